This is an optimization exercise on Yosys and OpenROAD, whose aim is a short achievable clock period and few clock cycles, not a production implementation. Where RTL was checked, it was by simulation tests only, not by an equivalence proof against the original. Runs are listed by start time; runs that overlapped did not see each other's results, and the first one shown may already differ from the original design. Some runs may be left out. An edit can pass the tests and still lose a function that they never use. No functional check of the RTL was part of runs 2 and 3. Power is estimated from default activity; no workload was simulated.

[design.v]
`default_nettype none
module processor( input         clk, reset,
                  output [31:0] PC,
                  input  [31:0] instruction,
                  output        WE,
                  output [31:0] address_to_mem,
                  output [31:0] data_to_mem,
                  input  [31:0] data_from_mem
                );
    wire BranchBeq;
    wire BranchBlt;
    wire BranchJal;
    wire RegWrite;
    wire BranchJalr;
    wire MemToReg;
    wire MemWrite;
    wire [3:0] ALUControl;
    wire ALUSrc;
    wire [2:0] immControl;
    wire luiSignal;
    wire auipcSignal;
    control_unit control_unit_inst (   .instruction ( instruction ), 
                                       .BranchBeq ( BranchBeq ), 
                                       .BranchBlt ( BranchBlt ), 
                                       .BranchJal ( BranchJal ), 
                                       .RegWrite ( RegWrite ), 
                                       .BranchJalr ( BranchJalr ), 
                                       .MemToReg ( MemToReg ), 
                                       .MemWrite ( MemWrite ), 
                                       .ALUControl ( ALUControl ), 
                                       .ALUSrc ( ALUSrc ), 
                                       .immControl ( immControl ),
                                       .luiSignal ( luiSignal ), 
                                       .auipcSignal ( auipcSignal )
                        ); 
    data_path  data_path_inst   (      .clk ( clk ), 
                                       .reset ( reset ), 
                                       .instruction ( instruction ), 
                                       .data_from_mem ( data_from_mem ), 
                                       .PC ( PC ), 
                                       .address_to_mem ( address_to_mem ),
                                       .data_to_mem ( data_to_mem ),
                                       .BranchBeq ( BranchBeq ), 
                                       .BranchBlt ( BranchBlt ), 
                                       .BranchJal ( BranchJal ), 
                                       .RegWrite ( RegWrite ), 
                                       .BranchJalr ( BranchJalr ), 
                                       .MemToReg ( MemToReg ), 
                                       .MemWrite ( MemWrite ), 
                                       .ALUControl ( ALUControl ), 
                                       .ALUSrc ( ALUSrc ), 
                                       .immControl ( immControl ),
                                       .luiSignal ( luiSignal ), 
                                       .auipcSignal ( auipcSignal )
                                ); 
    assign WE = MemWrite;
endmodule
module control_unit (   input   [31:0]   instruction, 
                        output           BranchBeq, 
                        output           BranchBlt, 
                        output           BranchJal, 
                        output           RegWrite, 
                        output           BranchJalr, 
                        output           MemToReg, 
                        output           MemWrite, 
                        output   [3:0]   ALUControl, 
                        output           ALUSrc, 
                        output   [2:0]   immControl,
                        output           luiSignal, 
                        output           auipcSignal
                    ); 
    reg [6:0] opcode;
    reg [2:0] funct3;
    reg [6:0] funct7;
    reg BranchBeq_res ;
    reg BranchBlt_res ;
    reg BranchJal_res ;
    reg RegWrite_res ;
    reg BranchJalr_res ;
    reg MemToReg_res ;
    reg MemWrite_res ;
    reg [3:0] ALUControl_res ;
    reg ALUSrc_res ;
    reg [2:0] immControl_res;
    reg luiSignal_res ;
    reg auipcSignal_res;
    always @(*) begin
        opcode = instruction[6:0];
        funct3 = instruction[14:12];
        funct7 = instruction[31:25];
        BranchBeq_res = 0;
        BranchBlt_res = 0;
        BranchJal_res = 0;
        RegWrite_res = 0;
        BranchJalr_res = 0;
        MemToReg_res = 0;
        MemWrite_res = 0;
        ALUControl_res = 0;
        ALUSrc_res = 0;
        immControl_res= 0;
        luiSignal_res = 0;
        auipcSignal_res= 0;
        case ( opcode )
            7'b0110011: begin
                RegWrite_res = 1;
                case (funct3)
                    3'b000: begin
                        case (funct7)
                            7'b0000000: begin
                                ALUControl_res = 0;
                            end
                            7'b0100000: begin
                                ALUControl_res = 1;
                            end
                        endcase
                    end
                    3'b111: begin
                        ALUControl_res = 2;
                    end
                    3'b010: begin
                        ALUControl_res = 3;
                    end
                    3'b100: begin
                        ALUControl_res = 4;
                    end
                    3'b110: begin
                        ALUControl_res = 5;
                    end
                    3'b001: begin
                        ALUControl_res = 6;
                    end
                    3'b101: begin
                        case ( funct7 ) 
                            7'b0000000: begin
                                ALUControl_res = 7;
                            end
                            7'b0100000: begin
                                ALUControl_res = 8;
                            end
                        endcase
                    end
                endcase
            end
            7'b0010011: begin
                immControl_res = 0;
                ALUSrc_res = 1;
                ALUControl_res = 0;  
                RegWrite_res = 1;
            end
            7'b1100011: begin
                immControl_res = 2;
                ALUSrc_res = 0;  
                case ( funct3 ) 
                    3'b000: begin
                        BranchBeq_res = 1;
                        ALUControl_res = 1;  
                    end
                    3'b100: begin
                        BranchBlt_res = 1;
                        ALUControl_res = 3;  
                    end
                endcase
            end
            7'b0000011: begin
                immControl_res = 0;
                ALUSrc_res = 1;
                MemToReg_res = 1;
                RegWrite_res = 1;
            end
            7'b0100011: begin
                immControl_res = 1;
                ALUSrc_res = 1;
                ALUControl_res = 0;   
                MemWrite_res = 1;
            end
            7'b0110111: begin
                immControl_res = 3;
                RegWrite_res = 1;
                luiSignal_res = 1;
            end
            7'b1101111: begin
                immControl_res = 4;
                RegWrite_res = 1;
                BranchJal_res = 1;
            end
            7'b1100111: begin
                immControl_res = 0;
                ALUSrc_res = 1;
                ALUControl_res = 0;  
                RegWrite_res = 1;
                BranchJalr_res = 1;
            end
            7'b0010111: begin
                immControl_res = 3;
                RegWrite_res = 1;
                auipcSignal_res = 1;
            end
        endcase
    end
    assign BranchBeq = BranchBeq_res ;
    assign BranchBlt = BranchBlt_res ;
    assign BranchJal = BranchJal_res ;
    assign RegWrite = RegWrite_res ;
    assign BranchJalr = BranchJalr_res ;
    assign MemToReg = MemToReg_res ;
    assign MemWrite = MemWrite_res ;
    assign ALUControl = ALUControl_res ;
    assign ALUSrc = ALUSrc_res ;
    assign immControl= immControl_res;
    assign luiSignal = luiSignal_res ;
    assign auipcSignal= auipcSignal_res;
endmodule
module data_path    (   input           clk, reset, 
                        input  [31:0]   instruction, 
                        input  [31:0]   data_from_mem, 
                        output [31:0]   PC, 
                        output [31:0]   address_to_mem,
                        output [31:0]   data_to_mem,
                        input           BranchBeq, 
                        input           BranchBlt, 
                        input           BranchJal, 
                        input           RegWrite, 
                        input           BranchJalr, 
                        input           MemToReg, 
                        input           MemWrite, 
                        input   [3:0]   ALUControl, 
                        input           ALUSrc, 
                        input   [2:0]   immControl,
                        input           luiSignal, 
                        input           auipcSignal 
                    ); 
    wire [31:0] data_to_reg,
                rs1, 
                rs2;
    gpr_set gpr_set_inst    (   .clk ( clk ), 
                                .we3 ( RegWrite ), 
                                .a1 ( instruction[19:15] ),
                                .a2 ( instruction[24:20] ),
                                .a3 ( instruction[11:7]  ),
                                .wd3 ( data_to_reg ), 
                                .rd1 ( rs1 ), 
                                .rd2 ( rs2 ) 
                            );
    wire [31:0] ImmOp;
    imm_decode imm_decode_inst  (   .imm_ctrl ( immControl ),    
                                    .inst ( instruction ),   
                                    .imm_out ( ImmOp ) 
                                );
    wire [31:0] SrcA, SrcB;
    assign SrcA = rs1;
    assign SrcB = ALUSrc ? ImmOp : rs2  ;
    wire [31:0] ALUOut;
    wire zeroFlag, lessThanFlag;
    alu alu_inst    (   .alu_ctrl ( ALUControl ),
                        .src_a ( SrcA ), 
                        .src_b ( SrcB ), 
                        .alu_out ( ALUOut ), 
                        .zero ( zeroFlag ), 
                        .lessThan ( lessThanFlag )
                    );
    wire [31:0] ImmPcSum;
    assign ImmPcSum = $signed(ImmOp) + PC;       
    wire [31:0] BranchTarget;
    assign BranchTarget = BranchJalr ? ALUOut : ImmPcSum ;
    wire BranchJalx;
    assign BranchJalx = BranchJal | BranchJalr  ;
    wire [31:0] PCPlus4;
    assign PCPlus4 = PC + 4;
    wire [31:0] ALUOut_PCPlus4_res;
    assign ALUOut_PCPlus4_res = BranchJalx ? PCPlus4 : ALUOut;
    wire [31:0] res;
    assign res = MemToReg ? data_from_mem : ALUOut_PCPlus4_res  ;
    reg [31:0] data_to_reg_res;
    always @ ( * ) begin
        data_to_reg_res = luiSignal ? ImmOp : auipcSignal ? ImmPcSum : res ;
    end
    assign data_to_reg = data_to_reg_res;
    wire BranchBeq_res = BranchBeq & zeroFlag ;
    wire BranchBlt_res = BranchBlt & lessThanFlag ;
    wire BranchOutcome;
    assign BranchOutcome = BranchJalx | BranchBeq_res | BranchBlt_res ;
    wire [31:0] PCn;
    assign PCn = BranchOutcome ? BranchTarget : PCPlus4 ;
    register register_inst  (   .data_in ( PCn ), 
                                .clk ( clk ),
                                .reset ( reset ),
                                .data_out ( PC ) 
                            );
    assign address_to_mem = ALUOut;     
    assign data_to_mem = rs2;
endmodule
module gpr_set (    input clk, we3, 
                    input [4:0] a1, a2, a3, 
                    input [31:0] wd3, 
                    output [31:0] rd1, rd2 
                );
    reg [31:0] registers [31:0];
    always @(posedge clk) begin
        registers[0] = 0;
        if ( we3 ) begin
            registers[a3] = wd3;
        end
        registers[0] = 0;
    end
    assign rd1 = registers[a1];
    assign rd2 = registers[a2];
endmodule
module imm_decode   (   input [2:0] imm_ctrl,    
                        input [31:0] inst,   
                        output [31:0] imm_out 
                    );
    reg [31:0] res;
    reg zero;
    always @(*) begin
        res = 0;
        zero = 0;
        case ( imm_ctrl ) 
            0: begin
                res = {{21{inst[31]}}, inst[30:20] };
            end
            1: begin
                res = {{21{inst[31]}}, inst[30:25], inst[11:8], inst[7] };
            end 
            2: begin
                res = {{20{inst[31]}}, inst[7], inst[30:25], inst[11:8], zero };
            end
            3: begin
                res = {inst[31], inst[30:20], inst[19:12], {12{zero}} };
            end
            4: begin
                res = {{12{inst[31]}}, inst[19:12], inst[20], inst[30:21], zero };
            end
            default: begin
                res = 0;
            end
        endcase
    end
    assign imm_out = res;
endmodule
module alu  (   input [3:0] alu_ctrl,
                input [31:0] src_a, src_b, 
                output [31:0] alu_out, 
                output zero, 
                output lessThan
            );
    reg [31:0] res;
    reg zero_res;
    reg lessThan_res;
    wire div_zero = src_b == 32'h00000000;
    wire div_ovf  = src_a == 32'h80000000 && src_b == 32'hffffffff;
    wire [31:0] divisor = ( div_zero | div_ovf ) ? 32'h00000001 : src_b;
    wire signed [31:0] quot = $signed(src_a) / $signed(divisor);
    wire signed [31:0] remd = $signed(src_a) % $signed(divisor);
    always @(*) begin
        zero_res = 0;
        lessThan_res = 0;
        case ( alu_ctrl ) 
            0:  begin
                res = $signed(src_a) + $signed(src_b);
            end
            1: begin
                res = $signed(src_a) - $signed(src_b);
            end
            2: begin
                res = src_a & src_b;
            end
            3: begin
                res = ($signed(src_a)) < ($signed(src_b)) ? 1 : 0;
                lessThan_res = res;
            end
            4: begin
                res = div_zero ? 32'hffffffff : quot;
            end
            5: begin
                res = div_zero ? src_a : remd;
            end
            6: begin
                res = src_a << src_b;
            end
            7: begin
                res = $unsigned(src_a) >> src_b;
            end
            8: begin
                res = $signed(src_a) >>> src_b;  
            end             
            default:  begin
                res = 0;
            end
        endcase
        zero_res = res == 0 ? 1 : 0;
    end
    assign alu_out = res;
    assign zero = zero_res;
    assign lessThan = lessThan_res;
endmodule
module register (   input [31:0] data_in, 
                    input clk,
                    input reset,
                    output [31:0] data_out 
                );
    reg [31:0] rgst;
    assign data_out = rgst;
    always @(posedge clk, posedge reset ) begin
        if ( reset ) begin
            rgst = 0;
        end
        else begin
            rgst = data_in;
        end
    end
endmodule
`default_nettype wire
[run.sh]
#!/bin/bash
# synth_recipe.tcl (not shown) runs the flow's synth.tcl, then flattens the netlist and writes it again
# the make line also repeats each setting of config.mk as NAME=value (left out here)
make -C /OpenROAD-flow-scripts/flow DESIGN_CONFIG=/design/flow/config.mk WORK_HOME=/design/flow/orfs CLKGATE_MAP_FILE= SYNTH_SCRIPT=/design/flow/synth_recipe.tcl finish
[config.mk]
export PLATFORM = sky130hd
export DESIGN_NAME = processor
export DESIGN_NICKNAME = processor
export VERILOG_FILES = /design/flow/design.v
export SDC_FILE = /design/flow/constraint.sdc
export NUM_CORES = 4
export LEC_CHECK = 0
export CAP_MARGIN = 20
export CORE_MARGIN = 2
export CORE_UTILIZATION = 40
export SLEW_MARGIN = 20
[constraint.sdc]
create_clock -name core_clock -period 150.0 [get_ports {clk}]
set_input_delay 30.0000 -clock core_clock [delete_from_list [all_inputs] [get_ports {clk}]]
set_output_delay 30.0000 -clock core_clock [all_outputs]
set_load 0.01 [all_outputs]
==> impl_metrics.env, run 1 <==
export IMPL_status="no timing/DRC/antenna violations"
export IMPL_grt_pass1_vias=95164
export IMPL_grt_pass1_wl_mm=702
export IMPL_fin_crit_sh_pct=97.3
export IMPL_cp_slowest_stage_delay_ns=0.54
export IMPL_syn_area_um2=95600
export IMPL_crit_type="input port to primary output"
export IMPL_syn_avg_cell_area_um2=9.43
export IMPL_cts_tree="built"
export IMPL_routedWlPerCell_um=33.4
export IMPL_postCtsHoldBufs=0
export IMPL_yosysWarningCount=6
export IMPL_critPathArrivalTime_ns=115.89
export IMPL_gp_routability_congestion=1.03
export IMPL_period_minus_slack_ns=145.89
export IMPL_start_util_pct=40.2
export IMPL_ctsHtreeMaxLevel=3
export IMPL_nets=12646
export IMPL_async_flop_share_pct=3.03
export IMPL_synth_largest_area_cell="edfxtp_1"
export IMPL_fin_skew_ns=0.0562
export IMPL_ys_flop_type="edfxtp_1"
export IMPL_clock_sinks=1056
export IMPL_cp_start_kind="input port"
export IMPL_multi_input_area_um2=63400
export IMPL_fp_coreArea_um2=238000
export IMPL_tns_ns=0
export IMPL_seq_area_frac_synth_pct=32.7
export IMPL_worst_hold_path_type="flop to flop"
export IMPL_synth_compound_area_share_pct=20.9
export IMPL_setup_ws_ns=4.11
export IMPL_cap_violations=0
export IMPL_routed_wirelength_mm=509
export IMPL_die_area_um2=243000
export IMPL_startpoint="instruction[15]"
export IMPL_worst_setup_path_end_kind="primary output"
export IMPL_port_buffers=162
export IMPL_reg2reg_depth=451
export IMPL_layoutNonFillerInstCount=15206
export IMPL_via_per_inst=6.40
export IMPL_drc_errors=0
export IMPL_cpMaxStageDelayCell="clkdlybuf4s50_1"
export IMPL_synth_xor_area_share_pct=4.98
export IMPL_slew_violations=0
export IMPL_cts_root_buf="clkbuf_16"
export IMPL_worst_slew_pin_slew_ns=1.21
export IMPL_ff_latch_area_um2=31200
export IMPL_yosys_area_share_simple_pct=15.3
export IMPL_netlist_instances=10139
export IMPL_num_io_pins=163
export IMPL_rrSetupSlack_ns=61.09
export IMPL_pre_cts_slack_ns=-3.24
export IMPL_pwr_density_cell_nw_per_um2=25.4
export IMPL_clkTransAtPathRegs_ns=0.06
export IMPL_crit_fanout=21
export IMPL_slew_headroom_pct=18.8
export IMPL_vdd_ir_drop_max_uv=38.5
export IMPL_cellLeakagePower_nw=49.7
export IMPL_yosysMostFrequentCell="edfxtp_1"
export IMPL_whs_ns=0.639
export IMPL_max_freq_ghz=0.00685
export IMPL_p_total_mw=3.09
export IMPL_cp_common_cell="buf_4"
export IMPL_placedCellCount=14875
export IMPL_antenna_found_initial=15
export IMPL_synthTopCellsByCount="edfxtp_1 (992), nor2_1 (928), nand2_1 (890)"
export IMPL_track_usage_pct=39.9
export IMPL_detail_route_antenna_nets=0
export IMPL_crit_path_end="address_to_mem[26]"
export IMPL_synth_edf_count=992
export IMPL_synth_cell_type_count=149
export IMPL_route_vias_total=97381
export IMPL_dp_hpwl_mm=379
export IMPL_yosys_area_share_adder_pct=8.32
export IMPL_die_h_um=493
export IMPL_drive_gt1_share_pct=26.5
export IMPL_r2r_end="data_path_inst.register_inst.rgst[1]$_DFFE_PP0P_"
export IMPL_synthTopCellsByArea="edfxtp_1 (31%), ha_1 (8.2%), mux2i_1 (7.8%), mux4_2 (5.1%), a21oi_1 (4.0%)"
export IMPL_rr_startpoint="data_path_inst.gpr_set_inst.registers[24][17]$_DFFE_PP_"
export IMPL_synth_mux_area_share_pct=13.8
export IMPL_ys_ff_latch=1056
export IMPL_numCtsBuffers=98
export IMPL_detail_route_iter0_violations=11140
export IMPL_clk_latency_ns=0.74
export IMPL_synth_top_area_share_pct=31.2
export IMPL_synth_top_family_by_area="compound AO/OA/AOI/OAI gates"
export IMPL_required_ns=120.00
export IMPL_die_x_um=493
export IMPL_overflow=0
export IMPL_rows=179
export IMPL_num_fill_cells=22065
export IMPL_final_hold_viol_count=0
export IMPL_grt_setup_unrepaired="true"
export IMPL_post_route_util_pct=51.1
export IMPL_setup_viol=0
export IMPL_grt_max_degree=67
export IMPL_syn_to_final_growth_pct=27.0
export IMPL_cts_buffer_depth=3
export IMPL_place_area_um2=114000
export IMPL_firstDrtPassIters=6
export IMPL_final_area_um2=121000
[registers in the layout, summed over array words and instances (netlist names)]
register                               count
data_path_inst.gpr_set_inst.registers   1024
data_path_inst.register_inst.rgst         32
[what timing repair did]
item | in CTS | in global routing
gates resized for setup | 74 | 436
setup buffers | 16 | 100
pin swaps | 8 | 115
hold endpoints to repair | 0 | 0
cloned | 3 | 21
setup endpoints to repair | 32 | 32
[final cells by class]
cell class / instances / share of cell area, %
flip-flops and latches: 1056 / 25.7
clock buffers: 129 / 2.23
diodes: 9 / 0.0186
multi-input cells: 8289 / 52.3
well taps: 3167 / 3.26
repair buffers: 2214 / 15.1
clock inverters: 54 / 0.529
inverters: 288 / 0.896
[how the worst min path moves through the flow]
stage / from / end / slack (ns) / depth (start not counted)
5_1_grt: data_path_inst.register_inst.rgst[0]$_DFFE_PP0P_ / data_path_inst.register_inst.rgst[0]$_DFFE_PP0P_ / 0.65 / 1
3_5_place_dp: data_path_inst.register_inst.rgst[0]$_DFFE_PP0P_ / data_path_inst.register_inst.rgst[0]$_DFFE_PP0P_ / 0.62 / 1
3_3_place_gp: data_path_inst.register_inst.rgst[0]$_DFFE_PP0P_ / data_path_inst.register_inst.rgst[0]$_DFFE_PP0P_ / 0.62 / 1
6_report: data_path_inst.register_inst.rgst[0]$_DFFE_PP0P_ / data_path_inst.register_inst.rgst[0]$_DFFE_PP0P_ / 0.64 / 1
2_1_floorplan: data_path_inst.register_inst.rgst[0]$_DFFE_PP0P_ / data_path_inst.register_inst.rgst[0]$_DFFE_PP0P_ / 0.57 / 1
4_1_cts: data_path_inst.register_inst.rgst[0]$_DFFE_PP0P_ / data_path_inst.register_inst.rgst[0]$_DFFE_PP0P_ / 0.63 / 1
[cells by family after synthesis]
group | count (synthesis)
AND/OR/NAND/NOR | 3064
other | 1
AO/OA/AOI/OAI | 2977
multiplexers | 1037
buffers and inverters | 828
flip-flops | 1056
XOR/XNOR | 543
adder cells (fa/ha/maj) | 633
[critical path, delay by kind of cell]
| family | cells | cell delay, ns |
|---|---|---|
| AOI/OAI and AO/OA | 232 | 43.62 |
| and+or+nand+nor | 123 | 21.36 |
| adders and majority gates | 32 | 8.99 |
| muxes | 6 | 1.78 |
| buffers and inverters | 58 | 9.78 |
[layout by cell type (no fill, tap or decap), types with 39 or more instances in the layout]
cell type and n:
a211oi_1 89, a21o_1 197, a21oi_1 701, a21oi_2 67, a22oi_1 339, a31oi_1 128
and2_1 66, and3_1 64, buf_4 1947, clkbuf_16 117, clkdlybuf4s50_1 144, edfxtp_1 992
ha_1 626, inv_1 270, mux2_2 65, mux2i_1 742, mux4_2 215, nand2_1 880
nand2b_1 68, nand3_1 221, nand4_1 69, nor2_1 871, nor2_4 39, nor2b_1 91
nor3_1 241, o211ai_1 85, o21a_1 140, o21ai_0 437, o21ai_1 63, o21bai_1 57
o31ai_1 52, or2_2 64, or3_1 73, xnor2_1 343, xor2_1 174
[report_power, final]
part | internal, mW | switching, mW | leakage, nW | total [mW]
clock | 0.146 | 0.117 | 1.64 | 0.262
sequential | 0.372 | 0.00972 | 9.54 | 0.381
combinational | 1.05 | 1.39 | 38.5 | 2.44
[routing by layer]
| layer | global-route usage (%) | routed length (um) | vias to the layer above |
|---|---|---|---|
| li1 | - | - | 42364 |
| met1 | 47.6 | 188000 | 48191 |
| met2 | 67.3 | 240000 | 5286 |
| met3 | 5.71 | 39700 | 1532 |
| met4 | 25.4 | 40800 | 8 |
| met5 | 0 | 58 | - |
Testbench counts, summed over its fixed seeds: cycles 30,283.
==> run 2: changes to the inputs <==
==> design.v (replaced) <==
`default_nettype none
module processor( input         clk, reset,
                  output [31:0] PC,
                  input  [31:0] instruction,
                  output        WE,
                  output [31:0] address_to_mem,
                  output [31:0] data_to_mem,
                  input  [31:0] data_from_mem
                );
    localparam K_ADD = 4'd0, K_SUB = 4'd1, K_AND = 4'd2, K_SLT = 4'd3,
               K_SLL = 4'd4, K_SRL = 4'd5, K_SRA = 4'd6, K_DIV = 4'd7,
               K_PASS = 4'd8, K_MEM = 4'd9, K_JALR = 4'd10;
    reg  [31:0] pc_q;
    reg         mc_q;           
    reg         s2_v;           
    reg         s2_wen;         
    reg  [3:0]  s2_k;
    reg  [4:0]  s2_rd;
    reg  [31:0] s2_a, s2_b;
    reg  [31:0] sd_q;           
    reg         we_q;
    reg         d_rem, d_first;
    reg  [31:0] d_r, d_q;
    reg  [1:0]  d_idx;          
    reg  [31:0] rf [1:31];
    assign PC = pc_q;
    assign WE = we_q;
    assign data_to_mem = sd_q;
    wire [31:0] pc4 = pc_q + 32'd4;
    wire [31:0] sum  = s2_a + s2_b;
    wire [31:0] diff = s2_a - s2_b;
    wire        slt  = $signed(s2_a) < $signed(s2_b);
    wire        big  = |s2_b[31:5];
    wire [31:0] shl  = big ? 32'd0 : (s2_a << s2_b[4:0]);
    wire [31:0] shr  = big ? 32'd0 : (s2_a >> s2_b[4:0]);
    wire signed [31:0] s2_as = s2_a;
    wire [31:0] sra0 = s2_as >>> s2_b[4:0];
    wire [31:0] sra  = big ? {32{s2_a[31]}} : sra0;
    assign address_to_mem = sum;
    wire [31:0] mag_a = s2_a[31] ? -s2_a : s2_a;
    wire [31:0] mag_b = s2_b[31] ? -s2_b : s2_b;
    wire [33:0] mag_b3 = {2'b00, mag_b} + {1'b0, mag_b, 1'b0};
    function [35:0] r16;        
        input [31:0] r;
        input [3:0]  nib;
        input [31:0] b;
        input [33:0] b3;
        reg   [36:0] rn, y;
        reg   [36:0] m0, m1;
        reg   [15:0] ge;
        reg   [31:0] ro;
        reg   [3:0]  q;
        integer k;
        begin
            rn = ~{1'b0, r, nib};               
            ge = 16'd1;
            ro = {r[27:0], nib};
            q  = 4'd0;
            for (k = 1; k < 16; k = k + 1) begin
                case (k[3:2])
                    2'd0: m0 = 37'd0;
                    2'd1: m0 = {3'd0, b, 2'd0};
                    2'd2: m0 = {2'd0, b, 3'd0};
                    default: m0 = {1'b0, b3, 2'd0};
                endcase
                case (k[1:0])
                    2'd0: m1 = 37'd0;
                    2'd1: m1 = {5'd0, b};
                    2'd2: m1 = {4'd0, b, 1'b0};
                    default: m1 = {3'd0, b3};
                endcase
                y = rn + m0 + m1;               
                ge[k] = y[36];                  
            end
            for (k = 1; k < 16; k = k + 1) begin
                case (k[3:2])
                    2'd0: m0 = 37'd0;
                    2'd1: m0 = {3'd0, b, 2'd0};
                    2'd2: m0 = {2'd0, b, 3'd0};
                    default: m0 = {1'b0, b3, 2'd0};
                endcase
                case (k[1:0])
                    2'd0: m1 = 37'd0;
                    2'd1: m1 = {5'd0, b};
                    2'd2: m1 = {4'd0, b, 1'b0};
                    default: m1 = {3'd0, b3};
                endcase
                y = rn + m0 + m1;
                if (ge[k] && (k == 15 || !ge[(k + 1) % 16])) begin
                    ro = ~y[31:0];
                    q  = k;
                end
            end
            r16 = {q, ro};
        end
    endfunction
    wire        t1 = (mag_a >> 8)  < mag_b;
    wire        t2 = (mag_a >> 16) < mag_b;
    wire        t3 = (mag_a >> 24) < mag_b;
    reg  [31:0] f_r;
    reg  [7:0]  f_byte;
    reg  [1:0]  f_idx;          
    always @(*) begin
        if (t1)      begin f_r = {8'd0, mag_a[31:8]};  f_byte = mag_a[7:0];   f_idx = 2'd0; end
        else if (t2) begin f_r = {16'd0, mag_a[31:16]}; f_byte = mag_a[15:8];  f_idx = 2'd1; end
        else if (t3) begin f_r = {24'd0, mag_a[31:24]}; f_byte = mag_a[23:16]; f_idx = 2'd2; end
        else         begin f_r = 32'd0;                 f_byte = mag_a[31:24]; f_idx = 2'd3; end
    end
    wire [31:0] b_r    = d_first ? f_r : d_r;
    wire [7:0]  b_byte = d_first ? f_byte : mag_a[{d_idx, 3'd0} +: 8];
    wire [31:0] b_q    = d_first ? 32'd0 : d_q;
    wire [35:0] dg1 = r16(b_r, b_byte[7:4], mag_b, mag_b3);
    wire [35:0] dg2 = r16(dg1[31:0], b_byte[3:0], mag_b, mag_b3);
    wire [31:0] o_r = dg2[31:0];
    wire [31:0] o_q = {b_q[23:0], dg1[35:32], dg2[35:32]};
    wire [1:0]  c_idx  = d_first ? f_idx : d_idx;
    wire        d_bz   = s2_b == 32'd0;
    wire        d_done = d_bz | (c_idx == 2'd0);
    wire        d_sa   = s2_a[31];
    wire        d_sq   = s2_a[31] ^ s2_b[31];
    wire [31:0] d_x    = d_bz ? (d_rem ? s2_a : 32'hffffffff) : (d_rem ? o_r : o_q);
    wire        d_neg  = !d_bz & (d_rem ? d_sa : d_sq);
    wire [31:0] d_res  = (d_x ^ {32{d_neg}}) + {31'd0, d_neg};
    reg [31:0] s2_res;
    always @(*) begin
        case (s2_k)
            K_ADD:   s2_res = sum;
            K_SUB:   s2_res = diff;
            K_AND:   s2_res = s2_a & s2_b;
            K_SLT:   s2_res = {31'd0, slt};
            K_SLL:   s2_res = shl;
            K_SRL:   s2_res = shr;
            K_SRA:   s2_res = sra;
            K_DIV:   s2_res = d_res;
            K_JALR:  s2_res = pc4;
            default: s2_res = s2_a;
        endcase
    end
    wire s2_isdiv = s2_v && s2_k == K_DIV;
    wire stall    = s2_isdiv && !d_done;
    wire s2_write = s2_v && s2_wen && !stall;
    always @(posedge clk)
        if (s2_write) rf[s2_rd] <= s2_res;
    always @(posedge clk or posedge reset) begin
        if (reset) d_first <= 1'b0;
        else       d_first <= !stall;     
    end
    always @(posedge clk) begin
        if (stall) begin
            d_r   <= o_r;
            d_q   <= o_q;
            d_idx <= c_idx - 2'd1;
        end
    end
    wire [6:0] op  = instruction[6:0];
    wire [2:0] f3  = instruction[14:12];
    wire [6:0] f7  = instruction[31:25];
    wire [4:0] rd  = instruction[11:7];
    wire [4:0] ra1 = instruction[19:15];
    wire [4:0] ra2 = instruction[24:20];
    wire is_r    = op == 7'b0110011;
    wire is_addi = op == 7'b0010011;
    wire is_br   = op == 7'b1100011;
    wire is_lw   = op == 7'b0000011;
    wire is_sw   = op == 7'b0100011;
    wire is_lui  = op == 7'b0110111;
    wire is_jal  = op == 7'b1101111;
    wire is_jalr = op == 7'b1100111;
    wire is_aui  = op == 7'b0010111;
    wire [31:0] imm_i = {{20{instruction[31]}}, instruction[31:20]};
    wire [31:0] imm_s = {{20{instruction[31]}}, instruction[31:25], instruction[11:7]};
    wire [31:0] imm_b = {{20{instruction[31]}}, instruction[7], instruction[30:25], instruction[11:8], 1'b0};
    wire [31:0] imm_u = {instruction[31:12], 12'd0};
    wire [31:0] imm_j = {{12{instruction[31]}}, instruction[19:12], instruction[20], instruction[30:21], 1'b0};
    wire fw1 = s2_write && s2_rd == ra1;
    wire fw2 = s2_write && s2_rd == ra2;
    wire [31:0] rv1 = fw1 ? s2_res : (ra1 == 5'd0) ? 32'd0 : rf[ra1];
    wire [31:0] rv2 = fw2 ? s2_res : (ra2 == 5'd0) ? 32'd0 : rf[ra2];
    wire beq_t = rv1 == rv2;
    wire blt_t = $signed(rv1) < $signed(rv2);
    wire taken = (f3 == 3'b000) ? beq_t : (f3 == 3'b100) ? blt_t : 1'b0;
    wire [31:0] br_tgt  = pc_q + imm_b;
    wire [31:0] jal_tgt = pc_q + imm_j;
    wire two   = is_lw | is_sw | is_jalr;     
    wire first = two & !mc_q;                
    reg        n_v, n_wen;
    reg [3:0]  n_k;
    reg [31:0] n_a, n_b;
    wire       mdiv = f7 == 7'b0000001;
    always @(*) begin
        n_v = 1'b1; n_wen = rd != 5'd0; n_k = K_ADD; n_a = rv1; n_b = rv2;
        if (is_r) begin
            if (mdiv) begin
                n_k = K_DIV;
            end else case (f3)
                3'b000:  n_k = f7[5] ? K_SUB : K_ADD;
                3'b111:  n_k = K_AND;
                3'b010:  n_k = K_SLT;
                3'b001:  n_k = K_SLL;
                3'b101:  n_k = f7[5] ? K_SRA : K_SRL;
                default: n_k = K_ADD;
            endcase
        end else if (is_addi) begin
            n_b = imm_i;
        end else if (is_lui) begin
            n_k = K_PASS; n_a = imm_u;
        end else if (is_aui) begin
            n_a = pc_q; n_b = imm_u;
        end else if (is_jal) begin
            n_k = K_PASS; n_a = pc4;
        end else if (is_jalr) begin
            n_k = K_JALR; n_b = imm_i;
            if (mc_q) n_v = 1'b0;
        end else if (is_lw) begin
            n_k = K_MEM; n_b = imm_i; n_wen = 1'b0;
            if (mc_q) begin n_k = K_PASS; n_a = data_from_mem; n_wen = rd != 5'd0; end
        end else if (is_sw) begin
            n_k = K_MEM; n_b = imm_s; n_wen = 1'b0;
            if (mc_q) n_v = 1'b0;
        end else begin
            n_v = 1'b0;
        end
    end
    wire jalr2 = is_jalr & mc_q;
    reg [31:0] pc_n;
    always @(*) begin
        if (is_jal)               pc_n = jal_tgt;
        else if (is_br && taken)  pc_n = br_tgt;
        else if (jalr2)           pc_n = sum;
        else                      pc_n = pc4;
    end
    always @(posedge clk or posedge reset) begin
        if (reset) begin
            pc_q <= 32'd0;
            mc_q <= 1'b0;
            s2_v <= 1'b0;
            we_q <= 1'b0;
        end else if (!stall) begin
            if (!first) pc_q <= pc_n;
            mc_q <= first;
            s2_v <= n_v;
            we_q <= is_sw & !mc_q;
        end
    end
    always @(posedge clk) begin
        if (!stall) begin
            s2_wen <= n_wen;
            s2_k   <= n_k;
            s2_rd  <= rd;
            s2_a   <= n_a;
            s2_b   <= n_b;
            sd_q   <= rv2;
            d_rem  <= f3[1];
        end
    end
endmodule
`default_nettype wire
==> flow/run.sh (new file) <==
#!/bin/bash
# The standard ORFS layout (standard.sh), with repair_timing asked to
# keep a setup margin: the I/O delays are fixed at 30 ns, so at the 150 ns
# clock every path has a large positive slack and the resizer would otherwise
# leave the critical paths alone.
set -euo pipefail
bash standard.sh SETUP_SLACK_MARGIN=116 finish > standard_make.log 2>&1
==> standard.sh (new file) <==
#!/bin/bash
# synth_recipe.tcl (not shown) runs the flow's synth.tcl, then flattens the netlist and writes it again
# the make line also repeats each setting of config.mk as NAME=value (left out here)
make -C /OpenROAD-flow-scripts/flow DESIGN_CONFIG=/design/flow/config.mk WORK_HOME=/design/flow/orfs CLKGATE_MAP_FILE= SYNTH_SCRIPT=/design/flow/synth_recipe.tcl "${@:-finish}"
removed: run.sh
==> run 2 against run 1 <==
Compared with the run above: worst hold slack got worse by 0.016 ns; synthesized cell count rose by 40%; via count rose by 34%; worst setup slack improved by 110 ns; sequential share of layout area fell by 1.7 points; register-to-register slack improved by 56 ns; non-clock buffer count fell by 1344; area after synthesis rose by 37%; first-iteration DRC count rose by 64%; die area rose by 36%; flip-flop and latch count rose by 137.
==> impl_metrics.env, run 2 <==
export IMPL_status="no timing/DRC/antenna violations"
export IMPL_port_buffers=162
export IMPL_nets=15726
export IMPL_min_to="d_q[19]$_DFFE_PP_"
export IMPL_required_ns=120.00
export IMPL_ys_flop_type="edfxtp_1"
export IMPL_die_x_um=575
export IMPL_layout_common_cells="a21oi_1 (1302), edfxtp_1 (1157), nor2_1 (1142)"
export IMPL_num_fill_cells=31152
export IMPL_final_hold_viol_count=0
export IMPL_largest_reg_flops=992
export IMPL_antenna_found_initial=40
export IMPL_worst_slew_pin_slew_ns=1.31
export IMPL_netlist_instances=14219
export IMPL_rrSetupSlack_ns=116.90
export IMPL_fp_coreArea_um2=324000
export IMPL_route_vias_total=130069
export IMPL_cp_slowest_stage_delay_ns=0.45
export IMPL_cpMaxStageDelayCell="edfxtp_1"
export IMPL_clk_latency_ns=0.84
export IMPL_cts_buffer_depth=3
export IMPL_cp_start_kind="flop"
export IMPL_slew_headroom_pct=12.4
export IMPL_reg2reg_depth=116
export IMPL_yosysMostFrequentCell="a21oi_1"
export IMPL_worst_setup_path_end_kind="primary output"
export IMPL_top_layer="met5"
export IMPL_final_common_cell="a21oi_1"
export IMPL_gp_routability_congestion=1.05
export IMPL_clock_sinks=1193
export IMPL_period_minus_slack_ns=36.09
export IMPL_yosysWarningCount=1
export IMPL_grt_max_degree=113
export IMPL_multi_input_area_um2=92100
export IMPL_ys_ff_latch=1193
export IMPL_numCtsBuffers=119
export IMPL_dp_hpwl_mm=481
export IMPL_r2r_end="pc_q[15]$_DFFE_PP0P_"
export IMPL_firstDrtPassIters=8
export IMPL_hold_path_depth=1
export IMPL_rr_startpoint="s2_b[0]$_DFFE_PN_"
export IMPL_num_io_pins=163
export IMPL_synth_top_area_share_pct=26.6
export IMPL_setup_viol=0
export IMPL_die_h_um=575
export IMPL_drive_gt1_share_pct=14.0
export IMPL_grt_pass1_vias=120073
export IMPL_tns_ns=0
export IMPL_syn_area_um2=130000
export IMPL_ctsHtreeMaxLevel=3
export IMPL_ff_latch_area_um2=35600
export IMPL_overflow=0
export IMPL_crit_family="compound AO/OA/AOI/OAI gates"
export IMPL_via_per_inst=6.85
export IMPL_routed_wirelength_mm=670
export IMPL_drc_errors=0
export IMPL_crit_type="flop to primary output"
export IMPL_clkTransAtPathRegs_ns=0.07
export IMPL_cts_root_buf="clkbuf_16"
export IMPL_routedWlPerCell_um=35.3
export IMPL_grt_pass1_wl_mm=924
export IMPL_synth_edf_count=1157
export IMPL_syn_avg_cell_area_um2=9.18
export IMPL_synthTopCellsByArea="edfxtp_1 (27%), ha_1 (11%), mux4_2 (9.1%), a21oi_1 (5.3%), xnor2_1 (4.9%)"
export IMPL_synth_largest_area_cell="edfxtp_1"
export IMPL_max_freq_ghz=0.0277
export IMPL_min_from="d_q[11]$_DFFE_PP_"
export IMPL_wl_met2_mm=284
export IMPL_critPathArrivalTime_ns=6.09
export IMPL_grt_setup_unrepaired="true"
export IMPL_worst_hold_path_type="flop to flop"
export IMPL_track_usage_pct=39.0
export IMPL_fin_skew_ns=0.148
export IMPL_wl_met3_mm=76.9
export IMPL_synth_cell_type_count=143
export IMPL_drt_met1_wl_mm=245
export IMPL_detail_route_iter0_violations=18253
export IMPL_async_flop_share_pct=3.02
export IMPL_fin_crit_sh_pct=24.1
export IMPL_postCtsHoldBufs=0
export IMPL_cap_violations=0
export IMPL_seq_area_frac_synth_pct=27.3
export IMPL_cts_tree="built"
export IMPL_crit_buf_inv=2
export IMPL_rows=209
export IMPL_start_util_pct=40.2
export IMPL_die_area_um2=331000
export IMPL_syn_to_final_growth_pct=13.9
export IMPL_detail_route_antenna_nets=0
export IMPL_synthTopCellsByCount="a21oi_1 (1377), nor2_1 (1202), edfxtp_1 (1157)"
export IMPL_crit_fanout=5
export IMPL_slew_violations=0
[run 2: logic make-up (layout without fill, tap and decap cells)]
kind of cell	after synthesis	count (layout)	synth area share, %
compound gates	4909	4910	25.0
xor+xnor	1073	1073	7.21
fa+ha+maj	1169	1169	11.3
buf+inv	1261	1662	3.75
flops	1193	1193	27.3
mux	889	889	11.9
other cells	0	31	0
simple gates	3725	3727	13.6
[run 2: worst max path at each step]
stage | from | endpoint | slack, ns | cells past startpoint
2_1_floorplan | s2_b[1]$_DFFE_PN_ | address_to_mem[31] | 114.78 | 36
3_3_place_gp | instruction[15] | pc_q[21]$_DFFE_PP0P_ | 112.28 | 30
3_5_place_dp | instruction[15] | pc_q[15]$_DFFE_PP0P_ | 112.20 | 30
4_1_cts | s2_b[0]$_DFFE_PN_ | address_to_mem[31] | 113.84 | 34
5_1_grt | s2_b[0]$_DFFE_PN_ | address_to_mem[31] | 113.55 | 34
6_report | s2_b[2]$_DFFE_PN_ | address_to_mem[30] | 113.91 | 33
[run 2: area by class of cell]
type / instances / share of cell area [%]
antenna: 31 / 0.0522
clock buffer: 141 / 2.07
clock inverter: 85 / 0.691
inverter: 562 / 1.45
multi-input combinational: 11768 / 62.0
sequential: 1193 / 24.0
tap: 4325 / 3.64
timing repair buffer: 870 / 6.13
timing repair inverter: 4 / 0.0236
[run 2: through the flow]
stage          hold slack [ns]  instance area [um2]  utilization (%)  std cells  worst slack (ns)
3_5_place_dp             0.607               140000             43.1      18504            112.20
4_1_cts                  0.624               148000             45.5      18888            113.84
2_1_floorplan            0.517               132000                -      14219            114.78
3_3_place_gp             0.609               140000             43.0      18501            112.28
6_report                 0.624               149000             45.8      18979            113.91
5_1_grt                  0.646               149000             45.8      18951            113.55
[run 2: metal layers]
metal,up-vias,GRT usage [%]
met1,63046,48.3
met2,9085,58.4
li1,55600,-
met4,26,30.8
met3,2312,8.89
met5,-,0
[run 2: repair_timing]
item	in CTS	in global routing
resized for setup	359	97
pin swaps	78	67
hold endpoints to repair	0	0
endpoints found under the setup margin	74	54
cloned	56	4
setup buffers	102	52
Power of run 2 is left out: the tool's default activity adds up to more than one toggle a clock period on the data nets, which glitch-free logic cannot reach.
==> run 3: changes to the inputs <==
==> design.v (replaced) <==
`default_nettype none
module processor( input         clk, reset,
                  output [31:0] PC,
                  input  [31:0] instruction,
                  output        WE,
                  output [31:0] address_to_mem,
                  output [31:0] data_to_mem,
                  input  [31:0] data_from_mem
                );
    reg  [31:0] pc_q;
    reg         mc_q;           
    reg         s2_v;           
    reg         s2_wen;         
    reg  [3:0]  s2_k;
    reg  [4:0]  s2_rd;
    reg  [31:0] s2_a, s2_b;
    reg  [31:0] sd_q;           
    reg         we_q;
    reg         d_rem, d_first;
    reg  [31:0] d_r, d_q;
    reg  [1:0]  d_idx;          
    assign PC = pc_q;
    assign WE = we_q;
    assign data_to_mem = sd_q;
    wire [31:0] pc4 = pc_q + 32'd4;
    wire [31:0] sum;
    rv_add add_inst ( .a(s2_a), .b(s2_b), .y(sum) );
    assign address_to_mem = sum;
    wire [31:0] o_r, o_q, d_res;
    wire [1:0]  c_idx;
    wire        d_done;
    rv_div div_inst ( .a(s2_a), .b(s2_b), .rem(d_rem), .first(d_first),
                      .r_in(d_r), .q_in(d_q), .idx_in(d_idx),
                      .r_out(o_r), .q_out(o_q), .idx_out(c_idx),
                      .done(d_done), .res(d_res) );
    wire [31:0] s2_res;
    rv_alu alu_inst ( .k(s2_k), .a(s2_a), .b(s2_b), .pc4(pc4), .div_res(d_res),
                      .res(s2_res) );
    wire s2_isdiv = s2_v && s2_k == 4'd7;
    wire stall    = s2_isdiv && !d_done;
    wire s2_write = s2_v && s2_wen && !stall;
    wire [1023:0] rf_flat;
    assign rf_flat[31:0] = 32'd0;
    genvar gi;
    generate
        for (gi = 1; gi < 32; gi = gi + 1) begin : g_rf
            reg [31:0] r;
            always @(posedge clk)
                if (s2_write && s2_rd == gi) r <= s2_res;
            assign rf_flat[gi*32 +: 32] = r;
        end
    endgenerate
    always @(posedge clk or posedge reset) begin
        if (reset) d_first <= 1'b0;
        else       d_first <= !stall;     
    end
    always @(posedge clk) begin
        if (stall) begin
            d_r   <= o_r;
            d_q   <= o_q;
            d_idx <= c_idx - 2'd1;
        end
    end
    wire [31:0] pc_n, n_a, n_b, rv2;
    wire        first, n_v, n_wen, we_n;
    wire [3:0]  n_k;
    rv_stage1 st1_inst ( .instruction(instruction), .rf(rf_flat), .pc(pc_q), .pc4(pc4),
                         .mc(mc_q), .fw_en(s2_write), .fw_rd(s2_rd), .fw_val(s2_res),
                         .data_from_mem(data_from_mem), .jalr_tgt(sum),
                         .pc_n(pc_n), .first(first), .n_v(n_v), .n_wen(n_wen),
                         .n_k(n_k), .n_a(n_a), .n_b(n_b), .rv2(rv2), .we_n(we_n) );
    always @(posedge clk or posedge reset) begin
        if (reset) begin
            pc_q <= 32'd0;
            mc_q <= 1'b0;
            s2_v <= 1'b0;
            we_q <= 1'b0;
        end else if (!stall) begin
            if (!first) pc_q <= pc_n;
            mc_q <= first;
            s2_v <= n_v;
            we_q <= we_n;
        end
    end
    always @(posedge clk) begin
        if (!stall) begin
            s2_wen <= n_wen;
            s2_k   <= n_k;
            s2_rd  <= instruction[11:7];
            s2_a   <= n_a;
            s2_b   <= n_b;
            sd_q   <= rv2;
            d_rem  <= instruction[13];
        end
    end
endmodule
module rv_stage1 ( input  [31:0]   instruction,
                   input  [1023:0] rf,
                   input  [31:0]   pc, pc4,
                   input           mc,
                   input           fw_en,
                   input  [4:0]    fw_rd,
                   input  [31:0]   fw_val,
                   input  [31:0]   data_from_mem,
                   input  [31:0]   jalr_tgt,
                   output [31:0]   pc_n,
                   output          first,
                   output reg      n_v, n_wen,
                   output reg [3:0]  n_k,
                   output reg [31:0] n_a, n_b,
                   output [31:0]   rv2,
                   output          we_n );
    wire [6:0] op  = instruction[6:0];
    wire [2:0] f3  = instruction[14:12];
    wire [6:0] f7  = instruction[31:25];
    wire [4:0] rd  = instruction[11:7];
    wire [4:0] ra1 = instruction[19:15];
    wire [4:0] ra2 = instruction[24:20];
    wire is_r    = op == 7'b0110011;
    wire is_addi = op == 7'b0010011;
    wire is_br   = op == 7'b1100011;
    wire is_lw   = op == 7'b0000011;
    wire is_sw   = op == 7'b0100011;
    wire is_lui  = op == 7'b0110111;
    wire is_jal  = op == 7'b1101111;
    wire is_jalr = op == 7'b1100111;
    wire is_aui  = op == 7'b0010111;
    wire [31:0] imm_i = {{20{instruction[31]}}, instruction[31:20]};
    wire [31:0] imm_s = {{20{instruction[31]}}, instruction[31:25], instruction[11:7]};
    wire [31:0] imm_b = {{20{instruction[31]}}, instruction[7], instruction[30:25], instruction[11:8], 1'b0};
    wire [31:0] imm_u = {instruction[31:12], 12'd0};
    wire [31:0] imm_j = {{12{instruction[31]}}, instruction[19:12], instruction[20], instruction[30:21], 1'b0};
    wire fw1 = fw_en && fw_rd == ra1;
    wire fw2 = fw_en && fw_rd == ra2;
    wire [31:0] rv1 = fw1 ? fw_val : rf[ra1*32 +: 32];
    assign      rv2 = fw2 ? fw_val : rf[ra2*32 +: 32];
    wire beq_t = rv1 == rv2;
    wire blt_t = $signed(rv1) < $signed(rv2);
    wire taken = is_br && ((f3 == 3'b000) ? beq_t : (f3 == 3'b100) ? blt_t : 1'b0);
    wire [31:0] tgt = pc + (is_jal ? imm_j : imm_b);
    wire two = is_lw | is_sw | is_jalr;      
    assign first = two & !mc;                
    wire jalr2 = is_jalr & mc;
    wire [31:0] seq = jalr2 ? jalr_tgt : pc4;
    assign pc_n = (is_jal | taken) ? tgt : seq;
    assign we_n = is_sw & !mc;
    wire mdiv = f7 == 7'b0000001;
    always @(*) begin
        n_v = 1'b1; n_wen = rd != 5'd0; n_k = 4'd0; n_a = rv1; n_b = rv2;
        if (is_r) begin
            if (mdiv) n_k = 4'd7;
            else case (f3)
                3'b000:  n_k = f7[5] ? 4'd1 : 4'd0;
                3'b111:  n_k = 4'd2;
                3'b010:  n_k = 4'd3;
                3'b001:  n_k = 4'd4;
                3'b101:  n_k = f7[5] ? 4'd6 : 4'd5;
                default: n_k = 4'd0;
            endcase
        end else if (is_addi) begin
            n_b = imm_i;
        end else if (is_lui) begin
            n_k = 4'd8; n_a = imm_u;
        end else if (is_aui) begin
            n_a = pc; n_b = imm_u;
        end else if (is_jal) begin
            n_k = 4'd8; n_a = pc4;
        end else if (is_jalr) begin
            n_k = 4'd10; n_b = imm_i;
            if (mc) n_v = 1'b0;
        end else if (is_lw) begin
            n_k = 4'd9; n_b = imm_i; n_wen = 1'b0;
            if (mc) begin n_k = 4'd8; n_a = data_from_mem; n_wen = rd != 5'd0; end
        end else if (is_sw) begin
            n_k = 4'd9; n_b = imm_s; n_wen = 1'b0;
            if (mc) n_v = 1'b0;
        end else begin
            n_v = 1'b0;
        end
    end
endmodule
module rv_add ( input [31:0] a, b, output [31:0] y );
    assign y = a + b;
endmodule
module rv_alu ( input [3:0] k, input [31:0] a, b, pc4, div_res, output reg [31:0] res );
    wire [31:0] sum  = a + b;
    wire [31:0] diff = a - b;
    wire        slt  = $signed(a) < $signed(b);
    wire        big  = |b[31:5];
    wire signed [31:0] as = a;
    wire [31:0] shl  = big ? 32'd0 : (a << b[4:0]);
    wire [31:0] shr  = big ? 32'd0 : (a >> b[4:0]);
    wire [31:0] sra0 = as >>> b[4:0];
    wire [31:0] sra  = big ? {32{a[31]}} : sra0;
    always @(*) begin
        case (k)
            4'd0:  res = sum;
            4'd1:  res = diff;
            4'd2:  res = a & b;
            4'd3:  res = {31'd0, slt};
            4'd4:  res = shl;
            4'd5:  res = shr;
            4'd6:  res = sra;
            4'd7:  res = div_res;
            4'd10: res = pc4;
            default: res = a;
        endcase
    end
endmodule
module rv_div ( input  [31:0] a, b,
                input         rem, first,
                input  [31:0] r_in, q_in,
                input  [1:0]  idx_in,
                output [31:0] r_out, q_out,
                output [1:0]  idx_out,
                output        done,
                output [31:0] res );
    wire [31:0] mag_a = a[31] ? -a : a;
    wire [31:0] mag_b = b[31] ? -b : b;
    wire [33:0] mag_b3 = {2'b00, mag_b} + {1'b0, mag_b, 1'b0};
    function [35:0] r16;        
        input [31:0] r;
        input [3:0]  nib;
        input [31:0] bb;
        input [33:0] b3;
        reg   [36:0] rn, y;
        reg   [36:0] m0, m1;
        reg   [15:0] ge;
        reg   [31:0] ro;
        reg   [3:0]  q;
        integer k;
        begin
            rn = ~{1'b0, r, nib};               
            ge = 16'd1;
            ro = {r[27:0], nib};
            q  = 4'd0;
            for (k = 1; k < 16; k = k + 1) begin
                case (k[3:2])
                    2'd0: m0 = 37'd0;
                    2'd1: m0 = {3'd0, bb, 2'd0};
                    2'd2: m0 = {2'd0, bb, 3'd0};
                    default: m0 = {1'b0, b3, 2'd0};
                endcase
                case (k[1:0])
                    2'd0: m1 = 37'd0;
                    2'd1: m1 = {5'd0, bb};
                    2'd2: m1 = {4'd0, bb, 1'b0};
                    default: m1 = {3'd0, b3};
                endcase
                y = rn + m0 + m1;               
                ge[k] = y[36];                  
            end
            for (k = 1; k < 16; k = k + 1) begin
                case (k[3:2])
                    2'd0: m0 = 37'd0;
                    2'd1: m0 = {3'd0, bb, 2'd0};
                    2'd2: m0 = {2'd0, bb, 3'd0};
                    default: m0 = {1'b0, b3, 2'd0};
                endcase
                case (k[1:0])
                    2'd0: m1 = 37'd0;
                    2'd1: m1 = {5'd0, bb};
                    2'd2: m1 = {4'd0, bb, 1'b0};
                    default: m1 = {3'd0, b3};
                endcase
                y = rn + m0 + m1;
                if (ge[k] && (k == 15 || !ge[(k + 1) % 16])) begin
                    ro = ~y[31:0];
                    q  = k;
                end
            end
            r16 = {q, ro};
        end
    endfunction
    wire        t1 = (mag_a >> 8)  < mag_b;
    wire        t2 = (mag_a >> 16) < mag_b;
    wire        t3 = (mag_a >> 24) < mag_b;
    reg  [31:0] f_r;
    reg  [7:0]  f_byte;
    reg  [1:0]  f_idx;          
    always @(*) begin
        if (t1)      begin f_r = {8'd0, mag_a[31:8]};  f_byte = mag_a[7:0];   f_idx = 2'd0; end
        else if (t2) begin f_r = {16'd0, mag_a[31:16]}; f_byte = mag_a[15:8];  f_idx = 2'd1; end
        else if (t3) begin f_r = {24'd0, mag_a[31:24]}; f_byte = mag_a[23:16]; f_idx = 2'd2; end
        else         begin f_r = 32'd0;                 f_byte = mag_a[31:24]; f_idx = 2'd3; end
    end
    wire [31:0] b_r    = first ? f_r : r_in;
    wire [7:0]  b_byte = first ? f_byte : mag_a[{idx_in, 3'd0} +: 8];
    wire [31:0] b_q    = first ? 32'd0 : q_in;
    wire [35:0] dg1 = r16(b_r, b_byte[7:4], mag_b, mag_b3);
    wire [35:0] dg2 = r16(dg1[31:0], b_byte[3:0], mag_b, mag_b3);
    assign r_out   = dg2[31:0];
    assign q_out   = {b_q[23:0], dg1[35:32], dg2[35:32]};
    assign idx_out = first ? f_idx : idx_in;
    wire   bz      = b == 32'd0;
    assign done    = bz | (idx_out == 2'd0);
    wire [31:0] x  = bz ? (rem ? a : 32'hffffffff) : (rem ? r_out : q_out);
    wire   neg     = !bz & (rem ? a[31] : a[31] ^ b[31]);
    assign res     = (x ^ {32{neg}}) + {31'd0, neg};
endmodule
`default_nettype wire
--- a/config.mk
+++ b/config.mk
@@ -11 +11,2 @@
 export SLEW_MARGIN = 20
+export SYNTH_HIERARCHICAL = 1
==> run 3 against run 2 <==
Compared with the run above: still clean; critical path depth fell by 12; worst hold slack improved by 0.0062 ns; die area increased by 1.5%; global-route usage decreased by 1.2 points; highest routed layer unchanged.
==> impl_metrics.env, run 3 <==
export IMPL_start_util_pct=40.1
export IMPL_nets=15526
export IMPL_firstDrtPassIters=11
export IMPL_track_usage_pct=37.8
export IMPL_antenna_found_initial=42
export IMPL_fin_crit_sh_pct=22.7
export IMPL_final_hold_viol_count=0
export IMPL_die_h_um=579
export IMPL_syn_area_um2=132000
export IMPL_gp_routability_congestion=1.05
export IMPL_status="no timing/DRC/antenna violations"
export IMPL_period_minus_slack_ns=34.05
export IMPL_numCtsBuffers=120
export IMPL_cts_buffer_depth=3
export IMPL_whs_ns=0.630
export IMPL_clkTransAtPathRegs_ns=0.06
export IMPL_die_area_um2=336000
export IMPL_layout_common_cells="a21oi_1 (1164), edfxtp_1 (1157), ha_1 (1123)"
export IMPL_crit_family="multiplexers"
export IMPL_postCtsHoldBufs=0
export IMPL_rows=211
export IMPL_syn_avg_cell_area_um2=9.49
export IMPL_final_common_cell="a21oi_1"
export IMPL_num_io_pins=163
export IMPL_cts_tree="built"
export IMPL_detail_route_antenna_nets=0
export IMPL_worst_slew_pin_slew_ns=1.33
export IMPL_largest_reg_flops=992
export IMPL_grt_pass1_wl_mm=907
export IMPL_crit_fanout=12
export IMPL_tns_ns=0
export IMPL_worstPathCellList="buf_16, buf_4, buf_12, buf_16, mux4_2, mux4_2, mux2i_4, a21oi_2, ha_1, nand4_4, or3_4, a2111oi_4, o41ai_4, buf_6, a211oi_4, buf_12, nor3_4, buf_12, a2111o_1, o221a_4, mux2_4"
export IMPL_dp_hpwl_mm=473
export IMPL_cpMaxStageDelayCell="mux4_2"
export IMPL_fp_coreArea_um2=330000
export IMPL_slew_headroom_pct=11.1
export IMPL_cp_slowest_stage_delay_ns=0.51
export IMPL_crit_type="input port to flop"
export IMPL_route_vias_total=129412
export IMPL_ctsHtreeMaxLevel=3
export IMPL_required_ns=150.67
export IMPL_clk_latency_ns=0.81
export IMPL_syn_to_final_growth_pct=13.3
export IMPL_critPathArrivalTime_ns=34.72
export IMPL_yosysWarningCount=10
export IMPL_overflow=0
export IMPL_clock_sinks=1193
export IMPL_fin_skew_ns=0.0914
export IMPL_netlist_instances=13955
export IMPL_cap_violations=0
export IMPL_detail_route_iter0_violations=18422
export IMPL_routed_wirelength_mm=657
export IMPL_drive_gt1_share_pct=14.9
export IMPL_cts_root_buf="clkbuf_16"
export IMPL_cp_common_cell="buf_12"
export IMPL_routedWlPerCell_um=34.9
export IMPL_worst_setup_path_end_kind="flop"
export IMPL_crit_buf_inv=7
export IMPL_rrSetupSlack_ns=117.55
export IMPL_via_per_inst=6.88
export IMPL_drc_errors=0
export IMPL_cp_start_kind="input port"
export IMPL_worst_hold_path_type="flop to flop"
export IMPL_setup_viol=0
export IMPL_grt_setup_unrepaired="true"
export IMPL_grt_pass1_vias=120046
export IMPL_port_buffers=162
export IMPL_grt_max_degree=73
export IMPL_max_freq_ghz=0.0294
export IMPL_slew_violations=0
export IMPL_die_x_um=579
==> run 3: cell types whose count changed in the layout (fill, tap and decap cells not counted), moves of 41 or more <==
cell,previous run,this run
a21oi_1,1302,1164
o21ai_0,818,767
mux2i_1,313,232
a21oi_2,75,34
nor3_1,314,273
a22oi_1,51,112
mux4_2,525,638
nor2_1,1142,939
o22ai_1,124,81
conb_1,0,64
==> run 3: worst reg2reg max path: cells and delay by family, from the launching register on <==
| kind | cells | cell delay (ns) |
|---|---|---|
| AO/OA/AOI/OAI | 54 | 14.61 |
| AND/OR/NAND/NOR | 34 | 8.51 |
| buffers and inverters | 15 | 3.66 |
| adder cells (fa/ha/maj) | 8 | 2.72 |
| XOR/XNOR | 4 | 1.50 |
| multiplexers | 3 | 0.94 |
| flip-flops | 1 | 0.46 |
==> run 3: path summary, 6_finish.rpt <==
| path | from | endpoint | cells past startpoint |
|---|---|---|---|
| max in group asynchronous | reset | d_first$_DFF_PP0_ | 3 |
| max reg2reg | s2_b[5]$_DFFE_PP_ | pc_q[29]$_DFFE_PP0P_ | 118 |
| min reg2reg | d_q[11]$_DFFE_PN_ | d_q[19]$_DFFE_PN_ | 1 |
| min in group asynchronous | reset | pc_q[30]$_DFFE_PP0P_ | 3 |
| min | d_q[11]$_DFFE_PN_ | d_q[19]$_DFFE_PN_ | 1 |
| max | instruction[15] | pc_q[29]$_DFFE_PP0P_ | 21 |
==> run 3: final cells by class <==
type / instances / area (um2)
Antenna cell: 40 / 100
Clock inverter: 96 / 1330
Inverter: 556 / 2090
Fill cell: 31387 / 180000
Sequential cell: 1193 / 35600
Multi-Input combinational cell: 11626 / 94100
Timing Repair Buffer: 805 / 8240
Tap cell: 4366 / 5460
Clock buffer: 131 / 3050
==> run 3: timing repair <==
item,in CTS,in global routing
pin swaps,20,31
endpoints found under the setup margin,58,46
setup buffers,38,55
hold endpoints to repair,0,0
gates cloned,49,10
gates resized for setup,202,100
==> run 3: per-layer routing <==
layer	part of all wire, %	up-vias	routed length [um]	track usage, %
met2	42	9452	275000	55.8
met3	13	2353	82600	9.95
met1	36	62422	234000	46.3
met4	9.9	20	65300	31.3
met5	0.025	-	162	0
li1	-	55165	-	-
==> run 3: through the flow <==
step / setup WS, ns / utilization, % / cells / cell area, um2
floorplan: 115.85 / - / 14018 / 133000
global placement: 113.30 / 42.9 / 18390 / 142000
detailed placement: 113.15 / 42.9 / 18391 / 142000
CTS: 115.86 / 45.0 / 18705 / 149000
global route: 115.87 / 45.4 / 18774 / 150000
finish: 115.95 / 45.5 / 18813 / 150000
Power of run 3 is left out for the same reason.
==> run 4: changes to the inputs <==
--- a/design.v
+++ b/design.v
@@ -9,3 +9,5 @@
                 );
-    reg  [31:0] pc_q;
+    reg  [31:0] pca_q, pcb_q;   
+    reg         pcsel_q;
+    reg  [31:0] ad_a, ad_b;     
     reg         mc_q;           
@@ -21,8 +23,9 @@
     reg  [1:0]  d_idx;          
-    assign PC = pc_q;
+    wire [31:0] pc_cur = pcsel_q ? pca_q : pcb_q;
+    assign PC = pc_cur;
     assign WE = we_q;
     assign data_to_mem = sd_q;
-    wire [31:0] pc4 = pc_q + 32'd4;
+    wire [31:0] pc4 = pc_cur + 32'd4;
     wire [31:0] sum;
-    rv_add add_inst ( .a(s2_a), .b(s2_b), .y(sum) );
+    rv_add add_inst ( .a(ad_a), .b(ad_b), .y(sum) );
     assign address_to_mem = sum;
@@ -63,13 +66,27 @@
     end
-    wire [31:0] pc_n, n_a, n_b, rv2;
-    wire        first, n_v, n_wen, we_n;
+    wire [31:0] tgt, seq, n_a, n_b, rv1, rv2, n_adb;
+    wire        first, n_v, n_wen, we_n, take;
     wire [3:0]  n_k;
-    rv_stage1 st1_inst ( .instruction(instruction), .rf(rf_flat), .pc(pc_q), .pc4(pc4),
+    rv_stage1 st1_inst ( .instruction(instruction), .rf(rf_flat), .pc(pc_cur), .pc4(pc4),
                          .mc(mc_q), .fw_en(s2_write), .fw_rd(s2_rd), .fw_val(s2_res),
                          .data_from_mem(data_from_mem), .jalr_tgt(sum),
-                         .pc_n(pc_n), .first(first), .n_v(n_v), .n_wen(n_wen),
-                         .n_k(n_k), .n_a(n_a), .n_b(n_b), .rv2(rv2), .we_n(we_n) );
+                         .tgt(tgt), .seq(seq), .first(first), .n_v(n_v), .n_wen(n_wen),
+                         .n_k(n_k), .n_a(n_a), .n_b(n_b), .rv1(rv1), .rv2(rv2),
+                         .n_adb(n_adb), .we_n(we_n) );
+    rv_take take_inst ( .instruction(instruction), .rf(rf_flat), .fw_en(s2_write),
+                        .fw_rd(s2_rd), .fw_val(s2_res), .take(take) );
+    wire hold = stall | first;
+    always @(posedge clk or posedge reset) begin
+        if (reset) begin
+            pca_q   <= 32'd0;
+            pcb_q   <= 32'd0;
+            pcsel_q <= 1'b0;
+        end else begin
+            pca_q   <= hold ? pc_cur : tgt;
+            pcb_q   <= hold ? pc_cur : seq;
+            pcsel_q <= take & !hold;
+        end
+    end
     always @(posedge clk or posedge reset) begin
         if (reset) begin
-            pc_q <= 32'd0;
             mc_q <= 1'b0;
@@ -78,3 +95,2 @@
         end else if (!stall) begin
-            if (!first) pc_q <= pc_n;
             mc_q <= first;
@@ -92,2 +108,4 @@
             sd_q   <= rv2;
+            ad_a   <= rv1;
+            ad_b   <= n_adb;
             d_rem  <= instruction[13];
@@ -105,3 +123,3 @@
                    input  [31:0]   jalr_tgt,
-                   output [31:0]   pc_n,
+                   output [31:0]   tgt, seq,
                    output          first,
@@ -110,3 +128,3 @@
                    output reg [31:0] n_a, n_b,
-                   output [31:0]   rv2,
+                   output [31:0]   rv1, rv2, n_adb,
                    output          we_n );
@@ -134,8 +152,6 @@
     wire fw2 = fw_en && fw_rd == ra2;
-    wire [31:0] rv1 = fw1 ? fw_val : rf[ra1*32 +: 32];
-    assign      rv2 = fw2 ? fw_val : rf[ra2*32 +: 32];
-    wire beq_t = rv1 == rv2;
-    wire blt_t = $signed(rv1) < $signed(rv2);
-    wire taken = is_br && ((f3 == 3'b000) ? beq_t : (f3 == 3'b100) ? blt_t : 1'b0);
-    wire [31:0] tgt = pc + (is_jal ? imm_j : imm_b);
+    assign rv1 = fw1 ? fw_val : rf[ra1*32 +: 32];
+    assign rv2 = fw2 ? fw_val : rf[ra2*32 +: 32];
+    assign tgt = pc + (is_jal ? imm_j : imm_b);
+    assign n_adb = is_sw ? imm_s : imm_i;
     wire two = is_lw | is_sw | is_jalr;      
@@ -143,4 +159,3 @@
     wire jalr2 = is_jalr & mc;
-    wire [31:0] seq = jalr2 ? jalr_tgt : pc4;
-    assign pc_n = (is_jal | taken) ? tgt : seq;
+    assign seq = jalr2 ? jalr_tgt : pc4;
     assign we_n = is_sw & !mc;
@@ -181,2 +196,29 @@
 endmodule
+module rv_take ( input  [31:0]   instruction,
+                 input  [1023:0] rf,
+                 input           fw_en,
+                 input  [4:0]    fw_rd,
+                 input  [31:0]   fw_val,
+                 output          take );
+    wire [6:0] op  = instruction[6:0];
+    wire [2:0] f3  = instruction[14:12];
+    wire [4:0] ra1 = instruction[19:15];
+    wire [4:0] ra2 = instruction[24:20];
+    wire fw1 = fw_en && fw_rd == ra1;
+    wire fw2 = fw_en && fw_rd == ra2;
+    reg  [31:0] v1, v2;
+    integer i;
+    always @(*) begin
+        v1 = fw1 ? fw_val : 32'd0;
+        v2 = fw2 ? fw_val : 32'd0;
+        for (i = 1; i < 32; i = i + 1) begin
+            if (!fw1 && ra1 == i) v1 = v1 | rf[i*32 +: 32];
+            if (!fw2 && ra2 == i) v2 = v2 | rf[i*32 +: 32];
+        end
+    end
+    wire beq_t = v1 == v2;
+    wire blt_t = $signed(v1) < $signed(v2);
+    assign take = (op == 7'b1101111) |
+                  ((op == 7'b1100011) && ((f3 == 3'b000) ? beq_t : (f3 == 3'b100) ? blt_t : 1'b0));
+endmodule
 module rv_add ( input [31:0] a, b, output [31:0] y );
--- a/flow/run.sh
+++ b/flow/run.sh
@@ -6,2 +6,2 @@
 set -euo pipefail
-bash standard.sh SETUP_SLACK_MARGIN=116 finish > standard_make.log 2>&1
+bash standard.sh SETUP_SLACK_MARGIN=118.5 finish > standard_make.log 2>&1
==> run 4 against run 3 <==
Compared with the run above: first-iteration DRC count increased by 61%; clock-buffer cell count increased by 43; worst setup slack got worse by 0.063 ns; design area increased by 24%; sequential share of layout area decreased by 3.2 points; critical path type unchanged; largest cell class unchanged.
==> impl_metrics.env, run 4 <==
export IMPL_nets=18804
export IMPL_crit_family="simple AND/OR/NAND/NOR gates"
export IMPL_overflow=0
export IMPL_worst_hold_path_type="flop to flop"
export IMPL_num_io_pins=163
export IMPL_worst_setup_path_end_kind="flop"
export IMPL_multi_input_area_um2=115000
export IMPL_via_per_inst=7.64
export IMPL_syn_to_final_growth_pct=21.7
export IMPL_cts_root_buf="clkbuf_16"
export IMPL_required_ns=150.87
export IMPL_firstDrtPassIters=14
export IMPL_post_route_util_pct=48.8
export IMPL_cp_common_cell="buf_4"
export IMPL_detail_route_antenna_nets=0
export IMPL_crit_type="input port to flop"
export IMPL_largest_reg_flops=992
export IMPL_routed_wirelength_mm=1030
export IMPL_routedWlPerCell_um=44.9
export IMPL_rrSetupSlack_ns=116.87
export IMPL_worstPathCellList="buf_4, xnor2_4, nand2_4, buf_16, o211ai_1, buf_4, o2111ai_1, or4_1, nor4_1, ha_4, nand4_1, nor3_4, o21a_1, o31ai_1, a211oi_4, inv_2, nor2_1"
export IMPL_cts_tree="built"
export IMPL_track_usage_pct=50.4
export IMPL_wl_met2_mm=410
export IMPL_port_buffers=162
export IMPL_num_fill_cells=35433
export IMPL_crit_path_end="pcsel_q$_DFF_PP0_"
export IMPL_cp_slowest_stage_delay_ns=0.55
export IMPL_fp_coreArea_um2=381000
export IMPL_startpoint="instruction[22]"
export IMPL_syn_area_um2=153000
export IMPL_yosysWarningCount=11
export IMPL_syn_avg_cell_area_um2=9.11
export IMPL_tns_ns=0
export IMPL_route_vias_total=174456
export IMPL_grt_pass1_vias=156848
export IMPL_grt_setup_unrepaired="true"
export IMPL_rows=227
export IMPL_final_common_cell="nand2_1"
export IMPL_dp_hpwl_mm=693
export IMPL_final_hold_viol_count=0
export IMPL_worst_slew_pin_slew_ns=1.38
export IMPL_fin_crit_sh_pct=22.7
export IMPL_max_freq_ghz=0.0293
export IMPL_drive_gt1_share_pct=21.2
export IMPL_die_h_um=623
export IMPL_ff_latch_area_um2=38400
export IMPL_rr_startpoint="s2_b[6]$_DFFE_PN_"
export IMPL_detail_route_iter0_violations=29686
export IMPL_clock_sinks=1290
export IMPL_die_area_um2=388000
export IMPL_layout_common_cells="nand2_1 (1233), edfxtp_1 (1221), a21oi_1 (1206)"
export IMPL_antenna_found_initial=100
export IMPL_period_minus_slack_ns=34.11
export IMPL_cts_buffer_depth=4
export IMPL_setup_viol=0
export IMPL_grt_max_degree=128
export IMPL_cap_violations=0
export IMPL_r2r_end="pcsel_q$_DFF_PP0_"
export IMPL_crit_fanout=81
export IMPL_slew_headroom_pct=7.10
export IMPL_gp_routability_congestion=1.07
export IMPL_reg2reg_depth=113
export IMPL_clkTransAtPathRegs_ns=0.07
export IMPL_slew_violations=0
export IMPL_critPathArrivalTime_ns=34.98
export IMPL_start_util_pct=40.1
export IMPL_status="no timing/DRC/antenna violations"
export IMPL_drt_met1_wl_mm=342
export IMPL_postCtsHoldBufs=0
export IMPL_ctsHtreeMaxLevel=4
export IMPL_wl_met3_mm=146
export IMPL_clk_latency_ns=0.97
export IMPL_cp_start_kind="input port"
export IMPL_crit_buf_inv=4
export IMPL_grt_pass1_wl_mm=1350
export IMPL_hold_path_depth=2
export IMPL_crit_cells=17
export IMPL_die_x_um=623
export IMPL_fin_skew_ns=0.127
export IMPL_top_layer="met5"
export IMPL_drc_errors=0
export IMPL_netlist_instances=16796
export IMPL_cpMaxStageDelayCell="o211ai_1"
export IMPL_numCtsBuffers=150
## run 4: through the flow
step           hold slack, ns  cell area (um2)  worst slack, ns  std cells
2_1_floorplan           0.507           155000           116.45      16859
3_3_place_gp            0.554           164000           112.23      21650
3_5_place_dp            0.559           164000           112.29      21652
4_1_cts                 0.572           182000           116.37      22481
5_1_grt                 0.609           186000           116.11      22749
6_report                0.564           186000           115.89      22827
## run 4: how the worst min path moves through the flow
stage | startpoint | endpoint | slack (ns)
floorplan | we_q$_DFFE_PP0N_ | we_q$_DFFE_PP0N_ | 0.51
global placement | d_q[9]$_DFFE_PP_ | d_q[17]$_DFFE_PP_ | 0.55
detailed placement | d_q[9]$_DFFE_PP_ | d_q[17]$_DFFE_PP_ | 0.56
CTS | d_q[9]$_DFFE_PP_ | d_q[17]$_DFFE_PP_ | 0.57
global route | d_q[9]$_DFFE_PP_ | d_q[17]$_DFFE_PP_ | 0.61
finish | we_q$_DFFE_PP0N_ | we_q$_DFFE_PP0N_ | 0.56
## run 4: tightest hold or removal path, cell delays in order, from the launching register on
cell     delay (ns)
dfrtp_1        0.40
nand2_1        0.08
nand2_1        0.06
## run 4: final cells by class
cell class / instances / area share [%]
multi-input combinational: 13874 / 61.5
inverter: 620 / 1.30
timing repair buffer: 1640 / 10.4
timing repair inverter: 1 / 0.00470
clock buffer: 174 / 2.09
sequential: 1290 / 20.6
antenna: 102 / 0.137
tap: 5038 / 3.38
clock inverter: 88 / 0.515
## run 4: metal layers
layer	GRT usage [%]	vias up
li1	-	68079
met4	48.3	70
met1	57.5	84332
met2	70.9	16429
met3	20.0	5546
met5	0.889	-
## run 4: repair_timing
item,in CTS,in global routing
buffers inserted,457,216
cloned,110,27
gates resized for setup,1740,477
pin swaps,243,139
endpoints found under the setup margin,351,823
hold endpoints to repair,0,0
Testbench counts for the RTL of run 4, summed over its fixed seeds: cycles 32,499.
Power of run 4 is left out for the same reason.
==> run 5: changes to the inputs <==
--- a/design.v
+++ b/design.v
@@ -11,3 +11,6 @@
     reg         pcsel_q;
-    reg  [31:0] ad_a, ad_b;     
+    reg         pcselo_q;       
+    reg  [12:0] ad_lo;
+    reg  [19:0] ad_hi, ad_hp, ad_hm;
+    reg         ad_s;           
     reg         mc_q;           
@@ -23,4 +26,5 @@
     reg  [1:0]  d_idx;          
-    wire [31:0] pc_cur = pcsel_q ? pca_q : pcb_q;
-    assign PC = pc_cur;
+    wire [31:0] pc_cur;
+    rv_pcmux pcmux_int ( .sel(pcsel_q), .a(pca_q), .b(pcb_q), .y(pc_cur) );
+    rv_pcmux pcmux_out ( .sel(pcselo_q), .a(pca_q), .b(pcb_q), .y(PC) );
     assign WE = we_q;
@@ -29,6 +33,6 @@
     wire [31:0] sum;
-    rv_add add_inst ( .a(ad_a), .b(ad_b), .y(sum) );
+    rv_addr addr_inst ( .lo(ad_lo), .hi(ad_hi), .hp(ad_hp), .hm(ad_hm), .s(ad_s), .y(sum) );
     assign address_to_mem = sum;
     wire [31:0] o_r, o_q, d_res;
-    wire [1:0]  c_idx;
+    wire [1:0]  n_idx;
     wire        d_done;
@@ -36,3 +40,3 @@
                       .r_in(d_r), .q_in(d_q), .idx_in(d_idx),
-                      .r_out(o_r), .q_out(o_q), .idx_out(c_idx),
+                      .r_next(o_r), .q_next(o_q), .idx_next(n_idx),
                       .done(d_done), .res(d_res) );
@@ -63,7 +67,10 @@
             d_q   <= o_q;
-            d_idx <= c_idx - 2'd1;
+            d_idx <= n_idx;
         end
     end
-    wire [31:0] tgt, seq, n_a, n_b, rv1, rv2, n_adb;
-    wire        first, n_v, n_wen, we_n, take;
+    wire [31:0] tgt, seq, n_a, n_b, rv2;
+    wire [12:0] n_adlo;
+    wire [19:0] n_adhi, n_adhp, n_adhm;
+    wire        n_ads;
+    wire        first, n_v, n_wen, we_n, take, take_o;
     wire [3:0]  n_k;
@@ -73,6 +80,8 @@
                          .tgt(tgt), .seq(seq), .first(first), .n_v(n_v), .n_wen(n_wen),
-                         .n_k(n_k), .n_a(n_a), .n_b(n_b), .rv1(rv1), .rv2(rv2),
-                         .n_adb(n_adb), .we_n(we_n) );
+                         .n_k(n_k), .n_a(n_a), .n_b(n_b), .rv2(rv2),
+                         .n_adlo(n_adlo), .n_adhi(n_adhi), .n_adhp(n_adhp), .n_adhm(n_adhm),
+                         .n_ads(n_ads), .we_n(we_n) );
     rv_take take_inst ( .instruction(instruction), .rf(rf_flat), .fw_en(s2_write),
-                        .fw_rd(s2_rd), .fw_val(s2_res), .take(take) );
+                        .fw_rd(s2_rd), .fw_val(s2_res), .stall(stall), .take(take),
+                        .take_o(take_o) );
     wire hold = stall | first;
@@ -83,2 +92,3 @@
             pcsel_q <= 1'b0;
+            pcselo_q <= 1'b0;
         end else begin
@@ -86,3 +96,4 @@
             pcb_q   <= hold ? pc_cur : seq;
-            pcsel_q <= take & !hold;
+            pcsel_q <= take;            
+            pcselo_q <= take_o;
         end
@@ -107,5 +118,2 @@
             s2_b   <= n_b;
-            sd_q   <= rv2;
-            ad_a   <= rv1;
-            ad_b   <= n_adb;
             d_rem  <= instruction[13];
@@ -113,2 +121,10 @@
     end
+    always @(posedge clk) begin
+        sd_q   <= rv2;
+        ad_lo  <= n_adlo;
+        ad_hi  <= n_adhi;
+        ad_hp  <= n_adhp;
+        ad_hm  <= n_adhm;
+        ad_s   <= n_ads;
+    end
 endmodule
@@ -128,3 +144,6 @@
                    output reg [31:0] n_a, n_b,
-                   output [31:0]   rv1, rv2, n_adb,
+                   output [31:0]   rv2,
+                   output [12:0]   n_adlo,
+                   output [19:0]   n_adhi, n_adhp, n_adhm,
+                   output          n_ads,
                    output          we_n );
@@ -152,6 +171,16 @@
     wire fw2 = fw_en && fw_rd == ra2;
-    assign rv1 = fw1 ? fw_val : rf[ra1*32 +: 32];
-    assign rv2 = fw2 ? fw_val : rf[ra2*32 +: 32];
-    assign tgt = pc + (is_jal ? imm_j : imm_b);
-    assign n_adb = is_sw ? imm_s : imm_i;
+    wire [31:0] rr1, rr2;
+    rv_rdport rp1 ( .ra(ra1), .rf(rf), .v(rr1) );
+    rv_rdport rp2 ( .ra(ra2), .rf(rf), .v(rr2) );
+    wire [31:0] rv1 = fw1 ? fw_val : rr1;
+    assign      rv2 = fw2 ? fw_val : rr2;
+    wire [31:0] tgt_j, tgt_b;
+    rv_add32 tgtj_inst ( .a(pc), .b(imm_j), .y(tgt_j) );
+    rv_add32 tgtb_inst ( .a(pc), .b(imm_b), .y(tgt_b) );
+    assign tgt = is_jal ? tgt_j : tgt_b;
+    wire [11:0] adb = is_sw ? imm_s[11:0] : imm_i[11:0];
+    rv_add12 adlo_inst ( .a(rv1[11:0]), .b(adb), .y(n_adlo) );
+    rv_incdec hi_inst ( .a(rv1[31:12]), .p(n_adhp), .m(n_adhm) );
+    assign n_adhi = rv1[31:12];
+    assign n_ads  = adb[11];
     wire two = is_lw | is_sw | is_jalr;      
@@ -201,3 +230,4 @@
                  input  [31:0]   fw_val,
-                 output          take );
+                 input           stall,
+                 output          take, take_o );
     wire [6:0] op  = instruction[6:0];
@@ -208,20 +238,64 @@
     wire fw2 = fw_en && fw_rd == ra2;
-    reg  [31:0] v1, v2;
-    integer i;
-    always @(*) begin
-        v1 = fw1 ? fw_val : 32'd0;
-        v2 = fw2 ? fw_val : 32'd0;
-        for (i = 1; i < 32; i = i + 1) begin
-            if (!fw1 && ra1 == i) v1 = v1 | rf[i*32 +: 32];
-            if (!fw2 && ra2 == i) v2 = v2 | rf[i*32 +: 32];
+    wire go  = !stall;
+    wire beq = go && op == 7'b1100011 && f3 == 3'b000;
+    wire blt = go && op == 7'b1100011 && f3 == 3'b100;
+    wire [7:0] m;
+    assign m[0] = go && op == 7'b1101111;      
+    assign m[1] = beq & !fw1 & !fw2;           
+    assign m[2] = blt & !fw1 & !fw2;           
+    assign m[3] = beq &  fw1 & !fw2;           
+    assign m[4] = blt &  fw1 & !fw2;           
+    assign m[5] = beq & !fw1 &  fw2;           
+    assign m[6] = blt & !fw1 &  fw2;           
+    assign m[7] = beq &  fw1 &  fw2;           
+    wire [31:0] v1, v2;
+    rv_rdport rp1 ( .ra(ra1), .rf(rf), .v(v1) );
+    rv_rdport rp2 ( .ra(ra2), .rf(rf), .v(v2) );
+    rv_cmpsel cs ( .v1(v1), .v2(v2), .fw(fw_val), .m(m), .take(take) );
+    assign take_o = take;
+endmodule
+module rv_cmpsel ( input [31:0] v1, v2, fw, input [7:0] m, output take );
+    function [1:0] cmp_lt_eq;
+        input [31:0] a, b;
+        reg   [31:0] lt, eq;
+        integer w, i;
+        begin
+            lt = ~a & b;
+            lt[31] = a[31] & ~b[31];
+            eq = ~(a ^ b);
+            for (w = 1; w < 32; w = w * 2)
+                for (i = 0; i < 32; i = i + 2 * w) begin
+                    lt[i] = lt[i + w] | (eq[i + w] & lt[i]);
+                    eq[i] = eq[i + w] & eq[i];
+                end
+            cmp_lt_eq = {lt[0], eq[0]};
         end
-    end
-    wire beq_t = v1 == v2;
-    wire blt_t = $signed(v1) < $signed(v2);
-    assign take = (op == 7'b1101111) |
-                  ((op == 7'b1100011) && ((f3 == 3'b000) ? beq_t : (f3 == 3'b100) ? blt_t : 1'b0));
+    endfunction
+    wire [1:0] c_rr = cmp_lt_eq(v1, v2);
+    wire [1:0] c_fr = cmp_lt_eq(fw, v2);
+    wire [1:0] c_rf = cmp_lt_eq(v1, fw);
+    assign take = m[0] | (m[1] & c_rr[0]) | (m[2] & c_rr[1]) |
+                  (m[3] & c_fr[0]) | (m[4] & c_fr[1]) |
+                  (m[5] & c_rf[0]) | (m[6] & c_rf[1]) | m[7];
+endmodule
+module rv_pcmux ( input sel, input [31:0] a, b, output [31:0] y );
+    assign y = sel ? a : b;
 endmodule
-module rv_add ( input [31:0] a, b, output [31:0] y );
+module rv_add32 ( input [31:0] a, b, output [31:0] y );
     assign y = a + b;
 endmodule
+module rv_add12 ( input [11:0] a, b, output [12:0] y );
+    assign y = {1'b0, a} + {1'b0, b};
+endmodule
+module rv_incdec ( input [19:0] a, output [19:0] p, m );
+    assign p = a + 20'd1;
+    assign m = a - 20'd1;
+endmodule
+module rv_rdport ( input [4:0] ra, input [1023:0] rf, output [31:0] v );
+    assign v = rf[ra*32 +: 32];
+endmodule
+module rv_addr ( input [12:0] lo, input [19:0] hi, hp, hm, input s, output [31:0] y );
+    assign y[11:0]  = lo[11:0];
+    assign y[31:12] = (lo[12] & !s) ? hp : (!lo[12] & s) ? hm : hi;
+endmodule
 module rv_alu ( input [3:0] k, input [31:0] a, b, pc4, div_res, output reg [31:0] res );
@@ -255,9 +329,12 @@
                 input  [1:0]  idx_in,
-                output [31:0] r_out, q_out,
-                output [1:0]  idx_out,
+                output [31:0] r_next, q_next,
+                output [1:0]  idx_next,
                 output        done,
                 output [31:0] res );
-    wire [31:0] mag_a = a[31] ? -a : a;
-    wire [31:0] mag_b = b[31] ? -b : b;
-    wire [33:0] mag_b3 = {2'b00, mag_b} + {1'b0, mag_b, 1'b0};
+    wire        sa = a[31];
+    wire        sb = b[31];
+    wire [31:0] mag_a = sa ? -a : a;
+    wire [31:0] mag_b = sb ? -b : b;
+    wire [31:0] bx = b ^ {32{sb}};
+    wire [33:0] mag_b3 = {2'b00, bx} + {1'b0, bx, 1'b0} + {32'd0, sb, sb};
     function [35:0] r16;        
@@ -319,24 +396,29 @@
     wire        t3 = (mag_a >> 24) < mag_b;
+    wire [31:0] b_r    = first ? {8'd0, mag_a[31:8]} : r_in;
+    wire [7:0]  b_byte = first ? mag_a[7:0] : mag_a[{idx_in, 3'd0} +: 8];
+    wire [23:0] b_q    = first ? 24'd0 : q_in[23:0];
+    wire [35:0] dg1 = r16(b_r, b_byte[7:4], mag_b, mag_b3);
+    wire [35:0] dg2 = r16(dg1[31:0], b_byte[3:0], mag_b, mag_b3);
+    wire [31:0] o_r = dg2[31:0];
+    wire [7:0]  qb  = {dg1[35:32], dg2[35:32]};
+    wire [31:0] o_q = {b_q, qb};
     reg  [31:0] f_r;
-    reg  [7:0]  f_byte;
-    reg  [1:0]  f_idx;          
+    reg  [1:0]  f_idx;
     always @(*) begin
-        if (t1)      begin f_r = {8'd0, mag_a[31:8]};  f_byte = mag_a[7:0];   f_idx = 2'd0; end
-        else if (t2) begin f_r = {16'd0, mag_a[31:16]}; f_byte = mag_a[15:8];  f_idx = 2'd1; end
-        else if (t3) begin f_r = {24'd0, mag_a[31:24]}; f_byte = mag_a[23:16]; f_idx = 2'd2; end
-        else         begin f_r = 32'd0;                 f_byte = mag_a[31:24]; f_idx = 2'd3; end
+        if (t2)      begin f_r = {16'd0, mag_a[31:16]}; f_idx = 2'd1; end
+        else if (t3) begin f_r = {24'd0, mag_a[31:24]}; f_idx = 2'd2; end
+        else         begin f_r = 32'd0;                 f_idx = 2'd3; end
     end
-    wire [31:0] b_r    = first ? f_r : r_in;
-    wire [7:0]  b_byte = first ? f_byte : mag_a[{idx_in, 3'd0} +: 8];
-    wire [31:0] b_q    = first ? 32'd0 : q_in;
-    wire [35:0] dg1 = r16(b_r, b_byte[7:4], mag_b, mag_b3);
-    wire [35:0] dg2 = r16(dg1[31:0], b_byte[3:0], mag_b, mag_b3);
-    assign r_out   = dg2[31:0];
-    assign q_out   = {b_q[23:0], dg1[35:32], dg2[35:32]};
-    assign idx_out = first ? f_idx : idx_in;
+    assign r_next   = first ? f_r : o_r;
+    assign q_next   = first ? 32'd0 : o_q;
+    assign idx_next = first ? f_idx : idx_in - 2'd1;
     wire   bz      = b == 32'd0;
-    assign done    = bz | (idx_out == 2'd0);
-    wire [31:0] x  = bz ? (rem ? a : 32'hffffffff) : (rem ? r_out : q_out);
-    wire   neg     = !bz & (rem ? a[31] : a[31] ^ b[31]);
-    assign res     = (x ^ {32{neg}}) + {31'd0, neg};
+    assign done    = bz | (first ? t1 : idx_in == 2'd0);
+    wire [23:0] nbq = -b_q;
+    wire [7:0]  nqb = -qb;
+    wire [31:0] neg_q = {(qb == 8'd0) ? nbq : ~b_q, nqb};
+    wire [31:0] neg_r = -o_r;
+    assign res = bz  ? (rem ? a : 32'hffffffff) :
+                 rem ? (sa ? neg_r : o_r) :
+                       ((sa ^ sb) ? neg_q : o_q);
 endmodule
==> run 5 against run 4 <==
Compared with the run above: cell count grew 10%; register-to-register slack gained 3.9 ns; routed wire length is 13% lower; worst setup slack improved by 1.4 ns.
==> impl_metrics.env, run 5 <==
export IMPL_fp_coreArea_um2=403000
export IMPL_crit_fanout=7
export IMPL_ctsHtreeMaxLevel=4
export IMPL_drc_errors=0
export IMPL_place_area_um2=172000
export IMPL_die_x_um=640
export IMPL_rows=233
export IMPL_route_vias_total=175888
export IMPL_antenna_found_initial=77
export IMPL_worst_setup_path_end_kind="flop"
export IMPL_routedWlPerCell_um=35.4
export IMPL_drive_gt1_share_pct=15.4
export IMPL_clkTransAtPathRegs_ns=0.07
export IMPL_final_area_um2=195000
export IMPL_worst_slew_pin_slew_ns=1.35
export IMPL_start_util_pct=40.2
export IMPL_setup_ws_ns=117.31
export IMPL_syn_area_um2=162000
export IMPL_routed_wirelength_mm=891
export IMPL_whs_ns=0.611
export IMPL_period_minus_slack_ns=32.69
export IMPL_cpMaxStageDelayCell="mux2_4"
export IMPL_port_buffers=162
export IMPL_syn_to_final_growth_pct=20.2
export IMPL_fin_skew_ns=0.0508
export IMPL_cts_root_buf="clkbuf_16"
export IMPL_netlist_instances=18827
export IMPL_track_usage_pct=40.9
export IMPL_grt_pass1_wl_mm=1210
export IMPL_rrSetupSlack_ns=120.75
export IMPL_fin_crit_sh_pct=21.8
export IMPL_worst_hold_path_type="flop to flop"
export IMPL_via_per_inst=6.98
export IMPL_cp_start_kind="input port"
export IMPL_grt_setup_unrepaired="true"
export IMPL_gp_routability_congestion=1.11
export IMPL_detail_route_antenna_nets=0
export IMPL_die_area_um2=410000
export IMPL_cp_slowest_stage_delay_ns=0.42
export IMPL_clock_sinks=1301
export IMPL_clk_latency_ns=0.87
export IMPL_crit_type="input port to flop"
export IMPL_detail_route_iter0_violations=26421
export IMPL_setup_viol=0
export IMPL_firstDrtPassIters=13
export IMPL_tns_ns=0
export IMPL_nets=20967
export IMPL_grt_max_degree=103
export IMPL_cap_violations=0
export IMPL_cts_tree="built"
export IMPL_numCtsBuffers=152
export IMPL_dp_hpwl_mm=562
export IMPL_required_ns=150.76
export IMPL_layout_common_cells="mux2i_1 (2184), a21oi_1 (1599), nand2_1 (1570)"
export IMPL_die_h_um=640
export IMPL_yosysWarningCount=11
export IMPL_overflow=0
export IMPL_max_freq_ghz=0.0306
export IMPL_pre_cts_slack_ns=114.13
export IMPL_slew_headroom_pct=7.84
export IMPL_critPathArrivalTime_ns=33.46
export IMPL_slew_violations=0
export IMPL_final_common_cell="mux2i_1"
export IMPL_syn_avg_cell_area_um2=8.60
export IMPL_num_io_pins=163
export IMPL_grt_pass1_vias=158872
export IMPL_cts_buffer_depth=4
export IMPL_postCtsHoldBufs=0
export IMPL_largest_reg_flops=992
export IMPL_status="no timing/DRC/antenna violations"
export IMPL_final_hold_viol_count=0
export IMPL_worstPathCellList="buf_12, buf_12, and2_4, buf_12, buf_16, buf_4, buf_6, buf_6, buf_16, buf_8, buf_8, a21oi_4, a31oi_4, nand3_4, mux2_4, buf_6, nor2_4, nand3_4, nor4_4, xor2_1"
-- run 5: changes by cell type in the layout (fill, tap and decap cells not counted), sizes merged, moves of 226 or more --
cell,delta
mux4,-649
mux2i,+2083
a21oi,+357
nand2,+305
nand3,+226
a211oi,-315
-- run 5: cell type report --
| cell class | instances | area [um2] |
|---|---|---|
| diodes | 85 | 213 |
| clock inverters | 79 | 906 |
| repair buffers | 1576 | 20000 |
| clock buffers | 181 | 4010 |
| inverters | 533 | 2010 |
| multi-input cells | 16043 | 123000 |
| flip-flops and latches | 1301 | 37700 |
| well taps | 5405 | 6760 |
| fillers | 37537 | 208000 |
-- run 5: layer usage --
metal  GRT usage (%)  share of wire [%]
met3            14.7                 14
met1            47.8                 34
met4            38.8                 12
met2            57.6                 39
met5           0.331              0.047
-- run 5: final timing paths --
kind                                    start                   to  cells past startpoint
setup reg to reg           s2_b[31]$_DFFE_PN_    pcsel_q$_DFF_PP0_                    103
max in group asynchronous               reset  pca_q[22]$_DFF_PP0_                      3
min in group asynchronous               reset   pcb_q[3]$_DFF_PP0_                      2
hold reg to reg              we_q$_DFFE_PP0N_     we_q$_DFFE_PP0N_                      1
setup / recovery              instruction[17]    ad_hm[11]$_DFF_P_                     20
hold / removal               we_q$_DFFE_PP0N_     we_q$_DFFE_PP0N_                      1
-- run 5: per-stage QoR --
stage,instances,utilization [%]
final,25203,48.3
after global routing,25131,48.3
after CTS,24917,47.2
after detailed placement,24021,42.6
after global placement,24020,42.6
after floorplan,18955,-
-- run 5: critical path: cells and delay by family --
family / cells / cell delay, ns
buf+inv: 11 / 1.46
simple gates: 5 / 1.04
mux: 1 / 0.42
xor+xnor: 1 / 0.26
compound gates: 2 / 0.23
-- run 5: what timing repair did --
| item | 4_1_cts | 5_1_grt |
|---|---|---|
| buffers inserted | 478 | 187 |
| pin swaps | 267 | 274 |
| gates cloned | 158 | 12 |
| resized for setup | 1528 | 457 |
| endpoints found under the setup margin | 337 | 273 |
Testbench counts for the RTL of run 5, summed over its fixed seeds: cycles 32,599.
Power of run 5 is left out for the same reason.
==> run 6: changes to the inputs <==
--- a/config.mk
+++ b/config.mk
@@ -7,6 +7,6 @@
 export LEC_CHECK = 0
-export CAP_MARGIN = 20
+export CAP_MARGIN = 40
 export CORE_MARGIN = 2
 export CORE_UTILIZATION = 40
-export SLEW_MARGIN = 20
+export SLEW_MARGIN = 40
 export SYNTH_HIERARCHICAL = 1
==> run 6 against run 5 <==
Compared with the run above: still clean; critical path depth is 1 higher; worst hold slack better by 0.0083 ns; clock skew rose by 0.024 ns; area after synthesis unchanged; synthesized cell count unchanged; sequential share of layout area barely moved; design area fell by 0.18%; critical endpoint is now ad_hm[17]$_DFF_P_; highest routed layer unchanged.
==> impl_metrics.env, run 6 <==
export IMPL_rows=233
export IMPL_gp_routability_congestion=1.11
export IMPL_largest_reg_flops=992
export IMPL_fp_coreArea_um2=403000
export IMPL_routedWlPerCell_um=35.2
export IMPL_antenna_found_initial=73
export IMPL_syn_avg_cell_area_um2=8.60
export IMPL_final_hold_viol_count=0
export IMPL_grt_pass1_vias=158817
export IMPL_cts_buffer_depth=4
export IMPL_setup_viol=0
export IMPL_status="no timing/DRC/antenna violations"
export IMPL_clk_latency_ns=0.89
export IMPL_netlist_instances=18827
export IMPL_final_common_cell="mux2i_1"
export IMPL_critPathArrivalTime_ns=33.44
export IMPL_syn_area_um2=162000
export IMPL_cts_root_buf="clkbuf_16"
export IMPL_syn_to_final_growth_pct=19.9
export IMPL_drc_errors=0
export IMPL_fin_crit_sh_pct=21.8
export IMPL_slew_violations=0
export IMPL_die_h_um=640
export IMPL_crit_type="input port to flop"
export IMPL_period_minus_slack_ns=32.70
export IMPL_yosysWarningCount=11
export IMPL_cap_violations=0
export IMPL_tns_ns=0
export IMPL_via_per_inst=6.99
export IMPL_numCtsBuffers=153
export IMPL_max_freq_ghz=0.0306
export IMPL_clock_sinks=1301
export IMPL_layout_common_cells="mux2i_1 (2194), a21oi_1 (1588), nand2_1 (1576)"
export IMPL_cts_tree="built"
export IMPL_drive_gt1_share_pct=15.4
export IMPL_ctsHtreeMaxLevel=4
export IMPL_crit_fanout=8
export IMPL_start_util_pct=40.2
export IMPL_fin_skew_ns=0.0747
export IMPL_overflow=0
export IMPL_worst_setup_path_end_kind="flop"
export IMPL_port_buffers=162
export IMPL_route_vias_total=175850
export IMPL_place_area_um2=172000
export IMPL_grt_pass1_wl_mm=1200
export IMPL_firstDrtPassIters=13
export IMPL_required_ns=150.74
export IMPL_die_area_um2=410000
export IMPL_clkTransAtPathRegs_ns=0.07
export IMPL_whs_ns=0.619
export IMPL_slew_headroom_pct=27.5
export IMPL_grt_setup_unrepaired="true"
export IMPL_grt_max_degree=103
export IMPL_die_x_um=640
export IMPL_detail_route_iter0_violations=25827
export IMPL_cp_start_kind="input port"
export IMPL_num_io_pins=163
export IMPL_dp_hpwl_mm=562
export IMPL_worst_hold_path_type="flop to flop"
export IMPL_detail_route_antenna_nets=0
export IMPL_nets=20942
export IMPL_final_area_um2=194000
export IMPL_routed_wirelength_mm=886
export IMPL_worst_slew_pin_slew_ns=1.08
export IMPL_track_usage_pct=40.6
[run 6: cell count changes in the layout (fill, tap and decap cells not counted), moves of 12 or more]
cell,delta
buf_4,-42
buf_8,+18
mux2i_2,+15
buf_16,-14
mux2i_4,-25
a21oi_2,+12
[run 6: layout make-up]
type | count | area [um2]
tap | 5405 | 6760
clock buffer | 186 | 4140
timing repair buffer | 1548 | 19700
fill | 37842 | 209000
clock inverter | 72 | 783
antenna | 84 | 210
sequential | 1301 | 37700
inverter | 533 | 2010
multi-input combinational | 16045 | 123000
[run 6: per-layer routing]
layer | vias up | share of wire (%) | track usage, %
met3 | 4648 | 14 | 13.8
met4 | 40 | 12 | 39.0
met2 | 14552 | 39 | 57.0
met1 | 82979 | 35 | 47.9
met5 | - | 0.061 | 0
li1 | 73631 | - | -
[run 6: repair_timing]
action | in CTS | in global routing
gates cloned | 154 | 13
hold buffers | 0 | 0
buffers inserted | 444 | 182
resized for setup | 1406 | 444
pin swaps | 227 | 260
setup endpoints to repair | 336 | 275
[run 6: worst max-delay path, cell delays in order]
cell     delay (ns)
buf_12         0.12
buf_16         0.14
buf_12         0.13
nor2_4         0.13
buf_12         0.18
buf_12         0.13
buf_4          0.11
buf_12         0.11
buf_16         0.14
buf_6          0.11
buf_6          0.10
a22o_1         0.16
nor3_2         0.05
a31oi_1        0.21
nand3_2        0.20
mux2_4         0.42
buf_6          0.17
nor2_4         0.17
nand3_4        0.21
nor3_4         0.22
xor2_1         0.22
[run 6: per-stage QoR]
stage / worst slack (ns) / util [%] / std cells
6_report: 117.30 / 48.2 / 25174
5_1_grt: 117.32 / 48.2 / 25109
4_1_cts: 117.52 / 47.2 / 24892
3_5_place_dp: 114.13 / 42.7 / 24036
3_3_place_gp: 114.18 / 42.6 / 24020
2_1_floorplan: 117.39 / - / 18955
[run 6: final timing paths]
| check | startpoint | to | slack, ns | cells past startpoint |
|---|---|---|---|---|
| worst max-delay path | instruction[15] | ad_hm[17]$_DFF_P_ | 117.30 | 21 |
| worst min-delay path | we_q$_DFFE_PP0N_ | we_q$_DFFE_PP0N_ | 0.62 | 1 |
| worst max register to register | s2_b[31]$_DFFE_PN_ | ad_hm[14]$_DFF_P_ | 121.20 | 101 |
| worst min register to register | we_q$_DFFE_PP0N_ | we_q$_DFFE_PP0N_ | 0.62 | 1 |
| max in group asynchronous | reset | pcb_q[30]$_DFF_PP0_ | 119.29 | 4 |
| min in group asynchronous | reset | pcselo_q$_DFF_PP0_ | 29.63 | 2 |
Power of run 6 is left out for the same reason.
==> run 7: changes to the inputs <==
==> run.sh (new file) <==
#!/bin/bash
# synth_recipe.tcl (not shown) runs the flow's synth.tcl, then flattens the netlist and writes it again
# the make line also repeats each setting of config.mk as NAME=value (left out here)
make -C /OpenROAD-flow-scripts/flow DESIGN_CONFIG=/design/flow/config.mk WORK_HOME=/design/flow/orfs CLKGATE_MAP_FILE= SYNTH_SCRIPT=/design/flow/synth_recipe.tcl finish
--- a/config.mk
+++ b/config.mk
@@ -7,6 +7,6 @@
 export LEC_CHECK = 0
-export CAP_MARGIN = 40
+export CAP_MARGIN = 20
 export CORE_MARGIN = 2
 export CORE_UTILIZATION = 40
-export SLEW_MARGIN = 40
+export SLEW_MARGIN = 20
 export SYNTH_HIERARCHICAL = 1
removed: flow/run.sh
removed: standard.sh
==> run 7 against run 6 <==
Compared with the run above: cell count fell by 3.1%; first-iteration DRC count down 0.64%; flip-flop and latch count stayed put.
==> impl_metrics.env, run 7 <==
export IMPL_die_area_um2=410000
export IMPL_clock_sinks=1301
export IMPL_cts_buffer_depth=4
export IMPL_syn_to_final_growth_pct=8.52
export IMPL_postCtsHoldBufs=0
export IMPL_cts_root_buf="clkbuf_16"
export IMPL_rr_startpoint="s2_b[31]$_DFFE_PN_"
export IMPL_layout_common_cells="mux2i_1 (2251), a21oi_1 (1662), nand2_1 (1600)"
export IMPL_firstDrtPassIters=8
export IMPL_num_io_pins=163
export IMPL_nets=20153
export IMPL_clkTransAtPathRegs_ns=0.06
export IMPL_crit_fanout=121
export IMPL_crit_type="input port to flop"
export IMPL_cts_setup_buffers=0
export IMPL_grt_pass1_vias=150609
export IMPL_gr_max_usage_layer="met2"
export IMPL_final_common_cell="mux2i_1"
export IMPL_dp_hpwl_mm=576
export IMPL_tns_ns=0
export IMPL_worst_setup_path_end_kind="flop"
export IMPL_grtUsageMet1_pct=49.3
export IMPL_route_vias_total=166230
export IMPL_worst_hold_path_type="flop to flop"
export IMPL_grt_setup_unrepaired="false"
export IMPL_reg2reg_depth=100
export IMPL_antenna_found_initial=102
export IMPL_cap_violations=0
export IMPL_cp_start_kind="input port"
export IMPL_netlist_instances=18827
export IMPL_fin_crit_sh_pct=23.9
export IMPL_start_util_pct=40.2
export IMPL_period_minus_slack_ns=35.90
export IMPL_rrSetupSlack_ns=120.52
export IMPL_die_h_um=640
export IMPL_num_fill_cells=40124
export IMPL_grt_max_degree=122
export IMPL_largest_reg_flops=992
export IMPL_use_met2_pct=52.2
export IMPL_grtUsageMet3_pct=13.9
export IMPL_rows=233
export IMPL_final_hold_viol_count=0
export IMPL_numCtsBuffers=154
export IMPL_syn_avg_cell_area_um2=8.60
export IMPL_detail_route_antenna_nets=0
export IMPL_ctsHtreeMaxLevel=4
export IMPL_gp_routability_congestion=1.07
export IMPL_overflow=0
export IMPL_syn_area_um2=162000
export IMPL_critPathArrivalTime_ns=36.70
export IMPL_yosysWarningCount=11
export IMPL_cts_resized=0
export IMPL_via_per_inst=6.82
export IMPL_detail_route_iter0_violations=25661
export IMPL_worst_slew_pin_slew_ns=1.29
export IMPL_max_freq_ghz=0.0279
export IMPL_status="no timing/DRC/antenna violations"
export IMPL_routed_wirelength_mm=815
export IMPL_cts_tree="built"
export IMPL_slew_headroom_pct=13.3
export IMPL_track_usage_pct=37.8
export IMPL_die_x_um=640
export IMPL_required_ns=150.79
export IMPL_startpoint="instruction[21]"
export IMPL_drc_errors=0
export IMPL_crit_path_end="pcsel_q$_DFF_PP0_"
export IMPL_routedWlPerCell_um=33.4
export IMPL_r2r_end="ad_hp[19]$_DFF_P_"
export IMPL_slew_violations=0
export IMPL_drive_gt1_share_pct=7.95
export IMPL_fin_skew_ns=0.0701
export IMPL_clk_latency_ns=0.88
export IMPL_port_buffers=162
export IMPL_setup_viol=0
export IMPL_fp_coreArea_um2=403000
export IMPL_grt_pass1_wl_mm=1130
## run 7: cell types whose count changed in the layout (fill, tap and decap cells not counted), moves of 102 or more
cell / delta
buf_12: -149
buf_16: -132
buf_4: -200
buf_6: -209
clkdlybuf4s50_1: +124
nand3_1: +102
## run 7: worst min path at each step
stage                     cells after the start         startpoint  slack (ns)                   to
final                                         3  ad_lo[11]$_DFF_P_        0.63  pcb_q[11]$_DFF_PP0_
after floorplan                               1   we_q$_DFFE_PP0N_        0.55     we_q$_DFFE_PP0N_
after global placement                        3  ad_lo[11]$_DFF_P_        0.61  pcb_q[11]$_DFF_PP0_
after CTS                                     3  ad_lo[11]$_DFF_P_        0.64  pcb_q[11]$_DFF_PP0_
after global routing                          3  ad_lo[11]$_DFF_P_        0.68  pcb_q[11]$_DFF_PP0_
after detailed placement                      3  ad_lo[11]$_DFF_P_        0.63  pcb_q[11]$_DFF_PP0_
## run 7: layout make-up
class / count / area, um2 / share of cell area, %
multi-input combinational: 16032 / 118000 / 67.1
sequential: 1301 / 37700 / 21.4
tap: 5405 / 6760 / 3.85
timing repair buffer: 771 / 6390 / 3.64
clock buffer: 201 / 4240 / 2.41
inverter: 533 / 2000 / 1.14
clock inverter: 63 / 629 / 0.358
antenna: 76 / 190 / 0.108
## run 7: metal layers
metal  vias up  wire length [um]
li1      71917                 -
met1     79894            316000
met2     11646            319000
met3      2711            119000
met4        62             60300
met5         -               441
## run 7: per-stage QoR
stage                     utilization [%]  hold slack, ns  area, um2  std cells  setup slack (ns)
after global placement               42.3           0.614     171000      24038            113.37
after floorplan                         -           0.550     162000      18955            117.15
final                                43.6           0.631     176000      24382            114.10
after global routing                 43.6           0.684     176000      24317            113.76
after CTS                            43.5           0.643     175000      24303            114.20
after detailed placement             42.3           0.628     171000      24039            113.28
## run 7: worst max-delay path, cell delays in order
cell	delay [ns]
buf_16	0.41
buf_4	0.90
buf_4	0.81
buf_4	0.80
buf_4	0.90
mux2i_1	0.29
a22o_1	0.17
nor3_1	0.05
a31oi_1	0.29
nand3_1	0.22
ha_1	0.35
nand4_1	0.13
nor3_1	0.41
nand4_1	0.22
o2111ai_1	0.28
a2111oi_2	0.07
nand4_1	0.17
Power of run 7 is left out for the same reason.

what the ideal ports hide:
No port has a modelled driver above. Below, the same layouts with a new extraction and two added sets of constraints.
Step 1 (the two cells are an assumption about what drives the block):
set clk [get_ports {clk}]
set_driving_cell -lib_cell sky130_fd_sc_hd__clkbuf_16 $clk
set_driving_cell -lib_cell sky130_fd_sc_hd__buf_2 [delete_from_list [all_inputs] $clk]
Step 2, shift: input delay + t, output delay - t, t = (earliest + latest rising clock arrival at the registers) / 2. This alone moves slack from input paths to output paths.
Three values: ideal, step 1, step 2; two values: the first two.
run	shift t [ns]	setup slack, ns	worst data-port slew with drivers (ns)
run 1	0.783	4.109 / 3.791 / 3.791	0.36
run 2	0.855	113.914 / 113.824 / 114.550	0.37
run 3	0.854	115.948 / 115.694 / 114.840	0.43
run 4	1.015	115.885 / 115.606 / 114.591	0.64
run 5	0.945	117.306 / 117.122 / 116.178	0.38
run 6	0.955	117.300 / 117.108 / 116.154	0.42
run 7	0.972	114.096 / 113.912 / 112.940	0.35
After both steps every run listed still meets setup and hold. For run 4, which loses most, drivers alone change the setup slack by -0.279 ns; drivers and shift together by -1.294 ns.
